Background: an optimization exercise with open tools, aiming at small area. Do not read the settings as production practice. Only simulation tests tie the RTL to the original design; equivalence was not proved. Runs are listed by start time; runs that overlapped did not see each other's results, and the first one shown may already differ from the original design. The series may have gaps, and a smaller design here may also do less where the tests do not look. No driver is modelled on the clock port, so clocking that relies on it looks cheaper here than on a real chip.

==> flow/design.v <==
module spi (
    input               clk,                 
    input               rst_n,               
    input               spi_start,           
    input      [15:0]   data_tx,             
    input               miso,                
    output reg  [7:0]   data_rx,             
    output reg          sclk,                
    output reg          mosi,                
    output reg          cs_n,                
    output              spi_busy             
);
    reg [4:0]   bit_cnt;                     
    reg [4:0]   cnt;                         
    reg [15:0]  shift_reg;                   
    reg [1:0]   state;                       
    reg         miso_sync;                   
    localparam  IDLE        = 2'b00, 
                LOAD        = 2'b01, 
                TRANSFER    = 2'b10, 
                DONE        = 2'b11;
    assign spi_busy = (state != IDLE);
    always @(posedge clk) begin
        miso_sync <= miso;
    end
    always @(posedge clk or negedge rst_n) begin
        if (!rst_n) begin
            state       <= IDLE;
            sclk        <= 0;
            cs_n        <= 1;
            mosi        <= 0;
            data_rx     <= 0;
            bit_cnt     <= 0;
            cnt         <= 0;
            shift_reg   <= 0;
        end else begin
            case (state)
                IDLE: begin
                    cs_n <= 1;
                    sclk <= 0;
                    if (spi_start) begin
                        state       <= LOAD;
                        shift_reg   <= data_tx;
                    end
                end
                LOAD: begin
                    cs_n    <= 0;
                    state   <= TRANSFER;
                    bit_cnt <= 16;
                end
                TRANSFER: begin
                    if (bit_cnt > 0) begin
                        cnt <= cnt + 1;
                        case (cnt)
                            0:  sclk <= 0;
                            8:  mosi <= shift_reg[15];                                
                            16: begin
                                sclk <= 1;
                                shift_reg <= {shift_reg[14:0], miso_sync};
                            end
                            24: bit_cnt <= bit_cnt - 1;
                        endcase
                    end else begin
                        cnt <= cnt + 1;
                        if (cnt == 0) begin
                            sclk    <= 0;
                            state   <= DONE;
                            data_rx <= shift_reg[7:0];
                        end
                    end
                end
                DONE: begin
                    cnt <= cnt + 1;
                    if (cnt == 16) begin
                        cnt     <= 0;
                        cs_n    <= 1;
                        state   <= IDLE;
                    end else begin
                        state   <= DONE;
                    end
                end
                default: state  <= IDLE;
            endcase
        end
    end
endmodule
module rc522 (
    input               clk,             
    input               rst_n,           
    input               miso,            
    output              sclk,            
    output              mosi,            
    output              cs_n,            
    output reg          rst,             
    output reg [31:0]   UID,             
    output reg          card_OK,         
    output              RGB1_B,
    output              RGB1_G,
    output              RGB1_R,
    output              RGB2_B,
    output              RGB2_G,
    output              RGB2_R          
);
    localparam  CommandReg              = 8'h01 << 1,    
                ComIEnReg               = 8'h02 << 1,    
                DivIEnReg               = 8'h03 << 1,    
                ComIrqReg               = 8'h04 << 1,    
                DivIrqReg               = 8'h05 << 1,    
                ErrorReg                = 8'h06 << 1,    
                Status1Reg              = 8'h07 << 1,    
                Status2Reg              = 8'h08 << 1,    
                FIFODataReg             = 8'h09 << 1,    
                FIFOLevelReg            = 8'h0A << 1,    
                WaterLevelReg           = 8'h0B << 1,    
                ControlReg              = 8'h0C << 1,    
                BitFramingReg           = 8'h0D << 1,    
                CollReg                 = 8'h0E << 1,    
                ModeReg                 = 8'h11 << 1,    
                TxModeReg               = 8'h12 << 1,    
                RxModeReg               = 8'h13 << 1,    
                TxControlReg            = 8'h14 << 1,    
                TxASKReg                = 8'h15 << 1,    
                TxSelReg                = 8'h16 << 1,    
                RxSelReg                = 8'h17 << 1,    
                RxThresholdReg          = 8'h18 << 1,    
                DemodReg                = 8'h19 << 1,    
                MfTxReg                 = 8'h1C << 1,    
                MfRxReg                 = 8'h1D << 1,    
                SerialSpeedReg          = 8'h1F << 1,    
                CRCResultRegH           = 8'h21 << 1,    
                CRCResultRegL           = 8'h22 << 1,
                ModWidthReg             = 8'h24 << 1,    
                RFCfgReg                = 8'h26 << 1,    
                GsNReg                  = 8'h27 << 1,    
                CWGsPReg                = 8'h28 << 1,    
                ModGsPReg               = 8'h29 << 1,    
                TModeReg                = 8'h2A << 1,    
                TPrescalerReg           = 8'h2B << 1,    
                TReloadRegH             = 8'h2C << 1,    
                TReloadRegL             = 8'h2D << 1,
                TCounterValueRegH       = 8'h2E << 1,    
                TCounterValueRegL       = 8'h2F << 1,
                TestSel1Reg             = 8'h31 << 1,    
                TestSel2Reg             = 8'h32 << 1,    
                TestPinEnReg            = 8'h33 << 1,    
                TestPinValueReg         = 8'h34 << 1,    
                TestBusReg              = 8'h35 << 1,    
                AutoTestReg             = 8'h36 << 1,    
                VersionReg              = 8'h37 << 1,    
                AnalogTestReg           = 8'h38 << 1,    
                TestDAC1Reg             = 8'h39 << 1,    
                TestDAC2Reg             = 8'h3A << 1,    
                TestADCReg              = 8'h3B << 1;    
    localparam  PCD_Idle                = 8'h00,         
                PCD_Mem                 = 8'h01,         
                PCD_GenerateRandomID    = 8'h02,         
                PCD_CalcCRC             = 8'h03,         
                PCD_Transmit            = 8'h04,         
                PCD_NoCmdChange         = 8'h07,         
                PCD_Receive             = 8'h08,         
                PCD_Transceive          = 8'h0C,         
                PCD_MFAuthent           = 8'h0E,         
                PCD_SoftReset           = 8'h0F;         
    localparam  PICC_CMD_REQA           = 8'h26,         
                PICC_CMD_WUPA          = 8'h52,          
                PICC_CMD_CT            = 8'h88,          
                PICC_CMD_SEL_CL1       = 8'h93,          
                PICC_CMD_SEL_CL2       = 8'h95,          
                PICC_CMD_SEL_CL3       = 8'h97,          
                PICC_CMD_HLTA          = 8'h50,          
                PICC_CMD_RATS          = 8'hE0,          
                PICC_CMD_MF_AUTH_KEY_A = 8'h60,          
                PICC_CMD_MF_AUTH_KEY_B = 8'h61,          
                PICC_CMD_MF_READ       = 8'h30,          
                PICC_CMD_MF_WRITE      = 8'hA0,          
                PICC_CMD_MF_DECREMENT  = 8'hC0,          
                PICC_CMD_MF_INCREMENT  = 8'hC1,          
                PICC_CMD_MF_RESTORE    = 8'hC2,          
                PICC_CMD_MF_TRANSFER   = 8'hB0,          
                PICC_CMD_UL_WRITE      = 8'hA2;          
    localparam  uid_1 = 32'h2359A629;        
    localparam  uid_2 = 32'hF3F3A414;        
    reg [5:0]   LED_state;              
    assign RGB1_B = LED_state[5];
    assign RGB1_G = LED_state[4];
    assign RGB1_R = LED_state[3];
    assign RGB2_B = LED_state[2];
    assign RGB2_G = LED_state[1];
    assign RGB2_R = LED_state[0];
    reg         spi_start;
    reg [15:0]  data_tx;     
    wire [7:0]  data_rx;
    wire        spi_busy;
    reg         new_card;
    spi spi_module (
        .clk            (clk),
        .rst_n          (rst_n),
        .spi_start      (spi_start),
        .data_tx        (data_tx),
        .data_rx        (data_rx),
        .sclk           (sclk),
        .mosi           (mosi),
        .miso           (miso),
        .cs_n           (cs_n),
        .spi_busy       (spi_busy)
    );
    reg [31:0]  cnt;
    reg [2:0]   cnt_2; 
    reg [7:0]   FIFOLevelReg_Value;
    reg [7:0]   BCC;
    reg [9:0] instr_step;
    task spi_write;
        input [7:0] reg_addr;
        input [7:0] value;
        begin
            spi_start   <= 1;
            data_tx     <= {reg_addr, value};
        end
    endtask
    task spi_read;
        input [7:0] reg_addr;
        begin
            spi_start   <= 1;
            data_tx     <= {reg_addr | 8'h80, 8'h00};
        end
    endtask
    always @(posedge clk or negedge rst_n) begin
        if (~rst_n) begin
            instr_step      <= 0;
            spi_start       <= 0;
            rst             <= 1;
            UID             <= 32'h00000000;
            LED_state       <= 6'b000000;
            cnt             <= 0;
            cnt_2           <= 0;
            new_card        <= 0;
            card_OK         <= 0;
        end else begin
            if  (&cnt[4:0] && spi_start)                                     
                spi_start   <= 0;
            if  (&cnt[9:0] && ~spi_busy) begin                               
                case (instr_step)
                    1:  rst <= 0;                                            
                    2:  rst <= 1;                                            
                    50: spi_write (TxModeReg,       8'h00);                  
                    51: spi_write (RxModeReg,       8'h00);                  
                    52: spi_write (ModWidthReg,     8'h26);                  
                    53: spi_write (TModeReg,        8'h80);                  
                    54: spi_write (TPrescalerReg,   8'hA9);            
                    55: spi_write (TReloadRegH,     8'h03);
                    56: spi_write (TReloadRegL,     8'hE8);
                    57: spi_write (TxASKReg,        8'h40);                  
                    58: spi_write (ModeReg,         8'h3D);                  
                    59: spi_read  (TxControlReg);
                    60: spi_write (TxControlReg,    8'h03 | data_rx);        
                    62: spi_write (CommandReg,      PCD_Idle);               
                    63: spi_write (ComIrqReg,       8'h7F);                  
                    64: spi_write (FIFOLevelReg,    8'h80);                  
                    65: spi_write (FIFODataReg,     PICC_CMD_REQA);          
                    66: spi_write (BitFramingReg,   8'h07);                  
                    67: spi_write (CommandReg,      PCD_Transceive);         
                    68: spi_write (BitFramingReg,   8'h87);                  
                    70: spi_read  (ComIrqReg);                               
                    71: if (data_rx[5])                                      
                            new_card <= 1;
                    73: spi_write (FIFOLevelReg,    8'h80);                  
                    74: spi_write (FIFODataReg,     PICC_CMD_SEL_CL1);       
                    75: spi_write (FIFODataReg,     8'h20);
                    76: spi_write (BitFramingReg,   8'h00);                  
                    77: spi_write (CommandReg,      PCD_Transceive);         
                    78: spi_write (BitFramingReg,   8'h80);                  
                    83: spi_read  (FIFOLevelReg);
                    84: FIFOLevelReg_Value <= data_rx;
                    85: spi_read  (FIFODataReg);
                    86: UID[31:24] <= data_rx;
                    87: spi_read  (FIFODataReg);
                    88: UID[23:16] <= data_rx;
                    89: spi_read  (FIFODataReg);
                    90: UID[15:8] <= data_rx;
                    91: spi_read  (FIFODataReg);
                    92: UID[7:0] <= data_rx;
                    93: spi_read  (FIFODataReg);
                    94: BCC <= data_rx;                                     
                    95: new_card <= 0;
                    96: if ((FIFOLevelReg_Value == 5) && (BCC == (UID[31:24] ^ UID[23:16] ^ UID[15:8] ^ UID[7:0])))
                            card_OK <= 1;
                    97: card_OK <= 0;
                    98: LED_state <= (UID == uid_1) ? 6'b111000 : (UID == uid_2) ? 6'b000111 : 6'b000000;
                    500:LED_state <= 6'b000000;
                endcase
                if (instr_step == 72 && ~new_card) begin
                    cnt_2 <= cnt_2 + 1;
                    if (cnt_2 == 5) begin
                        cnt_2 <= 0;
                        instr_step <= 62;
                    end else
                        instr_step <= 70;
                end else if (instr_step == 501)
                    instr_step <= 62;
                else
                    instr_step <= instr_step + 1;
            end
            cnt <= cnt + 1;
        end
    end
endmodule
==> flow/run.sh <==
#!/bin/bash
# synth_recipe.tcl (not shown) runs the flow's synth.tcl, then flattens the netlist and writes it again
# the make line also repeats each setting of config.mk as NAME=value (left out here)
make -C /OpenROAD-flow-scripts/flow DESIGN_CONFIG=/design/flow/config.mk WORK_HOME=/design/flow/orfs CLKGATE_MAP_FILE= SYNTH_SCRIPT=/design/flow/synth_recipe.tcl finish
==> flow/config.mk <==
export PLATFORM = sky130hd
export DESIGN_NAME = rc522
export DESIGN_NICKNAME = rc522
export VERILOG_FILES = /design/flow/design.v
export SDC_FILE = /design/flow/constraint.sdc
export NUM_CORES = 4
export LEC_CHECK = 0
export CAP_MARGIN = 20
export CORE_MARGIN = 2
export CORE_UTILIZATION = 40
export SLEW_MARGIN = 20
==> flow/constraint.sdc <==
create_clock -name core_clock -period 10.0 [get_ports {clk}]
set_input_delay 2.0000 -clock core_clock [delete_from_list [all_inputs] [get_ports {clk}]]
set_output_delay 2.0000 -clock core_clock [all_outputs]
set_load 0.01 [all_outputs]
==> summary.txt, run 1 <==
- Initial DRC Count: 503
- Reg-to-reg slack, setup: 6.60 ns
- Hold_buf cts: 0
- Critical path arrival: 1.49 ns
- H-tree Lvls: 4
- Critical Path Source Type: register
- R2r endpoint: data_tx[15]
- Fillers: 1538
- Max FFs per register: 32
- Postcts setup bufs: 0
- Top_reg_cell synth: dfrtp_1
- Worst path slowest cell: dfstp_2
- Clock buffer depth: 2
- Synth Cell Area: 6670 µm²
- Number of synthesized flops with an enable pin: 31
- Core outline area: 16500 µm²
- Crit path setup slack, layout: 6.51 ns
- Hold Path Class: reg -> reg
- # rows: 47
- WP buf/inv: 1
- Register area share after synthesis: 51.8%
- Cells after Synth: 617
- CP peak stage delay: 0.54 ns
- Synth area leaders: dfrtp_1 37%, edfxtp_1 14%, mux2_2 6.7%
- Starting Density: 40.5%
- Yosys warnings: 2
- Status: complete, no violations
- Antenna Nets Post-Route: 0
- Sink Count: 132
- Worst-path fanout max: 2
- Met1 usage: 26.9%
- Clock Skews: 0.0131 ns
- Clk slew on worst S/H paths: 0.06 ns
- Hold depth: 1
- Critical setup path kind: reg -> out
- CP required: 8.00 ns
- Wire length of the first global-routing pass: 25900 µm
- Final setup vio count: 0
- Die area: 17700 µm²
- Share of layout cells above drive strength 1: 13.5%
- Total track usage: 18.8%
- Count leader, synth: dfrtp_1
- Min Tclk post-route: 3.49 ns
- Post-route insts no fill: 885
- Via count: 4907
- Fmax: 287 MHz
- Drt drc: 0
- Commonest cells post-synth: 98 x dfrtp_1, 53 x nor2_1, 49 x nand2_1, 40 x mux2_2, 36 x o21ai_0
- N_diodes: 0
- Hold_ws: 0.453 ns
- DR WL/cell: 18.2 µm
- Final slew viol count: 0
- Crit path cell chain: clkdlybuf4s50_1
- Chip Width: 133 µm
- Grt total ovfl: 0
- Placed Instances: 853
- CTS tree: done
- Grt peak-use layer: met2
- Hold path start: cnt[0]
- Cts repair resizes: 0
- Delay-heaviest family, CP: flip-flops
- Yosys cell types: 64
- Syn_nets: 630
- Post-synth top area share: 36.7%
- CP endpoint kind: primary output
- FF-to-FF path depth: 8
- Dpl hpwl: 11100 µm
- GP Congestion: 0.897
- CTS Buf Count: 17
- Worst-Skew Late Latency: 0.42 ns
- Synth async-reset ratio: 75.8%
- Register bit count reported by yosys: 132
- Total wire length: 16100 µm
- Met3 Track Usage GR: 4.26%
- Place WS: 5.98 ns
- Initial antenna violation count: 0
- Post-Syn Area per Cell: 10.8 µm²
- Worst slew pin tran: 0.938 ns
- WHS Endpoint: cnt[0]
- Met2 Track Usage GR: 28.4%
- Number of global-route vias before repair: 4761
- Port Buffers: 45
- Pre-Repair DR Iteration Count: 5
- Fin. Hold Viols: 0
- Start of the worst register-to-register path: instr_step[0]
- RSZ-0062 raised after global routing: false
- Vias/cell: 5.54
- IO Pins: 46
- Root Driver: clkbuf_16
- Syn-to-layout area delta: 17.9%
- Fin crit share: 34.9%
- Setup TNS: 0 ns
- Layout Nets: 665
- Max-Cap Viols: 0
- Die height: 133 µm
- Relative slew slack: 37.2%
- Largest net degree at the start of global routing: 54
- Synth area leader: dfrtp_1
==> placed cells by master, fill, tap and decap left out, types with 21 or more instances in the layout <==
master / n
o21ai_0: 36
edfxtp_1: 31
nor2_1: 52
nand2_1: 49
mux2_2: 40
xnor2_1: 28
clkdlybuf4s50_1: 44
a21oi_1: 34
inv_1: 21
dfrtp_1: 98
nand3_1: 24
==> worst max path at each step <==
stage,startpoint,endpoint,slack (ns),cells after the start
6_report,rst,rst,6.51,1
5_1_grt,instr_step[0],data_tx[15],6.30,8
4_1_cts,instr_step[0],data_tx[15],6.39,8
3_5_place_dp,rst_n,data_tx[14],5.98,3
3_3_place_gp,rst_n,data_tx[15],6.07,3
2_1_floorplan,rst_n,BCC[0],6.65,2
==> area by class of cell <==
type,count,area [µm²],area share (%)
clock buffer,20,467,5.93
multi-input combinational,430,3000,38.2
timing repair buffer,50,485,6.17
clock inverter,12,103,1.30
sequential,132,3460,43.9
inverter,21,78.8,1.00
tap,220,275,3.50
==> stage by stage <==
stage | area [µm²] | utilization, %
2_1_floorplan | 6670 | -
3_3_place_gp | 7280 | 44.2
3_5_place_dp | 7290 | 44.3
4_1_cts | 7860 | 47.7
5_1_grt | 7870 | 47.8
6_report | 7870 | 47.8
==> layer usage <==
layer	up-vias	part of all wire, %
li1	2305	-
met1	2470	48
met2	111	46
met3	21	4.7
met4	0	1.4
met5	-	0
==> cell families after synthesis <==
family	share of synthesized area, %
simple gates	16.2
flops	51.8
compound gates	10.4
mux	9.77
buf+inv	3.64
xor+xnor	6.36
fa+ha+maj	1.87
Power of run 1 is not shown: the default activity estimate is doubtful for this run.
==> run 2, diff against run 1 <==
==> flow/design.v (replaced) <==
module spi (
    input               clk,
    input               rst_n,
    input               miso,
    input               tx_en,       
    input               tx_bit,
    input               rx_en,       
    input               rx_xor,      
    output reg          mosi,
    output reg  [7:0]   rx
);
    always @(posedge clk) begin
        if (rx_en)
            rx <= {rx[6:0], miso ^ (rx_xor & rx[7])};
    end
    always @(posedge clk or negedge rst_n) begin
        if (!rst_n)
            mosi <= 1'b0;
        else if (tx_en)
            mosi <= tx_bit;
    end
endmodule
module rc522 (
    input               clk,
    input               rst_n,
    input               miso,
    output              sclk,
    output              mosi,
    output              cs_n,
    output              rst,
    output reg [31:0]   UID,
    output              card_OK,
    output              RGB1_B,
    output              RGB1_G,
    output              RGB1_R,
    output              RGB2_B,
    output              RGB2_G,
    output              RGB2_R
);
    reg [9:0]   c;
    reg [8:0]   s;
    reg [2:0]   retry;
    reg         ok;
    wire [7:0]  rx;
    wire        step = (c == 10'd1020);
    reg         act;
    always @(*) begin
        case (s)
            51,52,53,54,55,56,57,58,59,60,61,
            63,64,65,66,67,68,69,
            71,
            74,75,76,77,78,79,
            84,86,88,90,92,94: act = 1'b1;
            default:           act = 1'b0;
        endcase
    end
    wire [15:0] w;
    assign w[0] = (~s[4] & ~s[2] & s[1] & s[0]) | (~s[4] & ~s[2] & ~s[1] & ~s[0]) | (s[3] & ~s[2] & s[1] & s[0]) | (s[5] & ~s[2] & ~s[1] & ~s[0]) | (~s[4] & ~s[3] & s[2] & ~s[1] & s[0]) | (s[4] & ~s[3] & s[2] & s[1] & s[0]) | (s[4] & s[3] & s[2] & ~s[1] & s[0]);
    assign w[1] = (~s[3] & ~s[2] & ~s[0]) | (~s[4] & ~s[2] & s[1] & s[0]) | (s[4] & s[2] & ~s[1] & s[0]) | (~s[3] & s[2] & ~s[1] & s[0]) | (s[5] & ~s[2] & ~s[1] & ~s[0]);
    assign w[2] = (~s[4] & ~s[3] & ~s[0]) | (~s[3] & s[2] & ~s[1] & s[0]) | (~s[4] & s[2] & s[1] & ~s[0]) | (~s[4] & ~s[3] & ~s[2] & s[1]) | (s[4] & s[3] & ~s[2] & s[1] & s[0]);
    assign w[3] = (s[4] & s[3] & ~s[2] & s[0]) | (~s[4] & ~s[3] & ~s[1] & ~s[0]) | (~s[4] & s[2] & s[1] & ~s[0]) | (s[4] & ~s[3] & s[2] & s[1] & s[0]);
    assign w[4] = (s[3] & ~s[2] & s[1] & s[0]) | (~s[4] & ~s[2] & ~s[1] & ~s[0]);
    assign w[5] = (~s[3] & ~s[2] & ~s[0]) | (s[4] & s[3] & ~s[2] & s[0]) | (s[4] & ~s[3] & s[2] & s[0]) | (~s[4] & s[3] & ~s[1] & ~s[0]);
    assign w[6] = (s[5] & ~s[2] & ~s[1] & s[0]) | (~s[4] & ~s[2] & ~s[1] & ~s[0]) | (s[5] & s[3] & s[1] & ~s[0]);
    assign w[7] = (~s[2] & ~s[1] & s[0]) | (~s[4] & s[3] & ~s[2]) | (s[5] & ~s[3] & s[2] & s[1]) | (~s[5] & s[3] & s[1] & s[0]) | (~s[4] & ~s[3] & ~s[1] & s[0]);
    assign w[8] = 1'b0;
    assign w[9] = (~s[5] & s[3] & s[2]) | (s[4] & s[3] & s[1]) | (s[3] & ~s[2] & s[0]) | (~s[4] & s[2] & ~s[1]) | (~s[4] & ~s[3] & ~s[2] & s[1]) | (~s[5] & s[4] & ~s[2]) | (~s[5] & s[4] & s[1]) | (s[4] & s[2] & s[1] & s[0]) | (s[5] & ~s[3] & ~s[1] & ~s[0]);
    assign w[10] = (s[5] & ~s[3] & s[1]) | (s[4] & ~s[3] & ~s[1] & ~s[0]) | (~s[4] & ~s[2] & ~s[1] & s[0]) | (~s[4] & s[3] & ~s[2] & ~s[0]);
    assign w[11] = (~s[4] & s[2] & s[0]) | (s[5] & s[3] & ~s[1]) | (s[5] & s[3] & ~s[0]) | (s[2] & ~s[1] & s[0]) | (~s[4] & ~s[2] & ~s[1] & ~s[0]) | (~s[5] & ~s[3] & s[1] & s[0]);
    assign w[12] = (~s[5] & s[4]) | (~s[5] & ~s[2] & s[1]) | (~s[4] & ~s[1] & s[0]) | (s[5] & ~s[2] & ~s[1]) | (s[4] & ~s[3] & s[2] & s[1]) | (~s[4] & s[3] & s[0]) | (~s[5] & s[3] & ~s[1]);
    assign w[13] = (s[5] & ~s[2] & s[1]) | (s[5] & s[2] & ~s[1] & ~s[0]) | (s[5] & s[3] & s[2] & ~s[1]);
    assign w[14] = (s[5] & ~s[2] & ~s[1]) | (s[5] & ~s[3] & s[2] & s[1]) | (s[5] & ~s[3] & ~s[1] & s[0]);
    assign w[15] = (~s[5] & s[4]) | (~s[5] & ~s[3] & s[2] & s[1]) | (s[5] & s[3] & s[2] & ~s[0]);
    wire [3:0]  k = c[8:5];
    wire        tx_bit = w[~k] | ((s[5:0] == 6'd61) & k[3] & rx[7]);
    wire        in_frame = act & ~c[9];
    assign sclk = in_frame & c[4];
    assign cs_n = ~(act & (~c[9] | (c[8:4] == 5'd0) | (&c)));
    spi spi_module (
        .clk    (clk),
        .rst_n  (rst_n),
        .miso   (miso),
        .tx_en  (in_frame & (c[4:0] == 5'd7)),
        .tx_bit (tx_bit),
        .rx_en  (in_frame & c[8] & (c[4:0] == 5'd14)),
        .rx_xor (s[3] & s[2] & s[1]),
        .mosi   (mosi),
        .rx     (rx)
    );
    always @(posedge clk or negedge rst_n) begin
        if (!rst_n) begin
            c     <= 10'd1021;
            s     <= 9'd0;
            retry <= 3'd0;
            UID   <= 32'd0;
        end else begin
            c <= c + 10'd1;
            if (step && s == 9'd72 && ~rx[5]) begin
                begin
                    if (retry == 3'd5) begin
                        retry <= 3'd0;
                        s     <= 9'd62;
                    end else begin
                        retry <= retry + 3'd1;
                        s     <= 9'd70;
                    end
                end
            end else if (step && s == 9'd501)
                s <= 9'd62;
            else
                s <= s + {8'd0, step};
            if (step) begin
                case (s)
                    86: UID[31:24] <= rx;
                    88: UID[23:16] <= rx;
                    90: UID[15:8]  <= rx;
                    92: UID[7:0]   <= rx;
                    default: ;
                endcase
            end
        end
    end
    always @(posedge clk) begin
        if (step && s == 9'd84)
            ok <= (rx == 8'd5);
        if (step && s == 9'd96)
            ok <= ok & (rx == (UID[31:24] ^ UID[23:16] ^ UID[15:8]));
    end
    assign card_OK = ok & (s == 9'd97);
    assign rst     = ~(s == 9'd2);
    wire led = (s >= 9'd99) && (s <= 9'd500);
    wire led1 = led & (UID == 32'h2359A629);
    wire led2 = led & (UID == 32'hF3F3A414);
    assign RGB1_B = led1;
    assign RGB1_G = led1;
    assign RGB1_R = led1;
    assign RGB2_B = led2;
    assign RGB2_G = led2;
    assign RGB2_R = led2;
endmodule
==> flow/flow/run.sh (new file) <==
#!/bin/bash
set -euo pipefail
export BUFFER_PORTS_ARGS="-buffer_cell sky130_fd_sc_hd__buf_1"
export CTS_ARGS="-sink_clustering_enable -repair_clock_nets -dont_use_dummy_load -buf_list sky130_fd_sc_hd__clkbuf_8"
bash standard.sh > flow_make.log 2>&1
==> flow/standard.sh (new file) <==
#!/bin/bash
# synth_recipe.tcl (not shown) runs the flow's synth.tcl, then flattens the netlist and writes it again
# the make line also repeats each setting of config.mk as NAME=value (left out here)
make -C /OpenROAD-flow-scripts/flow DESIGN_CONFIG=/design/flow/config.mk WORK_HOME=/design/flow/orfs CLKGATE_MAP_FILE= SYNTH_SCRIPT=/design/flow/synth_recipe.tcl "${@:-finish}"
--- a/flow/config.mk
+++ b/flow/config.mk
@@ -9,3 +9,3 @@
 export CORE_MARGIN = 2
-export CORE_UTILIZATION = 40
+export CORE_UTILIZATION = 55
 export SLEW_MARGIN = 20
removed: flow/run.sh
==> run 2 against run 1 <==
Effect of this change:
- maximum frequency is 25% lower
- synthesized area decreased by 41%
- global-route usage grew 6.9 points
- sequential share of layout area decreased by 5.0 points
- hold slack better by 0.053 ns
- critical path type unchanged
- still clean on timing, DRC and antenna
- largest cell class is now multi-input gates
==> summary.txt, run 2 <==
- Hold path start: spi_module.mosi
- Pre-Repair DR Iteration Count: 5 (unchanged)
- Start of the worst register-to-register path: s[1]
- Syn_nets: 396 (-37%)
- Port Buffers: 45 (unchanged)
- Max FFs per register: 32 (unchanged)
- Final slew viol count: 0 (unchanged)
- Core outline area: 6870 µm² (-58%)
- Yosys cell types: 68 (+6.3%)
- Root Driver: clkbuf_8
- Crit path capture: sclk
- Post-Syn Area per Cell: 10.2 µm² (-5.7%)
- FF-to-FF path depth: 5 (-3)
- Dpl hpwl: 6650 µm (-40%)
- Reg-to-reg slack, setup: 7.31 ns (+0.71 ns)
- Met2 Track Usage GR: 36.0% (+7.6 points)
- R2r endpoint: UID[17]
- Total wire length: 9480 µm (-41%)
- Post-route insts no fill: 514 (-42%)
- Initial DRC Count: 251 (-50%)
- Post-synth top area share: 29.1% (-7.7 points)
- Most frequent cells in the layout: 46 x dfrtp_1, 44 x buf_1, 31 x mux2_2, 28 x xnor2_1, 27 x nand2_1
- Cells after Synth: 388 (-37%)
- Antenna Nets Post-Route: 0 (unchanged)
- WP buf/inv: 2 (+1)
- Final setup vio count: 0 (unchanged)
- Grt total ovfl: 0 (unchanged)
- Met1 usage: 39.2% (+12 points)
- Total track usage: 25.6% (+6.9 points)
- CP endpoint kind: primary output
- Count leader, synth: dfrtp_1
- Clk slew on worst S/H paths: 0.06 ns (about the same)
- Cts repair resizes: 0 (unchanged)
- Clock buffer depth: 2 (unchanged)
- RSZ-0062 raised after global routing: false
- Top reg by flops: UID
- Grt peak-use layer: met1
- CP peak stage delay: 0.88 ns (+0.34 ns)
- Largest net degree at the start of global routing: 56 (+3.7%)
- Yosys warnings: 2 (unchanged)
- N_diodes: 0 (unchanged)
- Die height: 88.8 µm (-33%)
- Chip Width: 88.8 µm (-33%)
- Max-Cap Viols: 0 (unchanged)
- # rows: 30 (-36%)
- Wire length of the first global-routing pass: 15100 µm (-42%)
- Fin. Hold Viols: 0 (unchanged)
- Synth async-reset ratio: 85.9% (+10 points)
- Via count: 3119 (-36%)
- Vias/cell: 6.07 (+9.4%)
- DR WL/cell: 18.4 µm (+1.2%)
- Starting Density: 57.6% (+17 points)
- Fin crit share: 46.4% (+12 points)
- Critical setup path kind: reg -> out
- Commonest cells post-synth: 46 x dfrtp_1, 31 x mux2_2, 28 x xnor2_1, 27 x nand2_1, 17 x nor2_1
- Delay-heaviest family, CP: flip-flops
- Register area share after synthesis: 41.9% (-9.9 points)
- Crit path cell chain: inv_1, o41a_1, a31oi_1, nor3_1, and2_1, buf_1
- Hold Path Class: reg -> reg
- Status: complete, no violations
- Min Tclk post-route: 4.64 ns (+1.15 ns)
- CTS Buf Count: 9 (-8)
- Fmax: 215 MHz (-25%)
- Critical Path Source: s[2]
- Setup TNS: 0 ns (unchanged)
- Share of layout cells above drive strength 1: 15.3% (+1.8 points)
- Relative slew slack: 41.1% (+3.9 points)
- Worst-path fanout max: 27 (+25)
- Worst path slowest cell: dfrtp_1
- Synth area leader: dfrtp_1
- Sink Count: 64 (-52%)
- Register bit count reported by yosys: 64 (-52%)
- CTS tree: done
- Synth area leaders: dfrtp_1 29%, mux2_2 8.8%, edfxtp_1 6.8%
- H-tree Lvls: 3 (-1)
- CP required: 8.00 ns (about the same)
- Placed Instances: 505 (-41%)
- Syn-to-layout area delta: 7.65%
- Met3 Track Usage GR: 5.88% (+1.6 points)
- Hold_buf cts: 0 (unchanged)
- Top_reg_cell synth: dfrtp_1
- IO Pins: 46 (unchanged)
- Layout Nets: 428 (-36%)
- Clock Skews: 0.0334 ns (+0.0203 ns)
- Critical Path Source Type: register
- Die area: 7890 µm² (-55%)
- GP Congestion: 0.909 (+1.4%)
- Number of synthesized flops with an enable pin: 9 (-71%)
- Worst slew pin tran: 0.884 ns (-0.0545 ns)
- Commonest non-fill, non-tap cell in the layout: dfrtp_1
- Synth Cell Area: 3960 µm² (-41%)
- Critical path arrival: 2.64 ns (+1.15 ns)
- Worst-Skew Late Latency: 0.34 ns (-0.08 ns)
- Drt drc: 0 (unchanged)
- Fillers: 612 (-60%)
- Postcts setup bufs: 0 (unchanged)
- Number of global-route vias before repair: 2915 (-39%)
- Crit path depth: 6 (+5)
- Initial antenna violation count: 0 (unchanged)
[run 2: how the worst min path moves through the flow]
| stage | endpoint | cells after the start |
|---|---|---|
| after floorplan | retry[2] | 1 |
| after global placement | spi_module.mosi | 2 |
| after detailed placement | spi_module.mosi | 2 |
| after CTS | spi_module.mosi | 2 |
| after global routing | retry[1] | 1 |
| final | spi_module.mosi | 2 |
[run 2: cell type report]
cell class / instances / area (µm²) / share of cell area (%)
Clock buffer: 9 / 124 / 2.91
Timing Repair Buffer: 46 / 178 / 4.17
Sequential cell: 64 / 1660 / 38.9
Inverter: 12 / 45.0 / 1.06
Tap cell: 96 / 120 / 2.82
Multi-Input combinational cell: 287 / 2140 / 50.1
[run 2: metal layers]
| metal | part of all wire [%] | vias to the layer above |
|---|---|---|
| met1 | 48 | 1492 |
| met3 | 7.1 | 21 |
| met4 | 2.1 | 0 |
| met5 | 0 | - |
| li1 | - | 1474 |
| met2 | 43 | 132 |
[run 2: kinds of logic after synthesis]
logic type / count (synthesis) / share of synthesized area, %
xor+xnor: 42 / 9.29
mux: 33 / 9.36
flops: 64 / 41.9
simple gates: 142 / 22.0
compound gates: 65 / 11.8
fa+ha+maj: 5 / 1.58
buf+inv: 37 / 4.14
[run 2: through the flow]
stage | setup slack [ns] | util (%) | hold WS [ns] | instance area (µm²)
3_3_place_gp | 5.79 | 60.2 | 0.485 | 4140
3_5_place_dp | 5.75 | 60.2 | 0.491 | 4140
5_1_grt | 5.15 | 62.0 | 0.537 | 4260
4_1_cts | 5.37 | 62.0 | 0.517 | 4260
2_1_floorplan | 6.11 | - | 0.480 | 3960
6_report | 5.36 | 62.0 | 0.506 | 4260
[run 2: worst reg2reg max path, stage by stage (launching register included)]
cell and delay (ns):
dfrtp_1 0.70, or2_1 0.45, or4_4 0.56, or2_4 0.33, nor2_8 0.19, mux2_2 0.36
Power of run 2 is not shown: the default activity estimate is doubtful for this run.
==> run 3, diff against run 2 <==
--- a/flow/design.v
+++ b/flow/design.v
@@ -39,3 +39,4 @@
 );
-    reg [9:0]   c;
+    reg [9:0]   cb;
+    wire [9:0]  c = ~cb;
     reg [8:0]   s;
@@ -91,3 +92,3 @@
         if (!rst_n) begin
-            c     <= 10'd1021;
+            cb    <= 10'd2;
             s     <= 9'd0;
@@ -96,12 +97,10 @@
         end else begin
-            c <= c + 10'd1;
+            cb <= cb - 10'd1;
             if (step && s == 9'd72 && ~rx[5]) begin
                 begin
-                    if (retry == 3'd5) begin
-                        retry <= 3'd0;
+                    retry <= {retry[1:0], ~retry[2]};
+                    if (retry[2] & ~retry[1])
                         s     <= 9'd62;
-                    end else begin
-                        retry <= retry + 3'd1;
+                    else
                         s     <= 9'd70;
-                    end
                 end
--- a/flow/flow/run.sh
+++ b/flow/flow/run.sh
@@ -2,2 +2,3 @@
 set -euo pipefail
+export POST_FLOORPLAN_TCL="$PWD/flow/area_opt.tcl"
 export BUFFER_PORTS_ARGS="-buffer_cell sky130_fd_sc_hd__buf_1"
==> flow/flow/area_opt.tcl (new file) <==
# Sourced by ORFS floorplan.tcl (POST_FLOORPLAN_TCL hook).
# 1. Re-map the combinational logic for area with OpenROAD's restructure (ABC inside);
#    registers are left as they are.
# 2. Remove synthesis buffers, then swap each cell for the smallest cell of its family
#    (same name but for the drive-strength suffix: same function and pins).
set rdir [file join $::env(OBJECTS_DIR) restructure]
file mkdir $rdir
set ::ao_dont_use {}
if {[info exists ::env(DONT_USE_CELLS)]} { set ::ao_dont_use $::env(DONT_USE_CELLS) }
proc area_opt_dont_use {name} {
  foreach p $::ao_dont_use { if {[string match $p $name]} { return 1 } }
  return 0
}
# restructure hands ABC the liberty file as it is, don't-use cells included, so give it a
# copy of the library without them.
set lib [file join $rdir lib_allowed.lib]
set fin [open [lindex $::env(LIB_FILES) 0] r]
set fout [open $lib w]
set skip 0
set depth 0
while {[gets $fin line] >= 0} {
  if {!$skip && [regexp {^\s*cell\s*\(\s*"?([A-Za-z0-9_]+)"?\s*\)} $line -> cname] && [area_opt_dont_use $cname]} {
    set skip 1
    set depth 0
  }
  if {$skip} {
    incr depth [expr {[string length $line] - [string length [string map {"\{" ""} $line]]}]
    incr depth [expr {[string length [string map {"\}" ""} $line]] - [string length $line]}]
    if {$depth <= 0 && [string first "\}" $line] >= 0} { set skip 0 }
    continue
  }
  puts $fout $line
}
close $fin
close $fout
puts "area_opt: area before restructure [format %.1f [expr {[rsz::design_area]*1e12}]]"
restructure -target area -liberty_file $lib \
  -tielo_port sky130_fd_sc_hd__conb_1/LO -tiehi_port sky130_fd_sc_hd__conb_1/HI \
  -work_dir $rdir -abc_logfile [file join $rdir abc.log]
puts "area_opt: area after restructure [format %.1f [expr {[rsz::design_area]*1e12}]]"

remove_buffers
set db [ord::get_db]
set block [ord::get_db_block]
array set fam {}
foreach l [$db getLibs] {
  foreach m [$l getMasters] {
    set n [$m getName]
    if {[$m getType] ne "CORE"} continue
    if {![regexp {^(sky130_fd_sc_hd__[a-z0-9]+)_([0-9]+)$} $n -> base drv]} continue
    set skip 0
    foreach p $::ao_dont_use { if {[string match $p $n]} { set skip 1 } }
    if {$skip} continue
    if {[llength [get_lib_cells $n]] == 0} continue
    lappend fam($base) [list [expr {[$m getWidth] * [$m getHeight]}] $n]
  }
}
set swapped 0
foreach inst [$block getInsts] {
  set m [$inst getMaster]
  set n [$m getName]
  if {![regexp {^(sky130_fd_sc_hd__[a-z0-9]+)_([0-9]+)$} $n -> base drv]} continue
  if {![info exists fam($base)]} continue
  set best [lindex [lsort -real -index 0 $fam($base)] 0]
  if {[lindex $best 0] < [$m getWidth] * [$m getHeight]} {
    replace_cell [$inst getName] [lindex $best 1]
    incr swapped
  }
}
puts "area_opt: swapped $swapped cells for smaller ones; area now [format %.1f [expr {[rsz::design_area]*1e12}]]"

# refuse to go on with a don't-use cell in the design
foreach inst [[ord::get_db_block] getInsts] {
  set n [[$inst getMaster] getName]
  foreach p $::ao_dont_use {
    if {[string match $p $n]} { error "area_opt: don't-use cell $n on [$inst getName]" }
  }
}
==> run 3 against run 2 <==
Effect of this change:
- highest routed layer unchanged
- clock-buffer cell count did not move
- still clean
- final area shrank 9.1%
- largest cell class is now sequential cells
- cell count up 7.2%
- hold slack got worse by 0.032 ns
- die area decreased by 0.36%
- sequential share of layout area grew 3.6 points
- synthesized area is 0.38% lower
==> summary.txt, run 3 <==
- Register bit count reported by yosys: 64 (unchanged)
- Critical setup path kind: reg -> out
- Largest net degree at the start of global routing: 56 (unchanged)
- IO Pins: 46 (unchanged)
- Hold_buf cts: 0 (unchanged)
- Synth area leaders: dfrtp_1 34%, mux2_2 9.7%, edfxtp_1 6.9%
- Max FFs per register: 32 (unchanged)
- Complex-gate fraction of the synthesized area: 10.4% (-1.3 points)
- Final slew viol count: 0 (unchanged)
- Most frequent cells in the layout: 81 x clkinv_1, 55 x o22ai_1, 54 x dfrtp_1, 48 x nor2_1, 44 x buf_1
- Yosys warnings: 2 (unchanged)
- Count leader, synth: dfrtp_1
- Synth area leader: dfrtp_1
- Dpl hpwl: 7470 µm (+12%)
- Synth Cell Area: 3940 µm² (-0.38%)
- Total area of sequential cells: 1650 µm² (-0.60%)
- Number of global-route vias before repair: 3058 (+4.9%)
- # rows: 30 (unchanged)
- Delay-heaviest family, CP: simple AND/OR/NAND/NOR gates
- Hold_ws: 0.474 ns (-0.0321 ns)
- Antenna Nets Post-Route: 0 (unchanged)
- Critical path arrival: 3.19 ns (+0.55 ns)
- Final setup vio count: 0 (unchanged)
- H-tree Lvls: 3 (unchanged)
- CP peak stage delay: 0.67 ns (-0.21 ns)
- Reg-to-reg slack, setup: 6.75 ns (-0.56 ns)
- Clk slew on worst S/H paths: 0.06 ns (about the same)
- CTS tree: done
- Fin crit share: 51.9% (+5.4 points)
- Total wire length: 10000 µm (+5.6%)
- RSZ-0062 raised after global routing: false
- Mux cell area share after synthesis: 9.96% (+0.61 points)
- Setup TNS: 0 ns (unchanged)
- FF-to-FF path depth: 9 (+4)
- Grt total ovfl: 0 (unchanged)
- Fin util: 56.4% (-5.6 points)
- Pre-Repair DR Iteration Count: 6 (+1)
- Die area: 7860 µm² (-0.36%)
- Vias/cell: 6.26 (+3.2%)
- Postcts setup bufs: 0 (unchanged)
- Fmax: 193 MHz (-10%)
- Status: complete, no violations
- Sink Count: 64 (unchanged)
- Worst-path fanout max: 16 (-41%)
- Initial DRC Count: 326 (+30%)
- Place WS: 5.28 ns (-0.470 ns)
- Cells after Synth: 395 (+1.8%)
- Critical Path Source: s[2]
- WHS Endpoint: cb[9]
- GP Congestion: 0.909 (about the same)
- DR WL/cell: 18.2 µm (-1.5%)
- Fillers: 662 (+8.2%)
- Hold Path Class: reg -> reg
- WP buf/inv: 3 (+1)
- Syn_nets: 404 (+2.0%)
- Starting Density: 57.4% (-0.22 points)
- Core outline area: 6870 µm² (unchanged)
- Critical Path Source Type: register
- Post-synth top area share: 34.3% (+5.2 points)
- Via count: 3452 (+11%)
- Commonest cells post-synth: 54 x dfrtp_1, 34 x mux2_2, 33 x nand2_1, 24 x nor2_1, 23 x xnor2_1
- Share of layout cells above drive strength 1: 3.08% (-12 points)
- Xor/xnor share of the synthesized area: 8.66% (-0.63 points)
- Start of the worst register-to-register path: s[2]
- R2r endpoint: spi_module.mosi
- CP required: 8.00 ns (about the same)
- Largest family of logic cells by synthesized area: simple AND/OR/NAND/NOR gates
- Min Tclk post-route: 5.19 ns (+0.542 ns)
- Yosys cell types: 66 (-2.9%)
- Footprint of the multi-input gates: 1490 µm² (-30%)
- Number of synthesized flops with an enable pin: 9 (unchanged)
- Syn-to-layout area delta: -1.74%
- Register area share after synthesis: 41.8% (-0.094 points)
- CP endpoint kind: primary output
- Clock Skews: 0.0259 ns (-0.00751 ns)
- Hold path start: cb[9]
- Synth async-reset ratio: 85.9% (unchanged)
- Total track usage: 26.8% (+1.2 points)
- Initial antenna violation count: 0 (unchanged)
- Crit path setup slack, layout: 4.81 ns (-0.542 ns)
- Relative slew slack: 36.2% (-4.9 points)
- Top_reg_cell synth: dfrtp_1
- Top reg by flops: UID
- Clock buffer depth: 2 (unchanged)
- Post-Synth Adder-Cell Area: 1.90% (+0.32 points)
- Max-Cap Viols: 0 (unchanged)
- Cts repair resizes: 0 (unchanged)
- Fin. Hold Viols: 0 (unchanged)
- Post-synthesis simple-gate area fraction: 23.0% (+0.97 points)
- N_diodes: 0 (unchanged)
- Chip Width: 88.7 µm (-0.18%)
- Worst-Skew Late Latency: 0.33 ns (about the same)
- Root Driver: clkbuf_8
- Post-Syn Area per Cell: 9.98 µm² (-2.1%)
- Drt drc: 0 (unchanged)
- Worst slew pin tran: 0.950 ns (+0.0666 ns)
- Wire length of the first global-routing pass: 16000 µm (+5.7%)
- Hold depth: 1 (-1)
- CTS Buf Count: 9 (unchanged)
- Port Buffers: 45 (unchanged)
- Crit path cell chain: clkinv_1, nor2_1, clkinv_1, o32ai_1, nor4_1, o21ai_0, or2_0, nor2_1, buf_1
- Worst path slowest cell: dfrtp_1
- Layout Nets: 460 (+7.5%)
- Commonest non-fill, non-tap cell in the layout: clkinv_1
- Die height: 88.7 µm (-0.18%)
[run 3: cell count changes after synthesis, sizes merged, moves of 4 or more]
cell	before	now
nor2	21	25
dfrtp	46	54
xnor2	28	23
dfstp	9	1
nor4	5	1
nand2	27	33
nor3	9	18
[run 3: routing by layer]
metal  global-route usage (%)  part of all wire (%)
met3                     6.72                   9.1
met5                        0                     0
met1                     41.2                    48
met2                     38.2                    43
met4                     5.65                  0.68
[run 3: kinds of logic after synthesis]
kind of cell,Yosys count
adders and majority gates,6
xor gates and xnor gates,39
buffers and inverters,37
muxes,35
DFF,64
and+or+nand+nor,153
AOI/OAI and AO/OA,61
[run 3: how the worst max path moves through the flow]
| stage | to | slack [ns] | cells after the start |
|---|---|---|---|
| after floorplan | RGB2_G | 6.14 | 6 |
| after global placement | sclk | 5.32 | 9 |
| after detailed placement | sclk | 5.28 | 9 |
| after CTS | sclk | 4.92 | 9 |
| after global routing | sclk | 4.59 | 9 |
| final | sclk | 4.81 | 9 |
[run 3: per-stage QoR]
stage	area (µm²)	instances
floorplan	3940	395
global placement	3750	542
detailed placement	3750	542
CTS	3870	551
global route	3870	551
finish	3870	551
[run 3: layout make-up]
class | instances | share of cell area, %
sequential | 64 | 42.5
multi-input combinational | 254 | 38.6
inverter | 81 | 7.85
timing repair buffer | 47 | 4.78
clock buffer | 9 | 3.20
tap | 96 | 3.10
Power of run 3 is not shown: the default activity estimate is doubtful for this run.
==> run 4, diff against run 3 <==
--- a/flow/design.v
+++ b/flow/design.v
@@ -46,2 +46,3 @@
     wire        step = (c == 10'd1020);
+    wire        last = s[8] & s[7] & s[6] & s[5] & s[4] & s[2] & s[0];
     reg         act;
@@ -106,3 +107,3 @@
                 end
-            end else if (step && s == 9'd501)
+            end else if (step && last)
                 s <= 9'd62;
@@ -122,5 +123,5 @@
     always @(posedge clk) begin
-        if (step && s == 9'd84)
+        if (step && s[4] && !s[3] && s[2] && !s[1] && !s[0])
             ok <= (rx == 8'd5);
-        if (step && s == 9'd96)
+        else if (step && s[5])
             ok <= ok & (rx == (UID[31:24] ^ UID[23:16] ^ UID[15:8]));
@@ -129,3 +130,3 @@
     assign rst     = ~(s == 9'd2);
-    wire led = (s >= 9'd99) && (s <= 9'd500);
+    wire led = (s >= 9'd99) && !last;
     wire led1 = led & (UID == 32'h2359A629);
==> flow/flow/run.sh (replaced) <==
#!/bin/bash
set -euo pipefail
export POST_FLOORPLAN_TCL="$PWD/flow/area_opt.tcl"
export BUFFER_PORTS_ARGS="-buffer_cell sky130_fd_sc_hd__buf_1"
export CTS_ARGS="-sink_clustering_enable -repair_clock_nets -dont_use_dummy_load -buf_list sky130_fd_sc_hd__clkbuf_4"
export POST_CTS_TCL="$PWD/flow/clock_fix.tcl"
bash standard.sh > flow_make.log 2>&1
==> flow/flow/clock_fix.tcl (new file) <==
# Sourced at the end of ORFS cts.tcl (POST_CTS_TCL hook). CTS builds the tree from
# clkbuf_4; here each clock buffer whose loads would see a slew over the limit below
# (with placement parasitics) becomes a clkbuf_8, then the placement is legalized again.
set limit_ps 80.0
estimate_parasitics -placement
set block [ord::get_db_block]
set up 0
foreach inst [$block getInsts] {
  if {[[$inst getMaster] getName] ne "sky130_fd_sc_hd__clkbuf_4"} continue
  set out [$inst findITerm X]
  set net [$out getNet]
  if {$net eq "NULL" || [$net getSigType] ne "CLOCK"} continue
  set worst 0.0
  foreach it [$net getITerms] {
    if {[$it isOutputSignal]} continue
    set pin [get_pins "[[$it getInst] getName]/[[$it getMTerm] getName]"]
    foreach e {rise fall} {
      set s [expr {[sta::time_ui_sta [get_property $pin slew_max_$e]] * 1e12}]
      if {$s > $worst} { set worst $s }
    }
  }
  if {$worst > $limit_ps} {
    replace_cell [$inst getName] sky130_fd_sc_hd__clkbuf_8
    incr up
    puts "clock_fix: [$inst getName] slew [format %.1f $worst] ps -> clkbuf_8"
  }
}
puts "clock_fix: upsized $up clock buffers"
if {$up > 0} {
  detailed_placement
  check_placement -verbose
  estimate_parasitics -placement
}
set worst 0.0
foreach pin [all_registers -clock_pins -edge_triggered] {
  foreach e {rise fall} {
    set s [expr {[sta::time_ui_sta [get_property $pin slew_max_$e]] * 1e12}]
    if {$s > $worst} { set worst $s }
  }
}
puts "clock_fix: worst flip-flop clock slew now [format %.1f $worst] ps"
==> run 4 against run 3 <==
Effect of this change:
- cell count shrank 1.3%
- clock skew shrank 0.014 ns
- non-clock buffer count rose by 2
- critical endpoint is now cs_n
==> summary.txt, run 4 <==
- Min Tclk post-route: 4.91 ns (-0.272 ns)
- Commonest cells post-synth: 54 x dfrtp_1, 29 x nand2_1, 27 x xnor2_1, 23 x nor2_1, 18 x mux2_2
- Layout Nets: 453 (-1.5%)
- Post-Syn Area per Cell: 10.2 µm² (+1.8%)
- Worst slew pin tran: 0.899 ns (-0.0508 ns)
- Largest net degree at the start of global routing: 56 (unchanged)
- Grt peak-use layer: met2
- RSZ-0062 raised after global routing: false
- Share of layout cells above drive strength 1: 3.35% (+0.27 points)
- Hold Path Class: reg -> reg
- Sink Count: 64 (unchanged)
- Syn-to-layout area delta: -2.49%
- Clk slew on worst S/H paths: 0.07 ns (about the same)
- Relative slew slack: 39.6% (+3.4 points)
- Top reg by flops: UID
- Register area share after synthesis: 41.6% (-0.22 points)
- Max FFs per register: 32 (unchanged)
- Most frequent cells in the layout: 73 x clkinv_1, 54 x dfrtp_1, 48 x o22ai_1, 44 x buf_1, 43 x nor2_1
- Post-synth top area share: 34.1% (-0.18 points)
- Max-Cap Viols: 0 (unchanged)
- CP endpoint kind: primary output
- Count leader, synth: dfrtp_1
- Cells after Synth: 390 (-1.3%)
- Fin. Hold Viols: 0 (unchanged)
- Critical Path Source Type: register
- Vias/cell: 6.25 (-0.30%)
- Pre-Repair DR Iteration Count: 5 (-1)
- CP required: 8.00 ns (about the same)
- Start of the worst register-to-register path: cb[5]
- Die area: 7900 µm² (+0.51%)
- Yosys cell types: 66 (unchanged)
- Worst-Skew Late Latency: 0.33 ns (about the same)
- Met3 Track Usage GR: 5.17% (-1.5 points)
- Met2 Track Usage GR: 44.8% (+6.6 points)
- Setup TNS: 0 ns (unchanged)
- Status: complete, no violations
- Synth async-reset ratio: 85.9% (unchanged)
- Grt total ovfl: 0 (unchanged)
- Fmax: 203 MHz (+5.5%)
- Fin crit share: 49.1% (-2.7 points)
- Yosys warnings: 2 (unchanged)
- Dpl hpwl: 7350 µm (-1.7%)
- GP Congestion: 0.949 (+4.3%)
- Port Buffers: 45 (unchanged)
- IO Pins: 46 (unchanged)
- Critical path arrival: 2.91 ns (-0.28 ns)
- Met1 usage: 37.5% (-3.7 points)
- Hold_ws: 0.493 ns (+0.0192 ns)
- FF-to-FF path depth: 9 (unchanged)
- Core outline area: 6870 µm² (unchanged)
- Synth Cell Area: 3970 µm² (+0.54%)
- Total wire length: 10200 µm (+2.3%)
- Drt drc: 0 (unchanged)
- Syn_nets: 399 (-1.2%)
- Top_reg_cell synth: dfrtp_1
- Commonest non-fill, non-tap cell in the layout: clkinv_1
- DR WL/cell: 18.8 µm (+3.6%)
- Hold depth: 0 (-1)
- WHS Endpoint: spi_module.rx[4]
- Synth area leaders: dfrtp_1 34%, edfxtp_1 6.8%, mux2_4 6.1%
- Register bit count reported by yosys: 64 (unchanged)
- Chip Width: 88.9 µm (+0.25%)
- Clock Skews: 0.0115 ns (-0.0144 ns)
- Wire length of the first global-routing pass: 16400 µm (+2.9%)
- Worst-path fanout max: 15 (-1)
- Critical Path Source: s[1]
- Via count: 3398 (-1.6%)
- Initial DRC Count: 265 (-19%)
- Die height: 88.9 µm (+0.25%)
- Hold path start: spi_module.rx[3]
- R2r endpoint: UID[2]
- Critical setup path kind: reg -> out
- Number of synthesized flops with an enable pin: 9 (unchanged)
- CTS tree: done
- Number of global-route vias before repair: 3108 (+1.6%)
- Reg-to-reg slack, setup: 6.22 ns (-0.53 ns)
- Synth area leader: dfrtp_1
- # rows: 30 (unchanged)
- Initial antenna violation count: 0 (unchanged)
- Antenna Nets Post-Route: 0 (unchanged)
- Final setup vio count: 0 (unchanged)
- Starting Density: 57.7% (+0.31 points)
- Final slew viol count: 0 (unchanged)
- Total track usage: 27.6% (+0.82 points)
- N_diodes: 0 (unchanged)
[run 4: changes by cell type after synthesis, moves of 3 or more]
cell / before / now
nor4_1: 1 / 6
o21a_1: 0 / 4
mux2_4: 0 / 16
buf_4: 4 / 7
buf_2: 12 / 2
and3_1: 5 / 2
nor3_1: 14 / 11
clkbuf_1: 9 / 17
xnor2_1: 23 / 27
mux2_2: 34 / 18
a31oi_1: 7 / 3
nand2_1: 33 / 29
[run 4: worst max-delay path by stage]
stage                  end  slack [ns]  depth (start not counted)
finish                cs_n        5.09                          8
global route          cs_n        4.80                          8
detailed placement  RGB2_B        5.51                          5
global placement      cs_n        5.59                          8
floorplan           RGB2_G        5.90                          8
[run 4: logic make-up (layout without fill, tap and decap cells)]
logic type | after synthesis | after routing | synth area share (%)
AND/OR/NAND/NOR | 144 | 115 | 20.9
flip-flops | 64 | 64 | 41.6
AO/OA/AOI/OAI | 61 | 137 | 10.7
XOR/XNOR | 41 | 1 | 9.06
buffers and inverters | 40 | 131 | 4.73
multiplexers | 34 | 0 | 11.2
adder cells (fa/ha/maj) | 6 | 0 | 1.89
[run 4: cell type report]
| class | count | area (µm²) |
|---|---|---|
| Inverter | 73 | 274 |
| Tap cell | 96 | 120 |
| Timing Repair Buffer | 49 | 200 |
| Sequential cell | 64 | 1650 |
| Fill cell | 674 | 3000 |
| Multi-Input combinational cell | 253 | 1510 |
| Clock buffer | 9 | 118 |
[run 4: metal layers]
metal	vias to the layer above	part of all wire [%]
met3	23	7.1
li1	1631	-
met4	0	2.0
met5	-	0
met1	1560	43
met2	184	48
[run 4: critical path, cell delays in order, from the launching register on]
cell      delay, ns
dfrtp_1        0.62
clkinv_1       0.44
nor2_1         0.36
nand3_1        0.16
o2111a_1       0.17
o21a_1         0.16
o21ai_0        0.37
a31o_1         0.16
buf_1          0.15
[run 4: through the flow]
stage	area, µm²	utilization [%]	worst slack (ns)	std cells
final	3870	56.3	5.09	544
after floorplan	3970	-	5.90	390
after global placement	3750	54.6	5.59	535
after detailed placement	3750	54.6	5.51	535
after global routing	3870	56.3	4.80	544
Power of run 4 is not shown: the default activity estimate is doubtful for this run.
==> run 5, diff against run 4 <==
--- a/flow/config.mk
+++ b/flow/config.mk
@@ -7,2 +7,3 @@
 export LEC_CHECK = 0
+export ABC_AREA = 1
 export CAP_MARGIN = 20
==> run 5 against run 4 <==
Effect of this change:
- non-clock buffer count shrank 1
- global-route usage shrank 1.2 points
- setup slack lost 0.27 ns
- core utilization shrank 2.8 points
- still clean
- critical path depth grew 1
- first-iteration DRC count shrank 17%
- final area shrank 0.68%
==> summary.txt, run 5 <==
- Relative slew slack: 49.0% (+9.5 points)
- Commonest cells post-synth: 114 x nand2_1, 55 x nor2_1, 54 x dfrtp_1, 52 x nand3_1, 47 x inv_1
- Grt peak-use layer: met2
- Die height: 89.6 µm (+0.75%)
- Register area share after synthesis: 40.9% (-0.65 points)
- Die area: 8020 µm² (+1.5%)
- Drt drc: 0 (unchanged)
- Final slew viol count: 0 (unchanged)
- Synth area leader: dfrtp_1
- Register bit count reported by yosys: 64 (unchanged)
- Met2 Track Usage GR: 43.9% (-0.93 points)
- DR WL/cell: 18.4 µm (-2.1%)
- Fillers: 685 (+1.6%)
- N_diodes: 0 (unchanged)
- Layout Nets: 445 (-1.8%)
- Syn-to-layout area delta: -4.66%
- Worst-Skew Late Latency: 0.34 ns (about the same)
- Fmax: 193 MHz (-5.2%)
- Min Tclk post-route: 5.18 ns (+0.270 ns)
- CP required: 8.00 ns (about the same)
- Max FFs per register: 32 (unchanged)
- IO Pins: 46 (unchanged)
- Worst-path fanout max: 16 (+1)
- Antenna Nets Post-Route: 0 (unchanged)
- Vias/cell: 6.25 (about the same)
- Cells after Synth: 517 (+33%)
- Number of synthesized flops with an enable pin: 9 (unchanged)
- Pre-Repair DR Iteration Count: 5 (unchanged)
- Top reg by flops: UID
- Worst slew pin tran: 0.761 ns (-0.138 ns)
- CTS tree: done
- Share of layout cells above drive strength 1: 3.18% (-0.17 points)
- # rows: 31 (+3.3%)
- Top_reg_cell synth: dfrtp_1
- GP Congestion: 0.878 (-7.5%)
- Commonest non-fill, non-tap cell in the layout: clkinv_1
- Synth area leaders: dfrtp_1 34%, nand2_1 11%, edfxtp_1 6.7%
- Via count: 3368 (-0.88%)
- Post-Syn Area per Cell: 7.79 µm² (-23%)
- Yosys cell types: 37 (-44%)
- Clock Skews: 0.0232 ns (+0.0117 ns)
- Max-Cap Viols: 0 (unchanged)
- Core outline area: 7180 µm² (+4.5%)
- Count leader, synth: nand2_1
- Port Buffers: 45 (unchanged)
- Initial antenna violation count: 0 (unchanged)
- Critical setup path kind: reg -> out
- Synth async-reset ratio: 85.9% (unchanged)
- RSZ-0062 raised after global routing: false
- Total wire length: 9920 µm (-3.0%)
- Fin util: 53.5% (-2.8 points)
- Chip Width: 89.6 µm (+0.75%)
- Wire length of the first global-routing pass: 16000 µm (-2.6%)
- Number of global-route vias before repair: 3199 (+2.9%)
- Hold Path Class: reg -> reg
- Total track usage: 26.4% (-1.2 points)
- Syn_nets: 526 (+32%)
- Starting Density: 56.1% (-1.6 points)
- Critical path arrival: 3.18 ns (+0.27 ns)
- Initial DRC Count: 219 (-17%)
- Fin. Hold Viols: 0 (unchanged)
- Met1 usage: 33.1% (-4.5 points)
- Critical Path Source Type: register
- Grt total ovfl: 0 (unchanged)
- Largest net degree at the start of global routing: 56 (unchanged)
- Yosys warnings: 2 (unchanged)
- CP endpoint kind: primary output
- Clk slew on worst S/H paths: 0.08 ns (about the same)
- Most frequent cells in the layout: 77 x clkinv_1, 54 x dfrtp_1, 50 x o22ai_1, 44 x buf_1, 37 x nor2_1
- Setup TNS: 0 ns (unchanged)
- Fin crit share: 51.8% (+2.7 points)
- Dpl hpwl: 7340 µm (about the same)
- Post-synth top area share: 33.6% (-0.53 points)
- Synth Cell Area: 4030 µm² (+1.6%)
- Final setup vio count: 0 (unchanged)
- Status: complete, no violations
- Sink Count: 64 (unchanged)
- Met3 Track Usage GR: 5.30% (+0.13 points)
## run 5: cell types whose count changed after synthesis, sizes merged, moves of 17 or more
cell,delta
clkbuf,-17
mux2,-34
inv,+50
nand2,+86
o21ai,+34
nand3,+44
nor2,+40
## run 5: through the flow
stage	std cells	hold slack [ns]	area (µm²)	setup slack, ns
2_1_floorplan	517	0.456	4030	6.45
3_3_place_gp	530	0.472	3730	5.26
3_5_place_dp	530	0.477	3730	5.22
6_report	539	0.473	3840	4.82
5_1_grt	539	0.487	3840	4.47
## run 5: routing by layer
| metal | vias to the layer above | routed length [µm] | part of all wire [%] |
|---|---|---|---|
| met5 | - | 0 | 0 |
| met4 | 0 | 411 | 4.1 |
| met3 | 37 | 645 | 6.5 |
| met2 | 169 | 4680 | 47 |
| met1 | 1575 | 4180 | 42 |
| li1 | 1587 | - | - |
## run 5: final cells by class
class	instances	area [µm²]	share of cell area (%)
inverters	77	289	7.53
multi-input cells	242	1480	38.4
well taps	99	124	3.23
repair buffers	48	193	5.02
flip-flops and latches	64	1650	42.9
clock buffers	9	111	2.90
## run 5: critical path, stage by stage (launching register included)
cell and delay [ns]:
dfrtp_1 0.67, clkinv_1 0.52, nor2_1 0.36, clkinv_1 0.27, a221oi_1 0.34, nor4_1 0.07, o21ai_0 0.26, or2_0 0.20
nor2_1 0.05, buf_1 0.12
## run 5: logic make-up (layout without fill, tap and decap cells)
kind of cell    after synthesis  count (layout)  share of synthesized area, %
simple gates                276             107                          33.0
buf+inv                      78             134                          8.70
flops                        64              64                          40.9
compound gates               63             132                          9.01
xor+xnor                     30               3                          6.52
fa+ha+maj                     6               0                          1.86
## run 5: worst paths after layout
path,start,end,slack [ns],depth (start not counted)
max,s[2],sclk,4.82,9
min,spi_module.rx[6],spi_module.rx[7],0.47,0
max reg2reg,cb[5],UID[12],6.42,9
min reg2reg,spi_module.rx[6],spi_module.rx[7],0.47,0
max in group asynchronous,rst_n,cb[8],7.73,2
min in group asynchronous,rst_n,UID[1],1.79,2
Power of run 5 is not shown: the default activity estimate is doubtful for this run.
==> run 6, diff against run 5 <==
--- a/flow/config.mk
+++ b/flow/config.mk
@@ -10,3 +10,3 @@
 export CORE_MARGIN = 2
-export CORE_UTILIZATION = 55
+export CORE_UTILIZATION = 70
 export SLEW_MARGIN = 20
==> run 6 against run 5 <==
Effect of this change:
- global-route usage increased by 5.9 points
- largest cell class unchanged
- maximum frequency decreased by 1.7%
- core utilization increased by 15 points
- highest routed layer unchanged
- final area decreased by 1.2%
- routed wire length decreased by 3.4%
- setup slack got worse by 0.090 ns
- die area decreased by 21%
- clock skew decreased by 0.0059 ns
- synthesized area unchanged
- critical endpoint unchanged
- clock-buffer cell count unchanged
==> summary.txt, run 6 <==
- Pre-Repair DR Iteration Count: 5 (unchanged)
- CP endpoint kind: primary output
- Min Tclk post-route: 5.27 ns (+0.0897 ns)
- Register area share after synthesis: 40.9% (unchanged)
- Synth area leaders: dfrtp_1 34%, nand2_1 11%, edfxtp_1 6.7%
- Syn_nets: 526 (unchanged)
- Core outline area: 5540 µm² (-23%)
- Max-Cap Viols: 0 (unchanged)
- Footprint of the multi-input gates: 1480 µm² (unchanged)
- Commonest non-fill, non-tap cell in the layout: clkinv_1
- Total wire length: 9580 µm (-3.4%)
- IO Pins: 46 (unchanged)
- Via count: 3448 (+2.4%)
- Post-Syn Area per Cell: 7.79 µm² (unchanged)
- Post-synth top area share: 33.6% (unchanged)
- Top reg by flops: UID
- Final setup vio count: 0 (unchanged)
- Most frequent cells in the layout: 77 x clkinv_1, 54 x dfrtp_1, 50 x o22ai_1, 44 x buf_1, 37 x nor2_1
- Final slew viol count: 0 (unchanged)
- Count leader, synth: nand2_1
- Worst slew pin tran: 0.739 ns (-0.0224 ns)
- Critical path arrival: 3.27 ns (+0.09 ns)
- Largest net degree at the start of global routing: 56 (unchanged)
- Port Buffers: 45 (unchanged)
- RSZ-0062 raised after global routing: false
- Relative slew slack: 50.5% (+1.5 points)
- Starting Density: 72.7% (+17 points)
- Status: complete, no violations
- Chip Width: 79.9 µm (-11%)
- Synth async-reset ratio: 85.9% (unchanged)
- # rows: 27 (-13%)
- Worst-Skew Late Latency: 0.33 ns (about the same)
- Clock Skews: 0.0173 ns (-0.00591 ns)
- Fin. Hold Viols: 0 (unchanged)
- Critical Path Source: s[2]
- Yosys cell types: 37 (unchanged)
- Die height: 79.9 µm (-11%)
- Wire length of the first global-routing pass: 15700 µm (-2.1%)
- Hold Path Class: reg -> reg
- Commonest cells post-synth: 114 x nand2_1, 55 x nor2_1, 54 x dfrtp_1, 52 x nand3_1, 47 x inv_1
- Fillers: 453 (-34%)
- Hold_ws: 0.490 ns (+0.0167 ns)
- Syn-to-layout area delta: -5.81%
- Dpl hpwl: 6960 µm (-5.2%)
- Synth Cell Area: 4030 µm² (unchanged)
- Layout Nets: 445 (unchanged)
- Antenna Nets Post-Route: 0 (unchanged)
- Total area of sequential cells: 1650 µm² (unchanged)
- Start of the worst register-to-register path: cb[5]
- Cells after Synth: 517 (unchanged)
- Share of layout cells above drive strength 1: 3.18% (unchanged)
- Number of global-route vias before repair: 3068 (-4.1%)
- DR WL/cell: 18.7 µm (+1.7%)
- Die area: 6380 µm² (-21%)
- Total track usage: 32.4% (+5.9 points)
- Critical setup path kind: reg -> out
- GP Congestion: 0.923 (+5.2%)
- Max FFs per register: 32 (unchanged)
- Sink Count: 64 (unchanged)
- Clk slew on worst S/H paths: 0.07 ns (about the same)
- Number of synthesized flops with an enable pin: 9 (unchanged)
- Grt total ovfl: 0 (unchanged)
- Drt drc: 0 (unchanged)
- Register bit count reported by yosys: 64 (unchanged)
- N_diodes: 0 (unchanged)
- CP required: 8.00 ns (about the same)
- Crit path setup slack, layout: 4.73 ns (-0.0897 ns)
- Worst-path fanout max: 16 (unchanged)
- Fin crit share: 52.7% (+0.90 points)
- Yosys warnings: 2 (unchanged)
- Vias/cell: 6.73 (+7.8%)
- Reg-to-reg slack, setup: 6.37 ns (-0.05 ns)
- Initial DRC Count: 399 (+82%)
- Critical Path Source Type: register
- Setup TNS: 0 ns (unchanged)
- Place WS: 5.23 ns (+0.0132 ns)
- Hold path start: spi_module.mosi
- Initial antenna violation count: 0 (unchanged)
- Fmax: 190 MHz (-1.7%)
- Top_reg_cell synth: dfrtp_1
- Synth area leader: dfrtp_1
- CTS tree: done
-- run 6: kinds of logic (layout without fill, tap and decap cells) --
group,count (synthesis),in the layout,share of synthesized area [%]
simple gates,276,107,33.0
buf+inv,78,134,8.70
flops,64,64,40.9
compound gates,63,132,9.01
xor+xnor,30,3,6.52
fa+ha+maj,6,0,1.86
-- run 6: worst paths after layout --
path                                   end  depth (start not counted)
setup / recovery                      sclk                          9
hold / removal             spi_module.mosi                          1
setup reg to reg                   UID[17]                          9
hold reg to reg            spi_module.mosi                          1
max in group asynchronous          UID[28]                          2
min in group asynchronous            cb[2]                          2
-- run 6: worst max-delay path, cell delays in order (launching register included) --
cell      delay, ns
dfrtp_1        0.64
clkinv_1       0.50
nor2_1         0.36
clkinv_1       0.31
a221oi_1       0.35
nor4_1         0.07
o21ai_0        0.33
or2_0          0.21
nor2_1         0.05
buf_1          0.12
-- run 6: area by class of cell --
type / instances / share of cell area (%)
well taps: 72 / 2.37
flip-flops and latches: 64 / 43.4
inverters: 77 / 7.62
clock buffers: 9 / 2.61
repair buffers: 48 / 5.08
multi-input cells: 242 / 38.9
-- run 6: through the flow --
stage / cell area, µm² / utilization, % / cells
floorplan: 4030 / - / 517
global route: 3790 / 68.5 / 512
detailed placement: 3690 / 66.7 / 503
global placement: 3690 / 66.7 / 503
finish: 3790 / 68.5 / 512
-- run 6: routing by layer --
metal	share of wire [%]	vias to the layer above	routed length [µm]	global-route usage, %
li1	-	1579	-	-
met1	45	1617	4340	49.1
met2	43	229	4160	45.2
met3	9.5	23	906	7.01
met4	1.8	0	174	12.2
met5	0	-	0	0
Power of run 6 is not shown: the default activity estimate is doubtful for this run.
==> run 7, diff against run 6 <==
--- a/flow/flow/clock_fix.tcl
+++ b/flow/flow/clock_fix.tcl
@@ -1,5 +1,2 @@
-# Sourced at the end of ORFS cts.tcl (POST_CTS_TCL hook). CTS builds the tree from
-# clkbuf_4; here each clock buffer whose loads would see a slew over the limit below
-# (with placement parasitics) becomes a clkbuf_8, then the placement is legalized again.
-set limit_ps 80.0
+set limit_ps 95.0
 estimate_parasitics -placement
@@ -9,4 +6,3 @@
   if {[[$inst getMaster] getName] ne "sky130_fd_sc_hd__clkbuf_4"} continue
-  set out [$inst findITerm X]
-  set net [$out getNet]
+  set net [[$inst findITerm X] getNet]
   if {$net eq "NULL" || [$net getSigType] ne "CLOCK"} continue
@@ -15,2 +11,4 @@
     if {[$it isOutputSignal]} continue
+    # only flip-flop clock pins are limited
+    if {![string match "sky130_fd_sc_hd__*df*" [[[$it getInst] getMaster] getName]]} continue
     set pin [get_pins "[[$it getInst] getName]/[[$it getMTerm] getName]"]
==> run 7 against run 6 <==
Effect of this change:
- still clean
- cell count is the same
- clock skew up 0.0064 ns
- final area decreased by 0.33%
- non-clock buffer count is the same
- sequential cell count unchanged
- critical endpoint unchanged
- highest routed layer unchanged
==> summary.txt, run 7 <==
- Status: complete, no violations
- CP required: 8.00 ns (about the same)
- Fin. Hold Viols: 0 (unchanged)
- Yosys cell types: 37 (unchanged)
- Register area share after synthesis: 40.9% (unchanged)
- Total area of sequential cells: 1650 µm² (unchanged)
- Commonest cells post-synth: 114 x nand2_1, 55 x nor2_1, 54 x dfrtp_1, 52 x nand3_1, 47 x inv_1
- DR WL/cell: 18.5 µm (-1.3%)
- Largest net degree at the start of global routing: 56 (unchanged)
- Top_reg_cell synth: dfrtp_1
- CP endpoint kind: primary output
- Chip Width: 79.9 µm (unchanged)
- Register bit count reported by yosys: 64 (unchanged)
- Min Tclk post-route: 5.29 ns (+0.0115 ns)
- Syn_nets: 526 (unchanged)
- Post-Syn Area per Cell: 7.79 µm² (unchanged)
- Dpl hpwl: 6960 µm (unchanged)
- Relative slew slack: 49.6% (-0.92 points)
- Clk slew on worst S/H paths: 0.07 ns (about the same)
- Antenna Nets Post-Route: 0 (unchanged)
- Final slew viol count: 0 (unchanged)
- Most frequent cells in the layout: 77 x clkinv_1, 54 x dfrtp_1, 50 x o22ai_1, 44 x buf_1, 37 x nor2_1
- Fillers: 453 (unchanged)
- Footprint of the multi-input gates: 1480 µm² (unchanged)
- Hold_ws: 0.489 ns (-0.000791 ns)
- Number of synthesized flops with an enable pin: 9 (unchanged)
- Top reg by flops: UID
- Post-route insts no fill: 512 (unchanged)
- Total wire length: 9460 µm (-1.3%)
- Share of layout cells above drive strength 1: 3.18% (unchanged)
- Fin crit share: 52.9% (+0.11 points)
- Max FFs per register: 32 (unchanged)
- Yosys warnings: 2 (unchanged)
- CTS tree: done
- Commonest non-fill, non-tap cell in the layout: clkinv_1
- Crit path cell chain: clkinv_1, nor2_1, clkinv_1, a221oi_1, nor4_1, o21ai_0, or2_0, nor2_1, buf_1
- Syn-to-layout area delta: -6.12%
- Synth async-reset ratio: 85.9% (unchanged)
- Hold depth: 1 (unchanged)
- IO Pins: 46 (unchanged)
- Synth Cell Area: 4030 µm² (unchanged)
- FF-to-FF path depth: 9 (unchanged)
- Worst-path fanout max: 16 (unchanged)
- Layout Nets: 445 (unchanged)
- Die area: 6380 µm² (unchanged)
- Cells after Synth: 517 (unchanged)
- Initial DRC Count: 419 (+5.0%)
- Worst-Skew Late Latency: 0.40 ns (+0.07 ns)
- CP peak stage delay: 0.63 ns (about the same)
- Core outline area: 5540 µm² (unchanged)
- Worst slew pin tran: 0.753 ns (+0.0138 ns)
- Initial antenna violation count: 0 (unchanged)
- Port Buffers: 45 (unchanged)
- N_diodes: 0 (unchanged)
- Post-synth top area share: 33.6% (unchanged)
- Total track usage: 32.3% (-0.073 points)
- Die height: 79.9 µm (unchanged)
- Count leader, synth: nand2_1
- Drt drc: 0 (unchanged)
- RSZ-0062 raised after global routing: false
- Worst path slowest cell: dfrtp_1
- GP Congestion: 0.923 (unchanged)
- Critical setup path kind: reg -> out
- Critical Path Source Type: register
- Critical path arrival: 3.29 ns (+0.02 ns)
- Synth area leader: dfrtp_1
- Vias/cell: 6.70 (-0.55%)
- Sink Count: 64 (unchanged)
- Pre-Repair DR Iteration Count: 5 (unchanged)
- Synth area leaders: dfrtp_1 34%, nand2_1 11%, edfxtp_1 6.7%
- Number of global-route vias before repair: 3072 (+0.13%)
- Setup TNS: 0 ns (unchanged)
- Hold Path Class: reg -> reg
- Final setup vio count: 0 (unchanged)
- Starting Density: 72.7% (unchanged)
- Fmax: 189 MHz (-0.22%)
- Wire length of the first global-routing pass: 15600 µm (-0.27%)
- Placed Instances: 503 (unchanged)
- Grt total ovfl: 0 (unchanged)
- Fin util: 68.2% (-0.23 points)
- Clock Skews: 0.0237 ns (+0.00638 ns)
- Max-Cap Viols: 0 (unchanged)
- # rows: 27 (unchanged)
- Via count: 3429 (-0.55%)
==> run 7: cell counts after synthesis <==
Identical to the previous run, type by type.
==> run 7: cells by family (layout without fill, tap and decap cells) <==
kind of cell	count (synthesis)	in the layout	synth area share, %
AO/OA/AOI/OAI	63	132	9.01
XOR/XNOR	30	3	6.52
adder cells (fa/ha/maj)	6	0	1.86
buffers and inverters	78	134	8.70
flip-flops	64	64	40.9
AND/OR/NAND/NOR	276	107	33.0
==> run 7: cell type report <==
class | count | share of cell area (%)
Multi-Input combinational cell | 242 | 39.0
Inverter | 77 | 7.64
Tap cell | 72 | 2.38
Sequential cell | 64 | 43.6
Timing Repair Buffer | 48 | 5.10
Clock buffer | 9 | 2.28
==> run 7: metal layers <==
layer  wire [µm]  GRT usage (%)
met2        4080           45.0
met5           0              0
met3         962           7.01
met1        4240           49.0
met4         182           12.2
==> run 7: through the flow <==
stage | setup WS [ns] | area, µm²
final | 4.71 | 3780
after detailed placement | 5.23 | 3690
after global placement | 5.29 | 3690
after floorplan | 6.45 | 4030
after global routing | 4.31 | 3780
==> run 7: final timing paths <==
path,from,to,slack (ns)
setup / recovery,s[2],sclk,4.71
hold / removal,spi_module.mosi,spi_module.mosi,0.49
setup reg to reg,cb[5],UID[18],6.40
hold reg to reg,spi_module.mosi,spi_module.mosi,0.49
max in group asynchronous,rst_n,UID[2],7.81
min in group asynchronous,rst_n,UID[16],1.73
==> run 7: worst max-delay path, delay by kind of cell, from the launching register on <==
family	cells	cell delay, ns
buffers and inverters	3	0.90
AND/OR/NAND/NOR	4	0.71
AO/OA/AOI/OAI	2	0.65
flip-flops	1	0.63
Power of run 7 is not shown: the default activity estimate is doubtful for this run.
==> run 8, diff against run 7 <==
--- a/flow/config.mk
+++ b/flow/config.mk
@@ -10,3 +10,3 @@
 export CORE_MARGIN = 2
-export CORE_UTILIZATION = 70
+export CORE_UTILIZATION = 80
 export SLEW_MARGIN = 20
==> run 8 against run 7 <==
Effect of this change:
- maximum frequency down 0.32%
- via count rose by 0.29%
- final area fell by 0.40%
==> summary.txt, run 8 <==
- Status: complete, no violations
- Grt total ovfl: 0 (unchanged)
- RSZ-0062 raised after global routing: false
- Complex-gate fraction of the synthesized area: 9.01% (unchanged)
- Max-Cap Viols: 0 (unchanged)
- Total wire length: 9470 µm (about the same)
- Clock Skews: 0.0289 ns (+0.00515 ns)
- Largest net degree at the start of global routing: 56 (unchanged)
- Layout Nets: 444 (-0.22%)
- Placed Instances: 497 (-1.2%)
- Die area: 5620 µm² (-12%)
- Top_reg_cell synth: dfrtp_1
- Initial DRC Count: 683 (+63%)
- Fin util: 78.7% (+10 points)
- Port Buffers: 45 (unchanged)
- Critical path arrival: 3.30 ns (about the same)
- Synth area leaders: dfrtp_1 34%, nand2_1 11%, edfxtp_1 6.7%
- DR WL/cell: 18.7 µm (+1.2%)
- Relative slew slack: 52.7% (+3.0 points)
- Mux cell area share after synthesis: 0% (unchanged)
- Final setup vio count: 0 (unchanged)
- Vias/cell: 6.80 (+1.5%)
- Post-Synth Adder-Cell Area: 1.86% (unchanged)
- Drt drc: 0 (unchanged)
- Post-synthesis simple-gate area fraction: 33.0% (unchanged)
- Wire length of the first global-routing pass: 15100 µm (-3.1%)
- Die height: 75.0 µm (-6.1%)
- Hold Path Class: reg -> reg
- Sink Count: 64 (unchanged)
- Antenna Nets Post-Route: 0 (unchanged)
- Syn_nets: 526 (unchanged)
- Count leader, synth: nand2_1
- Fin crit share: 53.0% (+0.17 points)
- Setup TNS: 0 ns (unchanged)
- Starting Density: 84.2% (+11 points)
- Synth async-reset ratio: 85.9% (unchanged)
- Post-Syn Area per Cell: 7.79 µm² (unchanged)
- Worst slew pin tran: 0.705 ns (-0.0484 ns)
- Pre-Repair DR Iteration Count: 5 (unchanged)
- CP endpoint kind: primary output
- Worst-Skew Late Latency: 0.42 ns (+0.02 ns)
- Xor/xnor share of the synthesized area: 6.52% (unchanged)
- CP required: 8.00 ns (about the same)
- Top reg by flops: UID
- Clk slew on worst S/H paths: 0.07 ns (about the same)
- Commonest cells post-synth: 114 x nand2_1, 55 x nor2_1, 54 x dfrtp_1, 52 x nand3_1, 47 x inv_1
- Max FFs per register: 32 (unchanged)
- Yosys cell types: 37 (unchanged)
- Core outline area: 4790 µm² (-14%)
- Register bit count reported by yosys: 64 (unchanged)
- Worst-path fanout max: 16 (unchanged)
- Most frequent cells in the layout: 77 x clkinv_1, 54 x dfrtp_1, 50 x o22ai_1, 44 x buf_1, 37 x nor2_1
- Cells after Synth: 517 (unchanged)
- Number of global-route vias before repair: 3148 (+2.5%)
- Post-route insts no fill: 506 (-1.2%)
- Share of layout cells above drive strength 1: 3.19% (+0.0072 points)
- Crit path setup slack, layout: 4.70 ns (-0.0169 ns)
- Register area share after synthesis: 40.9% (unchanged)
- Initial antenna violation count: 0 (unchanged)
- Yosys warnings: 2 (unchanged)
- Chip Width: 75.0 µm (-6.1%)
- Syn-to-layout area delta: -6.49%
- Critical setup path kind: reg -> out
- Largest family of logic cells by synthesized area: simple AND/OR/NAND/NOR gates
- Post-synth top area share: 33.6% (unchanged)
- Fin. Hold Viols: 0 (unchanged)
- Fmax: 189 MHz (-0.32%)
- CTS tree: done
- Min Tclk post-route: 5.30 ns (+0.0169 ns)
- Commonest non-fill, non-tap cell in the layout: clkinv_1
- GP Congestion: 0.968 (+4.8%)
- Via count: 3439 (+0.29%)
- Critical Path Source Type: register
- IO Pins: 46 (unchanged)
- Number of synthesized flops with an enable pin: 9 (unchanged)
- Final slew viol count: 0 (unchanged)
- N_diodes: 0 (unchanged)
- Synth Cell Area: 4030 µm² (unchanged)
- # rows: 25 (-7.4%)
- Dpl hpwl: 6890 µm (-1.1%)
- Total track usage: 36.4% (+4.1 points)
- Place WS: 5.26 ns (+0.0303 ns)
- Synth area leader: dfrtp_1
==> run 8: cell counts after synthesis <==
Identical to the previous run, type by type.
==> run 8: path summary, 6_finish.rpt <==
path | from | end | slack [ns] | cells after the start
setup / recovery | s[2] | sclk | 4.70 | 9
hold / removal | cb[0] | cb[0] | 0.51 | 1
setup reg to reg | cb[6] | UID[20] | 6.48 | 9
hold reg to reg | cb[0] | cb[0] | 0.51 | 1
max in group asynchronous | rst_n | cb[3] | 7.80 | 2
min in group asynchronous | rst_n | UID[13] | 1.70 | 2
==> run 8: cell families (layout without fill, tap and decap cells) <==
group	after synthesis	in the layout
flops	64	64
xor+xnor	30	3
compound gates	63	132
fa+ha+maj	6	0
simple gates	276	107
buf+inv	78	133
==> run 8: final cells by class <==
type	count	area [µm²]
Sequential cell	64	1650
Fill cell	331	1020
Inverter	77	289
Timing Repair Buffer	47	185
Tap cell	67	83.8
Clock buffer	9	80.1
Multi-Input combinational cell	242	1480
==> run 8: per-stage QoR <==
| step | hold slack, ns | cell area [µm²] |
|---|---|---|
| 6_report | 0.512 | 3770 |
| 5_1_grt | 0.518 | 3770 |
| 3_5_place_dp | 0.489 | 3680 |
| 3_3_place_gp | 0.474 | 3680 |
| 2_1_floorplan | 0.456 | 4030 |
==> run 8: worst max-delay path, stage by stage (launching register included) <==
cell and delay (ns):
dfrtp_1 0.66, clkinv_1 0.51, nor2_1 0.36, clkinv_1 0.27
a221oi_1 0.33, nor4_1 0.07, o21ai_0 0.26, or2_0 0.26
nor2_1 0.06, buf_1 0.12
==> run 8: layer usage <==
layer,part of all wire (%),track usage [%],up-vias
met5,0,0,-
met1,43,54.1,1592
met3,12,11.6,31
li1,-,-,1589
met2,43,49.6,227
met4,2.4,14.5,0
Power of run 8 is not shown: the default activity estimate is doubtful for this run.

## separate check: timing with driven ports
How much do the figures lean on ideal ports? The routed layouts below were timed once more, with nothing changed but the port constraints.
Step 1 (the two cells are an assumption about what drives the block):
set clk [get_ports {clk}]
set_driving_cell -lib_cell sky130_fd_sc_hd__clkbuf_16 $clk
set_driving_cell -lib_cell sky130_fd_sc_hd__buf_2 [delete_from_list [all_inputs] $clk]
Step 2 adds t to the input delays and takes it off the output delays; t is the mean of the earliest and latest rising clock arrival at the registers after step 1. Input paths then give back, and output paths get back, about the clock's delay inside the block.
Slacks: no drivers / after step 1 / after step 2; pairs: no drivers / after step 1.
| run | shift t [ns] | setup slack, ns | worst setup path after step 2 | worst register clock-pin slew, ns | cell pins on the clock port's net |
|---|---|---|---|---|---|
| run 1 | 0.453 | 6.510 / 6.467 / 6.318 | input to register | 0.06 / 0.06 | 1 |
| run 2 | 0.360 | 5.356 / 5.323 / 5.684 | register to output | 0.08 / 0.08 | 1 |
| run 3 | 0.351 | 4.814 / 4.785 / 5.136 | register to output | 0.08 / 0.08 | 1 |
| run 4 | 0.354 | 5.086 / 5.055 / 5.410 | register to output | 0.07 / 0.07 | 1 |
| run 5 | 0.358 | 4.816 / 4.784 / 5.142 | register to output | 0.08 / 0.08 | 1 |
| run 6 | 0.353 | 4.726 / 4.697 / 5.050 | register to output | 0.08 / 0.08 | 1 |
| run 7 | 0.418 | 4.714 / 4.687 / 5.105 | register to output | 0.09 / 0.09 | 1 |
| run 8 | 0.430 | 4.698 / 4.671 / 5.101 | register to output | 0.09 / 0.09 | 1 |
After both steps setup and hold are still met in every run listed. The setup slack of run 1, which loses most, moves by -0.043 ns with the drivers and by -0.192 ns with both steps.
